This design comes from an exercise in tuning for small area on the open sky130 flow, not from production work.
RTL that was checked went through simulation tests only; none was proved equivalent to the original.
Runs are listed by start time; runs that overlapped did not see each other's results, and the first one shown may already differ from the original design.
Some runs may be left out. An edit can pass the tests and still lose a function that they never use.
Only the layout flow was run in run 4; the RTL was not checked for function there.
The flow treats the clock pin as an ideal source, which a real chip does not have.
Power and IR drop assume default switching activity.

## flow/run.sh

```bash
#!/bin/bash
# synth_recipe.tcl (not shown) runs the flow's synth.tcl, then flattens the netlist and writes it again
# the make line also repeats each setting of config.mk as NAME=value (left out here)
make -C /OpenROAD-flow-scripts/flow DESIGN_CONFIG=/design/flow/config.mk WORK_HOME=/design/flow/orfs CLKGATE_MAP_FILE= SYNTH_SCRIPT=/design/flow/synth_recipe.tcl finish
```

## flow/config.mk

```make
export PLATFORM = sky130hd
export DESIGN_NAME = NMRPulseSequencer
export DESIGN_NICKNAME = NMRPulseSequencer
export VERILOG_FILES = /design/flow/design.v
export SDC_FILE = /design/flow/constraint.sdc
export NUM_CORES = 4
export LEC_CHECK = 0
export CAP_MARGIN = 20
export CORE_MARGIN = 2
export CORE_UTILIZATION = 40
export PLACE_DENSITY = 0.6
export SLEW_MARGIN = 20
```

## flow/constraint.sdc

```tcl
create_clock -name core_clock -period 8.0 [get_ports {clk}]
set_input_delay 1.6000 -clock core_clock [delete_from_list [all_inputs] [get_ports {clk}]]
set_output_delay 1.6000 -clock core_clock [all_outputs]
set_load 0.01 [all_outputs]
```

## flow/design.v

```verilog
`timescale 1ns / 1ps
module NMRPulseSequencer #(
    parameter US_DIVIDER = 125
    )(
    input wire clk,
    input wire rst,
    input wire force_on,
    input wire amp_on,
    input wire [31:0] Alen_in, 
    input wire [31:0] Blen_in, 
    input wire [31:0] ABdly_in, 
    input wire [31:0] BBdly_in, 
    input wire [15:0] BBcnt_in,
    input wire [31:0] BlankLen_in,
    output wire     sync_out,
    output wire     pulse_out,
    output wire     blank_out
    );
    reg [$clog2(US_DIVIDER)-1:0] us_counter;
    wire us_zero = ~|us_counter;
    always @(posedge clk)
        if(rst) begin
            us_counter <= US_DIVIDER - 1;
        end else begin
            us_counter <= us_counter - 1;
            if (us_zero)
                us_counter <= US_DIVIDER - 1;
        end
     localparam  STATE_A_START = 0;
     localparam  STATE_AH = 1;
     localparam  STATE_AL = 2;
     localparam  STATE_BH = 3;
     localparam  STATE_BNEXT = 4;
     localparam  STATE_BL = 5;
     localparam  STATE_STOP = 6;
     reg  [4:0]  state;
     reg  [31:0] t;
     reg  [15:0] b_cnt;
     reg  [31:0] bn_start;
     reg  [31:0] bn_stop;
     reg         pulse_reg;
     reg         pulse_reg_prv;
     wire        blank_trigger = ~pulse_reg & pulse_reg_prv;
     reg  [31:0] blank_counter;
     wire        blank_counter_zero = ~|blank_counter;
     always @ (posedge clk)
        if(rst) begin
            state <= STATE_AH;
            t <= 0;
            pulse_reg <= 0;
            pulse_reg_prv <= 0;
            blank_counter <= 0;
            b_cnt <= BBcnt_in - 1;
            bn_start <= ABdly_in;
            bn_stop <= ABdly_in + Blen_in;
        end else begin
            if(us_zero)
            begin
                t <= t + 1;
            end
            case(state)
                STATE_AH: begin  
                        pulse_reg <= 1;
                        if( t == Alen_in )
                            state <= STATE_AL;
                    end
                STATE_AL: begin  
                        pulse_reg <= 0;
                        if( t == bn_start )
                        begin
                            if(|BBcnt_in)
                                state <= STATE_BH;
                            else
                                state <= STATE_STOP;
                        end
                    end
                STATE_BH: begin  
                        pulse_reg <= 1;
                        if( t == bn_stop )
                            state <= STATE_BNEXT;
                    end
                STATE_BNEXT: begin  
                        pulse_reg <= 0;
                        bn_start <= bn_start + BBdly_in;
                        bn_stop <= bn_stop + BBdly_in;
                        b_cnt <= b_cnt - 1;
                        if( |b_cnt)
                            state <= STATE_BL;
                        else
                            state <= STATE_STOP;
                    end
                STATE_BL: begin  
                        pulse_reg <= 0;
                        if( t == bn_start)
                            state <= STATE_BH;
                    end
                STATE_STOP: begin  
                        pulse_reg <= 0;
                        state <= STATE_STOP;
                    end
            endcase
            pulse_reg_prv <= pulse_reg;
            if(blank_trigger)
            begin
                blank_counter <= BlankLen_in;
            end
            if(~blank_counter_zero & us_zero)
                blank_counter <= blank_counter -1;
        end
        assign pulse_out = pulse_reg | force_on;
        assign sync_out = (state==STATE_AH) & pulse_out;
        assign blank_out = (~blank_counter_zero | blank_trigger) | ~amp_on;
endmodule
```

==> results of run 1 <==
-- metrics by stage --
stage                     instances  utilization (%)  hold slack (ns)
after floorplan                1572                -            0.427
after global placement         2123             47.1            0.439
after detailed placement       2123             47.1            0.466
after CTS                      2155             48.7            0.476
after global routing           2156             48.8            0.500
final                          2156             48.8            0.468
-- metal layers --
| metal | track usage [%] | vias up | share of wire (%) |
|---|---|---|---|
| met3 | 3.13 | 44 | 6.5 |
| met1 | 32.5 | 5645 | 47 |
| met5 | 0 | - | 0 |
| met2 | 36.7 | 407 | 45 |
| met4 | 5.83 | 0 | 1.5 |
| li1 | - | 6029 | - |
-- layout by cell type (no fill, tap or decap), types with 7 or more instances in the layout --
master	instances
nand2b_1	20
o21ai_0	100
ha_1	97
dfxtp_1	76
nor2_1	144
inv_1	38
edfxtp_1	80
xor2_1	105
and3_1	18
a21oi_1	117
or3_1	16
nand4_1	34
nand3b_1	7
nor4_1	25
a211oi_1	14
nand3_1	43
clkdlybuf4s50_1	181
nand2_1	125
nor3_1	38
or2_2	9
o21a_1	7
o211ai_1	22
o21bai_1	12
a31oi_1	25
clkbuf_16	17
nor3b_1	7
a221oi_1	7
xnor2_1	120
mux2i_1	24
a21o_1	48
nor2b_1	7
-- worst max-delay path: cells and delay by family --
kind                       cells  cell delay [ns]
adders and majority gates      2             0.67
xor gates and xnor gates       1             0.17
AOI/OAI and AO/OA              7             2.10
and+or+nand+nor                1             0.27
buffers and inverters          1             0.44
-- worst paths after layout --
path | startpoint | depth (start not counted) | slack [ns] | end
setup / recovery | BBdly_in[0] | 12 | 2.91 | bn_start[30]
hold / removal | us_counter[0] | 1 | 0.47 | us_counter[0]
setup reg to reg | bn_start[0] | 11 | 4.05 | bn_start[30]
hold reg to reg | us_counter[0] | 1 | 0.47 | us_counter[0]
-- cell type report --
class / count / area, um^2 / share of cell area (%)
Tap cell: 442 / 553 / 3.47
Multi-Input combinational cell: 1300 / 8870 / 55.7
Clock buffer: 19 / 443 / 2.78
Clock inverter: 13 / 104 / 0.652
Timing Repair Buffer: 187 / 1880 / 11.8
Inverter: 39 / 146 / 0.919
Sequential cell: 156 / 3920 / 24.6
-- report_power, final --
part           total (mW)  switching [mW]  leakage, nW  internal (mW)
logic                1.08           0.581         4.54          0.495
clock network       0.789           0.375        0.278          0.414
registers            1.03          0.0875         1.40          0.944
total                2.90            1.04         6.22           1.85
-- kinds of logic after synthesis --
group	synth area share (%)
flip-flops	29.6
buffers and inverters	3.50
AND/OR/NAND/NOR	20.1
adder cells (fa/ha/maj)	9.61
AO/OA/AOI/OAI	20.0
multiplexers	2.32
XOR/XNOR	14.9
-- cells in the mapped netlist, drive strengths merged (12+ instances only) --
master	count	area, um^2
a211oi	15	118
a21o	48	360
nand2	126	475
ha	97	1210
nand3	43	215
nand2b	20	125
o211ai	22	165
inv	39	146
dfxtp	76	1520
or3	17	111
o21ai	108	544
nand4	34	213
xnor2	120	1050
nor3	39	206
xor2	105	920
a31oi	25	156
buf	26	125
edfxtp	80	2400
a21oi	117	586
and3	18	113
nor4	27	199
mux2i	24	240
clkbuf	51	193
o21bai	12	90.1
nor2	145	552
==> metrics.cfg, run 1 <==
[status]
status = complete, no violations

[setup_path]
worstPathArrival_ns = 5.26
end_kind = register
worstSetupPathType = in -> reg
crit_path_max_fanout = 3
worstPathRequired_ns = 8.17
critPathMaxStageDelay_ns = 0.49
worst_setup_path_start_kind = primary input
worstPathCellList = clkdlybuf4s50_1 -> ha_1 -> fa_1 -> a211oi_1 -> o211ai_1 -> and3_1 -> a2111oi_2 -> o21ai_1 -> a221o_1 -> a311oi_1 -> xor2_1 -> o21ai_1
cp_slowest_cell = a2111oi_2
path_common_cell = o21ai_1

[sta]
worst_pin_slew_ns = 0.934
hold_viol = 0
setup_slack_ns = 2.91
fmax_ghz = 0.196
rsz0062_at_grt = no
fin_worst_skew_ns = 0.0117
finalSetupViolCount = 0
maxSlewViolCount = 0
max_slew_margin_pct = 37.7
tns_ns = 0
period_minus_slack_ns = 5.09
finalCritPeriodShare_pct = 63.7

[logic_synthesis]
ys.flop_type = edfxtp_1
synth_edf_count = 80
netlist_area_um2 = 13300
post_synth_inst_count = 1572
syn-num-nets = 1852
ys_seq_area_share_pct = 29.6
ys_types = 83
synthArstFlopShare_pct = 0
yosysWarnings = 1
syn_avg_cell_area_um2 = 8.43
ys_seq_elements = 156

[cts]
cts-resized-gates = 0
cts.clk_slew.worst_paths_ns = 0.07
cts_buffers = 17
htreeDepth = 4
clock-sinks = 156
post_cts_buffers = 0
hold_buffers = 0
clockBufferDepth = 2
cts_tree = done
root_buffer = clkbuf_16
clk_latency_ns = 0.44

[final_layout]
num-nets-final = 1981
fin_area_um2 = 15900
antennaDiodeCount = 0
area_growth_pct = 20.2
fillCellCount = 3152
layout-drive-gt1-share_pct = 4.49

[floorplan]
start_util_pct = 40.6
chipHeight_um = 186
rows = 66
core_um2 = 32600
dieArea_um2 = 34600
ios = 183
die_w_um = 186

[run]
cap_violations = 0

[global_routing]
antenna_found_initial = 0
grt_pass1_vias = 11540
overflow = 0
grtUsageTotal_pct = 23.0
grt_max_degree = 86
grt_pass1_wl_um = 61400

[routing]
dr.pass1.iters = 7
first_iter_violations = 995
drc_errors = 0
detail_route.wl_per_cell_um = 18.5
ant_nets = 0
vias = 12125
via_per_inst = 5.62
totalWireLength_um = 39900

[power_and_ir_drop]
total_power_mw = 2.90
p_leak_nw = 6.22
vdd_drop_max_mv = 0.131
powerDensity_nw_per_um2 = 182

[placement]
placed_area_um2 = 15300
finalWeightedCongestion = 0.904
pre_cts_ws_ns = 2.51
port-buffer-count = 182
place_hpwl_um = 31400

[min_path]
hold_class = reg -> reg

==> run 2: changes to the inputs <==
==> flow/design.v (replaced) <==
`timescale 1ns / 1ps
module NMRPulseSequencer #(
    parameter US_DIVIDER = 125
    )(
    input wire clk,
    input wire rst,
    input wire force_on,
    input wire amp_on,
    input wire [31:0] Alen_in,
    input wire [31:0] Blen_in,
    input wire [31:0] ABdly_in,
    input wire [31:0] BBdly_in,
    input wire [15:0] BBcnt_in,
    input wire [31:0] BlankLen_in,
    output wire     sync_out,
    output wire     pulse_out,
    output wire     blank_out
    );
    reg [$clog2(US_DIVIDER)-1:0] us_counter;
    wire us_zero = ~|us_counter;
    always @(posedge clk)
        if (rst | us_zero)
            us_counter <= US_DIVIDER - 1;
        else
            us_counter <= us_counter - 1;
    localparam STATE_AH    = 3'd0;
    localparam STATE_AL    = 3'd1;
    localparam STATE_BH    = 3'd2;
    localparam STATE_BL    = 3'd3;
    localparam STATE_BNEXT = 3'd4;
    localparam STATE_STOP  = 3'd5;
    reg  [2:0]  state;
    reg  [31:0] p;
    reg  [15:0] b_cnt;
    reg         pulse_reg;
    reg         pulse_reg_prv;
    reg         blank_act;
    reg  [31:0] blank_q;
    reg  [31:0] cmp;
    always @* begin
        case (state[1:0])
            2'd0: cmp = Alen_in;
            2'd1: cmp = ABdly_in;
            2'd2: cmp = Blen_in;
            default: cmp = BBdly_in;
        endcase
    end
    wire hit = (p == cmp);
    wire blank_trigger = ~pulse_reg & pulse_reg_prv;
    wire blank_nz = blank_act & (blank_q != BlankLen_in);
    wire blank_dec = blank_nz & us_zero;
    always @(posedge clk)
        if (rst) begin
            state <= STATE_AH;
            p <= 0;
            pulse_reg <= 0;
            pulse_reg_prv <= 0;
            blank_act <= 0;
            b_cnt <= 16'd1;
        end else begin
            if (~state[2] & state[0] & hit)
                p <= {31'd0, us_zero};
            else if (us_zero)
                p <= p + 1;
            pulse_reg <= 0;
            case (state)
                STATE_AH: begin
                        pulse_reg <= 1;
                        if (hit)
                            state <= STATE_AL;
                    end
                STATE_AL: begin
                        if (hit)
                            state <= (|BBcnt_in) ? STATE_BH : STATE_STOP;
                    end
                STATE_BH: begin
                        pulse_reg <= 1;
                        if (hit)
                            state <= STATE_BNEXT;
                    end
                STATE_BNEXT: begin
                        b_cnt <= b_cnt + 1;
                        state <= (b_cnt == BBcnt_in) ? STATE_STOP : STATE_BL;
                    end
                STATE_BL: begin
                        if (hit)
                            state <= STATE_BH;
                    end
                default: state <= STATE_STOP;
            endcase
            pulse_reg_prv <= pulse_reg;
            if (blank_dec)
                blank_q <= blank_q + 1;
            else if (blank_trigger) begin
                blank_q <= 0;
                blank_act <= 1;
            end
        end
    assign pulse_out = pulse_reg | force_on;
    assign sync_out = (state == STATE_AH) & pulse_out;
    assign blank_out = (blank_nz | blank_trigger) | ~amp_on;
endmodule
==> run 2 against run 1 <==
  * Still clean on timing, DRC and antenna
  * Fmax down 0.74%
  * Area after synthesis decreased by 55%
  * Critical path depth shrank 5
  * Register-to-register slack improved by 0.47 ns
  * Combinational power fell by 86%
  * Clock power is 49% lower
  * Core utilization rose by 7.7 points
  * Global-route usage down 2.9 points
  * Worst hold slack worse by 0.019 ns
  * Clock skew down 0.0018 ns
  * Final cell count decreased by 55%
  * Non-clock buffer count unchanged
==> metrics.cfg, run 2 <==
[setup_path]
worstPathCellList = clkdlybuf4s50_1 -> xor2_1 -> nor4_1 -> nand4_1 -> o21ai_1 -> nand3_1 -> clkdlybuf4s50_1  ; was clkdlybuf4s50_1 -> ha_1 -> fa_1 -> a211oi_1 -> o211ai_1 -> and3_1 -> a2111oi_2 -> o21ai_1 -> a221o_1 -> a311oi_1 -> xor2_1 -> o21ai_1
worst_setup_path_start_kind = primary input  ; unchanged
end_kind = primary output  ; was register
worstPathArrival_ns = 3.53  ; was 5.26 ns
cp_slowest_cell = clkdlybuf4s50_1  ; was a2111oi_2
critPathBufInv = 2  ; was 1
critPathMaxStageDelay_ns = 0.48  ; was 0.49 ns
path_common_cell = clkdlybuf4s50_1  ; was o21ai_1
worstSetupPathType = in -> out  ; was in -> reg
worstPathRequired_ns = 6.40  ; was 8.17 ns
path_delay_family = buffers and inverters  ; was compound AO/OA/AOI/OAI gates
crit_path_max_fanout = 2  ; was 3

[power_and_ir_drop]
swShare_pct = 21.9  ; was 36.0%
switchingPower_mw = 0.229  ; was 1.04 mW
p_comb_share_pct = 14.3  ; was 37.1%
total_power_mw = 1.05  ; was 2.90 mW
vdd_drop_max_mv = 0.109  ; was 0.131 mV
p_clk_share_pct = 38.1  ; was 27.2%
powerDensity_nw_per_um2 = 127  ; was 182 nW/um^2
p_int_mw = 0.818  ; was 1.85 mW
p_leak_nw = 2.73  ; was 6.22 nW
seqPwrFrac_pct = 47.6  ; was 35.6%

[placement]
port-buffer-count = 182  ; unchanged
finalWeightedCongestion = 0.847  ; was 0.904
pre_cts_ws_ns = 2.82  ; was 2.51 ns
placed_area_um2 = 7970  ; was 15300 um^2
placedCellCount = 962  ; was 2123
place_hpwl_um = 12500  ; was 31400 um

[status]
status = complete, no violations  ; unchanged

[floorplan]
core_um2 = 14600  ; was 32600 um^2
dieArea_um2 = 16000  ; was 34600 um^2
start_util_pct = 41.1  ; was 40.6%
die_w_um = 126  ; was 186 um
rows = 44  ; was 66
ios = 183  ; unchanged
chipHeight_um = 126  ; was 186 um

[cts]
post_cts_buffers = 0  ; unchanged
hold_buffers = 0  ; unchanged
htreeDepth = 3  ; was 4
clockBufferDepth = 2  ; unchanged
cts_buffers = 9  ; was 17
clk_latency_ns = 0.35  ; was 0.44 ns
cts.clk_slew.worst_paths_ns = 0.06  ; was 0.07 ns
cts-resized-gates = 0  ; unchanged
cts_tree = done  ; unchanged
root_buffer = clkbuf_16  ; unchanged
clock-sinks = 93  ; was 156

[final_layout]
fin_area_um2 = 8240  ; was 15900 um^2
finish.utilization_pct = 56.5  ; was 48.8%
largestRegisters = blank_q (32), p (32), b_cnt (16)
area_growth_pct = 37.4  ; was 20.2%
instances_no_fill = 978  ; was 2156
final_cell_mix = clkdlybuf4s50_1, nor2_1, xor2_1  ; was clkdlybuf4s50_1, nor2_1, nand2_1
layout_commonest_cell = clkdlybuf4s50_1  ; unchanged
num-nets-final = 974  ; was 1981
antennaDiodeCount = 0  ; unchanged
fillCellCount = 1294  ; was 3152
layout-drive-gt1-share_pct = 7.30  ; was 4.49%

[logic_synthesis]
netlist_area_um2 = 6000  ; was 13300 um^2
ys.flop_type = dfxtp_1  ; was edfxtp_1
ys_types = 43  ; was 83
post_synth_inst_count = 615  ; was 1572
syn-num-nets = 800  ; was 1852
ys_seq_area_share_pct = 36.4  ; was 29.6%
ys_seq_elements = 93  ; was 156
yosysTopAreaCell = dfxtp_1  ; was edfxtp_1
yosysWarnings = 1  ; unchanged
synth.top_cell.area_share_pct = 20.4  ; was 18.1%
synth_edf_count = 32  ; was 80
yosys-top-cells-area = dfxtp_1, edfxtp_1, xor2_1  ; was edfxtp_1, dfxtp_1, ha_1
synthArstFlopShare_pct = 0  ; unchanged
synthTopCellsByCount = nor2_1, xor2_1, xnor2_1, dfxtp_1, nand2_1  ; was nor2_1, nand2_1, xnor2_1, a21oi_1, xor2_1
yosys.cell_count.top_type = nor2_1  ; unchanged
syn_avg_cell_area_um2 = 9.75  ; was 8.43 um^2

[routing]
totalWireLength_um = 15800  ; was 39900 um
dr.pass1.iters = 6  ; was 7
vias = 5054  ; was 12125
drc_errors = 0  ; unchanged
ant_nets = 0  ; unchanged
via_per_inst = 5.17  ; was 5.62
first_iter_violations = 307  ; was 995
detail_route.wl_per_cell_um = 16.1  ; was 18.5 um

[global_routing]
antenna_found_initial = 0  ; unchanged
grt_pass1_vias = 5072  ; was 11540
grtUsageTotal_pct = 20.0  ; was 23.0%
grt_max_degree = 39  ; was 86
overflow = 0  ; unchanged
grt_pass1_wl_um = 25500  ; was 61400 um

[sta]
fmax_ghz = 0.195  ; was 0.196 GHz
fin_worst_skew_ns = 0.00992  ; was 0.0117 ns
period_minus_slack_ns = 5.13  ; was 5.09 ns
fin_hold_ws_ns = 0.450  ; was 0.468 ns
maxSlewViolCount = 0  ; unchanged
setup_slack_ns = 2.87  ; was 2.91 ns
hold_viol = 0  ; unchanged
rsz0062_at_grt = no  ; unchanged
finalSetupViolCount = 0  ; unchanged
finalCritPeriodShare_pct = 64.2  ; was 63.7%
worst_pin_slew_ns = 0.945  ; was 0.934 ns
tns_ns = 0  ; unchanged
max_slew_margin_pct = 36.4  ; was 37.7%

[run]
cap_violations = 0  ; unchanged

[min_path]
hold_class = reg -> reg  ; unchanged

==> run 2: cell count changes after synthesis, moves of 37 or more <==
cell,before,now
a21oi_1,117,8
o21ai_0,101,3
ha_1,97,5
nand2_1,125,34
xnor2_1,120,70
edfxtp_1,80,32
a21o_1,48,1
nor2_1,144,98
clkbuf_1,50,13
==> run 2: path summary, 6_finish.rpt <==
kind / from / to / slack, ns / cells after the start
worst max register to register: us_counter[0] / blank_q[30] / 4.52 / 8
worst max-delay path: BlankLen_in[29] / blank_out / 2.87 / 7
worst min-delay path: us_counter[0] / us_counter[0] / 0.45 / 1
worst min register to register: us_counter[0] / us_counter[0] / 0.45 / 1
==> run 2: cell type report <==
| type | instances | area (um^2) | share of cell area, % |
|---|---|---|---|
| repair buffers | 187 | 1860 | 22.6 |
| well taps | 184 | 230 | 2.79 |
| multi-input cells | 484 | 3650 | 44.3 |
| clock buffers | 12 | 246 | 2.99 |
| clock inverters | 4 | 22.5 | 0.273 |
| flip-flops and latches | 93 | 2180 | 26.5 |
| inverters | 14 | 52.6 | 0.637 |
==> run 2: cells by family (layout without fill, tap and decap cells) <==
group / count (synthesis) / count (layout) / share of synthesized area, %
buffers and inverters: 38 / 217 / 2.88
adders and majority gates: 5 / 5 / 1.04
and+or+nand+nor: 269 / 269 / 22.5
muxes: 33 / 33 / 12.2
DFF: 93 / 93 / 36.4
AOI/OAI and AO/OA: 20 / 20 / 2.11
xor gates and xnor gates: 157 / 157 / 22.9
==> run 2: power by group through the flow <==
stage	Sequential, mW	Combinational, mW	Clock, mW
5_1_grt	0.499	0.161	0.428
6_report	0.499	0.150	0.399
3_3_place_gp	0.509	0.149	0
3_5_place_dp	0.509	0.151	0
4_1_cts	0.499	0.152	0.409
2_1_floorplan	0.507	0.0492	0
==> run 2: layer usage <==
layer | vias to the layer above | wire length (um) | global-route usage [%]
met5 | - | 0 | 0
li1 | 2523 | - | -
met1 | 2383 | 7240 | 27.8
met4 | 0 | 234 | 5.49
met2 | 131 | 7360 | 31.4
met3 | 17 | 932 | 4.81
==> run 2: worst register-to-register path, stage by stage, from the launching register on <==
cell	delay, ns
dfxtp_1	0.32
inv_1	0.08
ha_1	0.14
or3b_2	0.49
nor2_1	0.63
nand2b_1	0.56
buf_4	0.38
a21oi_2	0.13
buf_4	0.38
==> run 3: changes to the inputs <==
--- a/flow/design.v
+++ b/flow/design.v
@@ -56,12 +56,13 @@
             pulse_reg <= 0;
             pulse_reg_prv <= 0;
             blank_act <= 0;
+            blank_q <= 0;
             b_cnt <= 16'd1;
         end else begin
             if (~state[2] & state[0] & hit)
                 p <= {31'd0, us_zero};
-            else if (us_zero)
-                p <= p + 1;
+            else
+                p <= p + us_zero;
             pulse_reg <= 0;
             case (state)
                 STATE_AH: begin
@@ -79,7 +80,6 @@
                             state <= STATE_BNEXT;
                     end
                 STATE_BNEXT: begin
-                        b_cnt <= b_cnt + 1;
                         state <= (b_cnt == BBcnt_in) ? STATE_STOP : STATE_BL;
                     end
                 STATE_BL: begin
@@ -88,13 +88,13 @@
                     end
                 default: state <= STATE_STOP;
             endcase
+            b_cnt <= b_cnt + (state == STATE_BNEXT);
             pulse_reg_prv <= pulse_reg;
-            if (blank_dec)
-                blank_q <= blank_q + 1;
-            else if (blank_trigger) begin
+            if (blank_trigger & ~blank_dec) begin
                 blank_q <= 0;
                 blank_act <= 1;
-            end
+            end else
+                blank_q <= blank_q + blank_dec;
         end
     assign pulse_out = pulse_reg | force_on;
     assign sync_out = (state == STATE_AH) & pulse_out;
==> flow/flow/run.sh (new file) <==
#!/bin/bash
# Layout flow: the standard ORFS flow (standard.sh) with
#  - the standard synthesis, but an area-oriented ABC script (flow/synth.tcl)
#  - minimum-size buffers on the ports (every port still gets one)
#  - small clock-tree buffers
# ORFS writes each step's full log under orfs/logs/; make's output goes to standard.log.
set -euo pipefail
W=$(pwd)
export MY_ABC_SCRIPT=$W/flow/area.abc
bash standard.sh \
  SYNTH_SCRIPT=$W/flow/synth.tcl \
  "BUFFER_PORTS_ARGS=-buffer_cell sky130_fd_sc_hd__buf_1" \
  finish > $W/standard.log 2>&1
==> flow/flow/area.abc (new file) <==
&get -n
&st
&dch -f
&nf -p -a -R 1000
&put
topo
==> flow/flow/synth.tcl (new file) <==
# The standard synthesis (synth_recipe.tcl), with only the ABC script that
# maps the combinational logic replaced by an area-oriented one (flow/area.abc).
# Registers are mapped by dfflibmap before ABC runs, so they are unchanged.
proc synth {args} { yosys synth -nofsm -noshare {*}$args }
proc abc {args} {
  set i [lsearch -exact $args -script]
  if {$i >= 0} { lset args [expr {$i+1}] $::env(MY_ABC_SCRIPT) }
  yosys abc {*}$args
}
source $::env(SCRIPTS_DIR)/synth.tcl
# left out here: clear keep_hierarchy, flatten, clean up, hide names made inside functions, write 1_2_yosys.v
==> flow/standard.sh (new file) <==
#!/bin/bash
# synth_recipe.tcl (not shown) runs the flow's synth.tcl, then flattens the netlist and writes it again
# the make line also repeats each setting of config.mk as NAME=value (left out here)
make -C /OpenROAD-flow-scripts/flow DESIGN_CONFIG=/design/flow/config.mk WORK_HOME=/design/flow/orfs CLKGATE_MAP_FILE= SYNTH_SCRIPT=/design/flow/synth_recipe.tcl "${@:-finish}"
--- a/flow/config.mk
+++ b/flow/config.mk
@@ -8,5 +8,6 @@
 export CAP_MARGIN = 20
 export CORE_MARGIN = 2
 export CORE_UTILIZATION = 40
+export CTS_BUF_LIST = sky130_fd_sc_hd__clkbuf_8
 export PLACE_DENSITY = 0.6
 export SLEW_MARGIN = 20
removed: flow/run.sh
==> run 3 against run 2 <==
  * Wire length is 5.4% lower
  * Highest routed layer unchanged
  * Register-to-register slack lost 0.57 ns
  * Critical path type unchanged
  * Via count increased by 7.1%
  * Clock power down 24%
  * Largest cell class unchanged
  * Critical endpoint unchanged
  * Still clean on timing, DRC and antenna
==> metrics.cfg, run 3 <==
[final_layout]
num-nets-final = 1038  ; was 974
layout.area.seq_um2 = 1860  ; was 2180 um^2
final_cell_mix = buf_1, nand2_1, nor2_1  ; was clkdlybuf4s50_1, nor2_1, xor2_1
largestRegisters = blank_q (32), p (32), b_cnt (16)  ; unchanged
fin_area_um2 = 6510  ; was 8240 um^2
finish.utilization_pct = 49.5  ; was 56.5%
layout-drive-gt1-share_pct = 2.92  ; was 7.30%
fillCellCount = 1349  ; was 1294
area_growth_pct = 21.8  ; was 37.4%
instances_no_fill = 1031  ; was 978
layout_commonest_cell = buf_1  ; was clkdlybuf4s50_1
antennaDiodeCount = 0  ; unchanged
multiInputGateArea_um2 = 3480  ; was 3650 um^2

[routing]
ant_nets = 0  ; unchanged
drc_errors = 0  ; unchanged
first_iter_violations = 445  ; was 307
detail_route.wl_per_cell_um = 14.5  ; was 16.1 um
via_per_inst = 5.25  ; was 5.17
dr.pass1.iters = 9  ; was 6
totalWireLength_um = 14900  ; was 15800 um
vias = 5415  ; was 5054

[global_routing]
grt_pass1_vias = 5138  ; was 5072
overflow = 0  ; unchanged
antenna_found_initial = 0  ; unchanged
grt_max_degree = 33  ; was 39
grt_pass1_wl_um = 24100  ; was 25500 um
grtUsageTotal_pct = 20.8  ; was 20.0%

[placement]
finalWeightedCongestion = 0.881  ; was 0.847
place_hpwl_um = 11700  ; was 12500 um
placed_area_um2 = 6320  ; was 7970 um^2
pre_cts_ws_ns = 3.20  ; was 2.82 ns
placedCellCount = 1015  ; was 962
port-buffer-count = 182  ; unchanged

[logic_synthesis]
syn_avg_cell_area_um2 = 8.22  ; was 9.75 um^2
yosys-top-cells-area = dfxtp_1, xnor2_1, xor2_1  ; was dfxtp_1, edfxtp_1, xor2_1
ys_seq_elements = 93  ; unchanged
yosys.cell_count.top_type = nand2_1  ; was nor2_1
yosysWarnings = 1  ; unchanged
yosysTopAreaCell = dfxtp_1  ; unchanged
netlist_area_um2 = 5350  ; was 6000 um^2
post_synth_inst_count = 650  ; was 615
synthArstFlopShare_pct = 0  ; unchanged
synth_edf_count = 0  ; was 32
ys.flop_type = dfxtp_1  ; unchanged
synthTopCellsByCount = nand2_1, nor2_1, dfxtp_1, xnor2_1, xor2_1  ; was nor2_1, xor2_1, xnor2_1, dfxtp_1, nand2_1
synth.top_cell.area_share_pct = 34.8  ; was 20.4%
ys_seq_area_share_pct = 34.8  ; was 36.4%
syn-num-nets = 838  ; was 800
ys_types = 33  ; was 43

[sta]
fmax_ghz = 0.213  ; was 0.195 GHz
finalSetupViolCount = 0  ; unchanged
worst_pin_slew_ns = 0.667  ; was 0.945 ns
tns_ns = 0  ; unchanged
maxSlewViolCount = 0  ; unchanged
period_minus_slack_ns = 4.69  ; was 5.13 ns
rsz0062_at_grt = no  ; unchanged
fin_worst_skew_ns = 0.0135  ; was 0.00992 ns
hold_viol = 0  ; unchanged
setup_slack_ns = 3.31  ; was 2.87 ns
max_slew_margin_pct = 55.5  ; was 36.4%
finalCritPeriodShare_pct = 58.6  ; was 64.2%

[power_and_ir_drop]
p_leak_nw = 2.27  ; was 2.73 nW
powerDensity_nw_per_um2 = 132  ; was 127 nW/um^2
vdd_drop_max_mv = 0.0882  ; was 0.109 mV

[cts]
post_cts_buffers = 0  ; unchanged
htreeDepth = 3  ; unchanged
cts-resized-gates = 0  ; unchanged
hold_buffers = 0  ; unchanged
cts.clk_slew.worst_paths_ns = 0.09  ; was 0.06 ns
clk_latency_ns = 0.37  ; was 0.35 ns
clock-sinks = 93  ; unchanged
clockBufferDepth = 2  ; unchanged
cts_buffers = 9  ; unchanged
cts_tree = done  ; unchanged
root_buffer = clkbuf_8  ; was clkbuf_16

[run]
cap_violations = 0  ; unchanged

[min_path]
holdPathEnd = blank_act  ; was us_counter[0]
hold_class = reg -> reg  ; unchanged
worstHoldStart = blank_act  ; was us_counter[0]
hold_depth = 2  ; was 1

[setup_path]
worstPathArrival_ns = 3.09  ; was 3.53 ns
reg2reg_depth = 17  ; was 8
r2r_end = p[30]  ; was blank_q[30]
crit_path_max_fanout = 2  ; unchanged
worstSetupPathType = in -> out  ; unchanged
rrSetupSlack_ns = 3.95  ; was 4.52 ns
worstPathRequired_ns = 6.40  ; about the same
end_kind = primary output  ; unchanged
worstReg2RegStart = us_counter[2]  ; was us_counter[0]
worst_setup_path_start_kind = primary input  ; unchanged

[floorplan]
die_w_um = 120  ; was 126 um
core_um2 = 13100  ; was 14600 um^2
chipHeight_um = 120  ; was 126 um
dieArea_um2 = 14300  ; was 16000 um^2
ios = 183  ; unchanged
start_util_pct = 40.7  ; was 41.1%
rows = 42  ; was 44

[status]
status = complete, no violations  ; unchanged

-- run 3: how the worst max path moves through the flow --
stage / start / end / cells after the start
finish: BlankLen_in[21] / blank_out / 7
global route: BlankLen_in[21] / blank_out / 7
CTS: BlankLen_in[21] / blank_out / 7
detailed placement: BlankLen_in[21] / blank_q[31] / 15
global placement: BlankLen_in[21] / blank_q[30] / 17
floorplan: BlankLen_in[14] / blank_q[31] / 14
-- run 3: metrics by stage --
step,hold slack (ns),total power [mW]
after global routing,0.491,0.896
after floorplan,0.411,0.518
after detailed placement,0.451,0.569
after global placement,0.451,0.566
after CTS,0.466,0.868
final,0.467,0.861
-- run 3: cells by family after synthesis --
kind of cell	count (synthesis)	synth area share, %
flops	93	34.8
compound gates	48	7.77
xor+xnor	150	24.6
simple gates	344	30.2
buf+inv	5	0.351
mux	2	0.375
fa+ha+maj	8	1.87
-- run 3: worst max-delay path, stage by stage --
cell     delay (ns)
buf_1          0.08
xor2_1         0.14
nor4_1         0.48
nand4_1        0.17
o21ai_0        0.33
nand3_1        0.13
buf_1          0.14
-- run 3: final cells by class --
| type | instances | share of cell area (%) |
|---|---|---|
| sequential | 93 | 28.6 |
| multi-input combinational | 552 | 53.4 |
| clock buffer | 12 | 2.54 |
| inverter | 5 | 0.288 |
| tap | 176 | 3.38 |
| clock inverter | 4 | 0.365 |
| timing repair buffer | 189 | 11.4 |
-- run 3: power by group --
group	internal [mW]	leakage, nW	switching, mW	total, mW
Sequential	0.466	0.751	0.00296	0.469
Combinational	0.0427	1.41	0.0461	0.0888
Clock	0.137	0.101	0.166	0.304
-- run 3: per-layer routing --
layer | global-route usage [%] | wire [um] | vias to the layer above
met5 | 0 | 0 | -
met4 | 4.19 | 130 | 0
met3 | 4.28 | 938 | 10
met2 | 34.8 | 6870 | 184
met1 | 27.8 | 6980 | 2512
li1 | - | - | 2709
==> run 4: changes to the inputs <==
--- a/flow/design.v
+++ b/flow/design.v
@@ -16,13 +16,13 @@
     output wire     pulse_out,
     output wire     blank_out
     );
-    reg [$clog2(US_DIVIDER)-1:0] us_counter;
-    wire us_zero = ~|us_counter;
+    reg  [6:0] us_lfsr;
+    wire us_zero = (us_lfsr == 7'b1010000);
     always @(posedge clk)
         if (rst | us_zero)
-            us_counter <= US_DIVIDER - 1;
+            us_lfsr <= 7'd0;
         else
-            us_counter <= us_counter - 1;
+            us_lfsr <= {us_lfsr[5:0], ~(us_lfsr[6] ^ us_lfsr[5])};
     localparam STATE_AH    = 3'd0;
     localparam STATE_AL    = 3'd1;
     localparam STATE_BH    = 3'd2;
@@ -34,7 +34,6 @@
     reg  [15:0] b_cnt;
     reg         pulse_reg;
     reg         pulse_reg_prv;
-    reg         blank_act;
     reg  [31:0] blank_q;
     reg  [31:0] cmp;
     always @* begin
@@ -47,7 +46,7 @@
     end
     wire hit = (p == cmp);
     wire blank_trigger = ~pulse_reg & pulse_reg_prv;
-    wire blank_nz = blank_act & (blank_q != BlankLen_in);
+    wire blank_nz = |blank_q;
     wire blank_dec = blank_nz & us_zero;
     always @(posedge clk)
         if (rst) begin
@@ -55,9 +54,8 @@
             p <= 0;
             pulse_reg <= 0;
             pulse_reg_prv <= 0;
-            blank_act <= 0;
             blank_q <= 0;
-            b_cnt <= 16'd1;
+            b_cnt <= BBcnt_in;
         end else begin
             if (~state[2] & state[0] & hit)
                 p <= {31'd0, us_zero};
@@ -80,7 +78,7 @@
                             state <= STATE_BNEXT;
                     end
                 STATE_BNEXT: begin
-                        state <= (b_cnt == BBcnt_in) ? STATE_STOP : STATE_BL;
+                        state <= (b_cnt == 16'd1) ? STATE_STOP : STATE_BL;
                     end
                 STATE_BL: begin
                         if (hit)
@@ -88,13 +86,12 @@
                     end
                 default: state <= STATE_STOP;
             endcase
-            b_cnt <= b_cnt + (state == STATE_BNEXT);
+            b_cnt <= b_cnt - (state == STATE_BNEXT);
             pulse_reg_prv <= pulse_reg;
-            if (blank_trigger & ~blank_dec) begin
-                blank_q <= 0;
-                blank_act <= 1;
-            end else
-                blank_q <= blank_q + blank_dec;
+            if (blank_trigger & ~blank_dec)
+                blank_q <= BlankLen_in;
+            else
+                blank_q <= blank_q - blank_dec;
         end
     assign pulse_out = pulse_reg | force_on;
     assign sync_out = (state == STATE_AH) & pulse_out;
==> flow/flow/run.sh (replaced) <==
#!/bin/bash
# Layout flow: the standard ORFS flow (standard.sh) with
#  - the standard synthesis, but an area-oriented ABC script (flow/synth.tcl,
#    flow/area.abc) for the combinational logic; registers are unchanged
#  - minimum-size buffers on the ports (every port still gets one)
#  - small clock-tree buffers and no dummy clock loads
# ORFS writes each step's full log under orfs/logs/; make's output goes to standard.log.
set -euo pipefail
W=$(pwd)
export MY_ABC_SCRIPT=$W/flow/area.abc
bash standard.sh \
  SYNTH_SCRIPT=$W/flow/synth.tcl \
  "BUFFER_PORTS_ARGS=-buffer_cell sky130_fd_sc_hd__buf_1" \
  "CTS_ARGS=-sink_clustering_enable -repair_clock_nets -dont_use_dummy_load -buf_list sky130_fd_sc_hd__clkbuf_8" \
  finish > $W/standard.log 2>&1
==> flow/flow/area.abc (replaced) <==
&get -n
&st
&deepsyn -T 60
&dch -f
&nf -p -a -R 1000
&put
topo
==> run 4 against run 3 <==
  * Critical path depth grew 3
  * Clock power decreased by 18%
  * Design area is 10% lower
  * Combinational power grew 18%
  * Critical path type is now reg -> out
  * Still clean
  * Core utilization shrank 0.22 points
  * Highest routed layer unchanged
  * Count of clock-buffer cells in the layout is 3 lower
  * Via count decreased by 5.0%
  * Sequential power up 3%
  * Synthesized cell count is 10% lower
  * Power is 2.7% lower
==> metrics.cfg, run 4 <==
[cts]
clk_latency_ns = 0.37  ; about the same
hold_buffers = 0  ; unchanged
root_buffer = clkbuf_8  ; unchanged
cts-resized-gates = 0  ; unchanged
clock-sinks = 92  ; was 93
htreeDepth = 3  ; unchanged
post_cts_buffers = 0  ; unchanged
cts_tree = done  ; unchanged
cts_buffers = 9  ; unchanged
cts.clk_slew.worst_paths_ns = 0.09  ; about the same
clockBufferDepth = 2  ; unchanged

[floorplan]
start_util_pct = 40.5  ; was 40.7%
die_w_um = 114  ; was 120 um
ios = 183  ; unchanged
dieArea_um2 = 12900  ; was 14300 um^2
core_um2 = 11900  ; was 13100 um^2
rows = 40  ; was 42
chipHeight_um = 114  ; was 120 um

[sta]
finalCritPeriodShare_pct = 59.6  ; was 58.6%
worst_pin_slew_ns = 1.01  ; was 0.667 ns
fmax_ghz = 0.210  ; was 0.213 GHz
max_slew_margin_pct = 32.6  ; was 55.5%
fin_worst_skew_ns = 0.0151  ; was 0.0135 ns
hold_viol = 0  ; unchanged
tns_ns = 0  ; unchanged
fin_hold_ws_ns = 0.457  ; was 0.467 ns
maxSlewViolCount = 0  ; unchanged
rsz0062_at_grt = no  ; unchanged
period_minus_slack_ns = 4.77  ; was 4.69 ns
finalSetupViolCount = 0  ; unchanged

[power_and_ir_drop]
powerDensity_nw_per_um2 = 143  ; was 132 nW/um^2
vdd_drop_max_mv = 0.0786  ; was 0.0882 mV
p_leak_nw = 2.14  ; was 2.27 nW

[logic_synthesis]
synthArstFlopShare_pct = 0  ; unchanged
synthTopCellsByCount = dfxtp_1, nand2_1, nor3_1, o21ai_0, a21oi_1  ; was nand2_1, nor2_1, dfxtp_1, xnor2_1, xor2_1
yosys.cell_count.top_type = dfxtp_1  ; was nand2_1
syn_avg_cell_area_um2 = 8.24  ; was 8.22 um^2
syn-num-nets = 770  ; was 838
post_synth_inst_count = 583  ; was 650
yosys-top-cells-area = dfxtp_1, nand2_1, a222oi_1  ; was dfxtp_1, xnor2_1, xor2_1
ys_types = 40  ; was 33
yosysTopAreaCell = dfxtp_1  ; unchanged
ys.flop_type = dfxtp_1  ; unchanged
ys_seq_elements = 92  ; was 93
synth.top_cell.area_share_pct = 38.3  ; was 34.8%
netlist_area_um2 = 4800  ; was 5350 um^2
yosysWarnings = 1  ; unchanged
ys_seq_area_share_pct = 38.3  ; was 34.8%
synth_edf_count = 0  ; unchanged

[placement]
placedCellCount = 918  ; was 1015
finalWeightedCongestion = 0.820  ; was 0.881
place_hpwl_um = 10600  ; was 11700 um
port-buffer-count = 182  ; unchanged

[global_routing]
grt_pass1_wl_um = 22200  ; was 24100 um
antenna_found_initial = 0  ; unchanged
grt_pass1_vias = 4800  ; was 5138
grtUsageTotal_pct = 21.3  ; was 20.8%
grt_max_degree = 42  ; was 33
overflow = 0  ; unchanged

[final_layout]
layout_commonest_cell = buf_1  ; unchanged
largestRegisters = blank_q (32), p (32), b_cnt (16)  ; unchanged
final_cell_mix = buf_1, dfxtp_1, nand2_1  ; was buf_1, nand2_1, nor2_1
layout-drive-gt1-share_pct = 2.44  ; was 2.92%
antennaDiodeCount = 0  ; unchanged
instances_no_fill = 927  ; was 1031
area_growth_pct = 21.8  ; about the same
num-nets-final = 969  ; was 1038

[status]
status = complete, no violations  ; unchanged

[setup_path]
worstSetupPathType = reg -> out  ; was in -> out
worstPathArrival_ns = 3.17  ; was 3.09 ns
end_kind = primary output  ; unchanged
worst_setup_path_start_kind = register  ; was primary input
worstPathRequired_ns = 6.40  ; about the same
crit_path_max_fanout = 5  ; was 2

[min_path]
hold_class = reg -> reg  ; unchanged

[routing]
detail_route.wl_per_cell_um = 15.1  ; was 14.5 um
via_per_inst = 5.55  ; was 5.25
drc_errors = 0  ; unchanged
totalWireLength_um = 14000  ; was 14900 um
dr.pass1.iters = 8  ; was 9
first_iter_violations = 307  ; was 445
vias = 5144  ; was 5415
ant_nets = 0  ; unchanged

[run]
cap_violations = 0  ; unchanged

-- run 4: cell types whose count changed in the layout (fill, tap and decap cells not counted), sizes merged, moves of 29 or more --
cell and change:
xor2 -56, a21oi +32, xnor2 -48, nand4 -29, o21ai +45, nor2 -67
-- run 4: power breakdown --
part           switching [mW]  internal, mW
Sequential             0.0126         0.473
Clock                   0.147         0.101
Combinational          0.0543        0.0502
Total                   0.214         0.624
-- run 4: metal layers --
| metal | vias to the layer above | track usage (%) | wire length [um] |
|---|---|---|---|
| li1 | 2609 | - | - |
| met1 | 2361 | 25.9 | 6400 |
| met2 | 160 | 38.8 | 6670 |
| met3 | 14 | 2.87 | 749 |
| met4 | 0 | 6.50 | 181 |
| met5 | - | 0 | 0 |
-- run 4: logic make-up after synthesis --
group           share of synthesized area, %
buf+inv                                0.547
flops                                   38.3
fa+ha+maj                               1.82
simple gates                            27.2
compound gates                          23.3
xor+xnor                                8.39
mux                                    0.443
-- run 4: worst max-delay path, cell delays in order (launching register included) --
cell and delay, ns:
dfxtp_1 0.32, or2_0 0.28, or4_1 0.49, or4_1 0.44, or3_1 0.35, nor3_1 0.22, nand2_1 0.16, nor2_1 0.14
and3_1 0.20, nand3_1 0.09, buf_1 0.13
-- run 4: cell type report --
class	count	area, um^2
Clock buffer	9	124
Fill cell	1211	6010
Inverter	7	26.3
Multi-Input combinational cell	484	2950
Sequential cell	92	1840
Tap cell	147	184
Timing Repair Buffer	188	728
-- run 4: worst paths after layout --
| path | startpoint | endpoint | slack [ns] | cells past startpoint |
|---|---|---|---|---|
| max | blank_q[12] | blank_out | 3.23 | 10 |
| max reg2reg | us_lfsr[6] | p[31] | 3.64 | 19 |
| min | us_lfsr[1] | us_lfsr[2] | 0.46 | 1 |
| min reg2reg | us_lfsr[1] | us_lfsr[2] | 0.46 | 1 |
-- run 4: metrics by stage --
step | total power, mW | utilization, % | worst slack [ns] | instance area, um^2
3_3_place_gp | 0.598 | 48.3 | 3.40 | 5730
4_1_cts | 0.847 | 49.3 | 3.18 | 5850
6_report | 0.838 | 49.3 | 3.23 | 5850
3_5_place_dp | 0.601 | 48.3 | 3.30 | 5730
5_1_grt | 0.878 | 49.3 | 2.93 | 5850
2_1_floorplan | 0.547 | - | 3.97 | 4800
==> run 5: changes to the inputs <==
--- a/flow/design.v
+++ b/flow/design.v
@@ -16,13 +16,26 @@
     output wire     pulse_out,
     output wire     blank_out
     );
-    reg  [6:0] us_lfsr;
-    wire us_zero = (us_lfsr == 7'b1010000);
-    always @(posedge clk)
-        if (rst | us_zero)
-            us_lfsr <= 7'd0;
-        else
-            us_lfsr <= {us_lfsr[5:0], ~(us_lfsr[6] ^ us_lfsr[5])};
+    wire us_zero;
+    generate
+        if (US_DIVIDER == 125) begin : g_lfsr
+            reg  [6:0] us_lfsr;
+            assign us_zero = (us_lfsr == 7'b1010000);
+            always @(posedge clk)
+                if (rst | us_zero)
+                    us_lfsr <= 7'd0;
+                else
+                    us_lfsr <= {us_lfsr[5:0], ~(us_lfsr[6] ^ us_lfsr[5])};
+        end else begin : g_count
+            reg [$clog2(US_DIVIDER)-1:0] us_counter;
+            assign us_zero = ~|us_counter;
+            always @(posedge clk)
+                if (rst | us_zero)
+                    us_counter <= US_DIVIDER - 1;
+                else
+                    us_counter <= us_counter - 1;
+        end
+    endgenerate
     localparam STATE_AH    = 3'd0;
     localparam STATE_AL    = 3'd1;
     localparam STATE_BH    = 3'd2;
@@ -45,6 +58,8 @@
         endcase
     end
     wire hit = (p == cmp);
+    wire b_start = ~state[2] & state[0] & hit;
+    wire b_zero = ~|b_cnt;
     wire blank_trigger = ~pulse_reg & pulse_reg_prv;
     wire blank_nz = |blank_q;
     wire blank_dec = blank_nz & us_zero;
@@ -57,7 +72,7 @@
             blank_q <= 0;
             b_cnt <= BBcnt_in;
         end else begin
-            if (~state[2] & state[0] & hit)
+            if (b_start)
                 p <= {31'd0, us_zero};
             else
                 p <= p + us_zero;
@@ -70,7 +85,7 @@
                     end
                 STATE_AL: begin
                         if (hit)
-                            state <= (|BBcnt_in) ? STATE_BH : STATE_STOP;
+                            state <= b_zero ? STATE_STOP : STATE_BH;
                     end
                 STATE_BH: begin
                         pulse_reg <= 1;
@@ -78,7 +93,7 @@
                             state <= STATE_BNEXT;
                     end
                 STATE_BNEXT: begin
-                        state <= (b_cnt == 16'd1) ? STATE_STOP : STATE_BL;
+                        state <= b_zero ? STATE_STOP : STATE_BL;
                     end
                 STATE_BL: begin
                         if (hit)
@@ -86,7 +101,7 @@
                     end
                 default: state <= STATE_STOP;
             endcase
-            b_cnt <= b_cnt - (state == STATE_BNEXT);
+            b_cnt <= b_cnt - b_start;
             pulse_reg_prv <= pulse_reg;
             if (blank_trigger & ~blank_dec)
                 blank_q <= BlankLen_in;
==> run 5 against run 4 <==
  * Still clean
  * Synthesized cell count up 0.51%
  * Non-clock buffer count shrank 3
  * Count of clock-buffer cells in the layout unchanged
  * Final cell count fell by 0.43%
  * Power down 1.4%
  * Critical path depth up 9
  * Die area down 0.22%
  * Via count is 1.8% higher
  * Sequential power barely moved
  * Core utilization is 0.96 points higher
  * Global-route usage rose by 1.1 points
  * Combinational power shrank 5%
  * Critical path type is now reg -> reg
  * Largest cell class unchanged
==> metrics.cfg, run 5 <==
[status]
status = complete, no violations  ; unchanged

[sta]
finalCritPeriodShare_pct = 68.2  ; was 59.6%
max_slew_margin_pct = 37.1  ; was 32.6%
fmax_ghz = 0.183  ; was 0.210 GHz
maxSlewViolCount = 0  ; unchanged
finalSetupViolCount = 0  ; unchanged
worst_pin_slew_ns = 0.944  ; was 1.01 ns
rsz0062_at_grt = no  ; unchanged
hold_viol = 0  ; unchanged
fin_worst_skew_ns = 0.0299  ; was 0.0151 ns
period_minus_slack_ns = 5.46  ; was 4.77 ns
tns_ns = 0  ; unchanged

[cts]
htreeDepth = 3  ; unchanged
clock-sinks = 92  ; unchanged
cts.clk_slew.worst_paths_ns = 0.08  ; was 0.09 ns
cts_tree = done  ; unchanged
post_cts_buffers = 0  ; unchanged
clockBufferDepth = 2  ; unchanged
cts-resized-gates = 0  ; unchanged
hold_buffers = 0  ; unchanged
root_buffer = clkbuf_8  ; unchanged
clk_latency_ns = 0.36  ; was 0.37 ns
cts_buffers = 9  ; unchanged

[global_routing]
grt_max_degree = 49  ; was 42
use_met1_pct = 31.6  ; was 25.9%
grtUsageTotal_pct = 22.4  ; was 21.3%
grt_pass1_wl_um = 23600  ; was 22200 um
grt_pass1_vias = 4971  ; was 4800
met3_usage_pct = 4.89  ; was 2.87%
antenna_found_initial = 0  ; unchanged
use_met2_pct = 35.1  ; was 38.8%
grt-busiest-layer = met2  ; unchanged
overflow = 0  ; unchanged

[logic_synthesis]
post_synth_inst_count = 586  ; was 583
netlist_area_um2 = 4790  ; was 4800 um^2
yosysTopAreaCell = dfxtp_1  ; unchanged
synth.top_cell.area_share_pct = 38.4  ; was 38.3%
synthArstFlopShare_pct = 0  ; unchanged
yosys-top-cells-area = dfxtp_1, nand2_1, o21ai_0  ; was dfxtp_1, nand2_1, a222oi_1
yosys.cell_count.top_type = dfxtp_1  ; unchanged
syn-num-nets = 772  ; was 770
ys.flop_type = dfxtp_1  ; unchanged
synth_edf_count = 0  ; unchanged
ys_seq_elements = 92  ; unchanged
ys_seq_area_share_pct = 38.4  ; was 38.3%
yosysWarnings = 1  ; unchanged
syn_avg_cell_area_um2 = 8.18  ; was 8.24 um^2
synthTopCellsByCount = dfxtp_1, nand2_1, nor2_1, o21ai_0, nor3_1  ; was dfxtp_1, nand2_1, nor3_1, o21ai_0, a21oi_1
ys_types = 45  ; was 40

[final_layout]
layout_commonest_cell = buf_1  ; unchanged
layout-drive-gt1-share_pct = 1.92  ; was 2.44%
instances_no_fill = 923  ; was 927
area_growth_pct = 21.3  ; was 21.8%
antennaDiodeCount = 0  ; unchanged
final_cell_mix = buf_1, dfxtp_1, nand2_1  ; unchanged
layout.area.seq_um2 = 1840  ; unchanged
fillCellCount = 1170  ; was 1211
largestRegisters = blank_q (32), p (32), b_cnt (16)  ; unchanged
multiInputGateArea_um2 = 2930  ; was 2950 um^2
num-nets-final = 968  ; was 969

[power_and_ir_drop]
swShare_pct = 24.7  ; was 25.6%
vdd_drop_max_mv = 0.120  ; was 0.0786 mV
switchingPower_mw = 0.205  ; was 0.214 mW
p_comb_share_pct = 12.1  ; was 12.5%
p_leak_nw = 2.09  ; was 2.14 nW
powerDensity_nw_per_um2 = 142  ; was 143 nW/um^2
p_int_mw = 0.622  ; was 0.624 mW
seqPwrFrac_pct = 58.8  ; was 57.9%
p_clk_share_pct = 29.2  ; was 29.6%

[routing]
ant_nets = 0  ; unchanged
vias = 5235  ; was 5144
drc_errors = 0  ; unchanged
dr.pass1.iters = 6  ; was 8
detail_route.wl_per_cell_um = 15.6  ; was 15.1 um
first_iter_violations = 367  ; was 307
totalWireLength_um = 14400  ; was 14000 um
via_per_inst = 5.67  ; was 5.55

[floorplan]
rows = 39  ; was 40
ios = 183  ; unchanged
chipHeight_um = 113  ; was 114 um
core_um2 = 11600  ; was 11900 um^2
dieArea_um2 = 12900  ; about the same
die_w_um = 113  ; was 114 um
start_util_pct = 41.4  ; was 40.5%

[placement]
placedCellCount = 914  ; was 918
place_hpwl_um = 11100  ; was 10600 um
finalWeightedCongestion = 0.908  ; was 0.820
port-buffer-count = 182  ; unchanged

[setup_path]
worstReg2RegStart = state[0]  ; was us_lfsr[6]
worstPathArrival_ns = 5.65  ; was 3.17 ns
worst_setup_path_start_kind = register  ; unchanged
rrSetupSlack_ns = 2.54  ; was 3.64 ns
reg2reg_depth = 19  ; unchanged
end_kind = register  ; was primary output
crit_path_max_fanout = 22  ; was 5
worstPathRequired_ns = 8.19  ; was 6.40 ns
r2r_end = b_cnt[12]  ; was p[31]
worstSetupPathType = reg -> reg  ; was reg -> out

[run]
cap_violations = 0  ; unchanged

[min_path]
worstHoldStart = g_lfsr.us_lfsr[3]  ; was us_lfsr[1]
hold_class = reg -> reg  ; unchanged
holdPathEnd = g_lfsr.us_lfsr[4]  ; was us_lfsr[2]
hold_depth = 1  ; unchanged

-- run 5: cell types whose count changed after synthesis, sizes merged, moves of 4 or more --
| cell | delta |
|---|---|
| a21boi | -13 |
| a221oi | -6 |
| a222oi | -18 |
| and3 | -6 |
| nand2 | -7 |
| nand2b | +4 |
| nand3 | -4 |
| nor2 | +16 |
| nor3 | -6 |
| o221ai | +16 |
| o22a | +16 |
| o22ai | +9 |
| or3 | -4 |
| xnor2 | -5 |
-- run 5: cell families after synthesis --
family	count (synthesis)	synth area share (%)
and+or+nand+nor	267	27.8
AOI/OAI and AO/OA	175	24.4
DFF	92	38.4
xor gates and xnor gates	39	7.13
buffers and inverters	6	0.470
adders and majority gates	6	1.57
muxes	1	0.209
-- run 5: area by class of cell --
type / count / area share [%]
clock buffer: 9 / 2.13
inverter: 6 / 0.387
multi-input combinational: 488 / 50.5
sequential: 92 / 31.7
tap: 143 / 3.08
timing repair buffer: 185 / 12.3
-- run 5: worst max-delay path: stages, from the launching register on --
cell       delay, ns
dfxtp_1         0.54
nand2b_1        0.78
o22a_1          0.26
o221ai_1        0.16
a22oi_1         0.20
o21ai_0         0.10
a21oi_1         0.12
o2111ai_1       0.12
a2111oi_0       0.32
o2111ai_1       0.17
nor4_1          0.68
and2_0          0.32
ha_1            0.26
ha_1            0.20
nand2b_1        0.10
nor3_1          0.19
nand2_1         0.15
nor3_1          0.36
xnor2_1         0.16
o21ai_0         0.09
-- run 5: worst max-delay path by stage --
stage,start,to,slack [ns],depth (start not counted)
floorplan,BBdly_in[30],b_cnt[14],3.21,18
global placement,BBdly_in[30],b_cnt[12],2.57,19
detailed placement,BBdly_in[30],b_cnt[12],2.31,19
CTS,state[0],b_cnt[12],2.62,19
global route,state[0],b_cnt[12],1.95,19
finish,state[0],b_cnt[12],2.54,19
-- run 5: metrics by stage --
stage          hold slack, ns  worst slack [ns]  utilization (%)  instance area, um^2  total power, mW
5_1_grt                 0.475              1.95             50.3                 5820            0.874
3_5_place_dp            0.459              2.31             49.2                 5690            0.596
2_1_floorplan           0.439              3.21                -                 4790            0.542
4_1_cts                 0.477              2.62             50.3                 5810            0.838
6_report                0.473              2.54             50.3                 5820            0.827
3_3_place_gp            0.451              2.57             49.1                 5670            0.593
-- run 5: routing by layer --
layer	up-vias	part of all wire, %
met1	2438	48
met3	7	5.6
met2	162	46
met4	0	0.60
met5	-	0
li1	2628	-
-- run 5: power by group through the flow --
stage / Sequential, mW / Combinational, mW / Clock, mW
after global placement: 0.496 / 0.0970 / 0
after detailed placement: 0.497 / 0.0990 / 0
after global routing: 0.488 / 0.112 / 0.274
final: 0.486 / 0.0997 / 0.241
after CTS: 0.486 / 0.0998 / 0.253
after floorplan: 0.493 / 0.0492 / 0
==> run 6: changes to the inputs <==
==> flow/config.mk (replaced) <==
export PLATFORM = sky130hd
export DESIGN_NAME = NMRPulseSequencer
export DESIGN_NICKNAME = NMRPulseSequencer
export VERILOG_FILES = /design/flow/design.v
export SDC_FILE = /design/flow/constraint.sdc
export NUM_CORES = 4
export LEC_CHECK = 0
export CAP_MARGIN = 0
export CORE_MARGIN = 2
export CORE_UTILIZATION = 40
export PLACE_DENSITY = 0.6
export SLEW_MARGIN = 0
==> run 6 against run 5 <==
  * Die area is the same
  * Global-route usage fell by 0.076 points
  * Combinational power hardly changed
  * Register-to-register slack better by 0.09 ns
  * Design area decreased by 0.30%
  * Core utilization decreased by 0.15 points
  * Non-clock buffer count is 1 lower
  * Via count down 0.82%
  * Largest cell class unchanged
==> metrics.cfg, run 6 <==
[status]
status = complete, no violations  ; unchanged

[routing]
via_per_inst = 5.63  ; was 5.67
drc_errors = 0  ; unchanged
dr.pass1.iters = 5  ; was 6
vias = 5192  ; was 5235
totalWireLength_um = 14300  ; was 14400 um
first_iter_violations = 367  ; unchanged
detail_route.wl_per_cell_um = 15.5  ; was 15.6 um
ant_nets = 0  ; unchanged

[global_routing]
grt_max_degree = 49  ; unchanged
grt_pass1_vias = 4886  ; was 4971
grtUsageTotal_pct = 22.3  ; was 22.4%
antenna_found_initial = 0  ; unchanged
grt_pass1_wl_um = 23300  ; was 23600 um
overflow = 0  ; unchanged

[floorplan]
dieArea_um2 = 12900  ; unchanged
chipHeight_um = 113  ; unchanged
core_um2 = 11600  ; unchanged
start_util_pct = 41.4  ; unchanged
rows = 39  ; unchanged
ios = 183  ; unchanged
die_w_um = 113  ; unchanged

[final_layout]
final_cell_mix = buf_1, dfxtp_1, nand2_1  ; unchanged
num-nets-final = 967  ; was 968
largestRegisters = blank_q (32), p (32), b_cnt (16)  ; unchanged
fillCellCount = 1208  ; was 1170
instances_no_fill = 922  ; was 923
area_growth_pct = 21.0  ; was 21.3%
layout_commonest_cell = buf_1  ; unchanged
antennaDiodeCount = 0  ; unchanged
layout-drive-gt1-share_pct = 1.67  ; was 1.92%

[logic_synthesis]
ys_seq_area_share_pct = 38.4  ; unchanged
yosysWarnings = 1  ; unchanged
ys_seq_elements = 92  ; unchanged
netlist_area_um2 = 4790  ; unchanged
ys.flop_type = dfxtp_1  ; unchanged
syn_avg_cell_area_um2 = 8.18  ; unchanged
yosys.cell_count.top_type = dfxtp_1  ; unchanged
syn-num-nets = 772  ; unchanged
synth_edf_count = 0  ; unchanged
synthArstFlopShare_pct = 0  ; unchanged
post_synth_inst_count = 586  ; unchanged
yosysTopAreaCell = dfxtp_1  ; unchanged
synthTopCellsByCount = dfxtp_1, nand2_1, nor2_1, o21ai_0, nor3_1  ; unchanged
yosys-top-cells-area = dfxtp_1, nand2_1, o21ai_0  ; unchanged
synth.top_cell.area_share_pct = 38.4  ; unchanged
ys_types = 45  ; unchanged

[cts]
clock-sinks = 92  ; unchanged
cts.clk_slew.worst_paths_ns = 0.08  ; about the same
clockBufferDepth = 2  ; unchanged
cts_buffers = 9  ; unchanged
cts_tree = done  ; unchanged
clk_latency_ns = 0.35  ; was 0.36 ns
post_cts_buffers = 0  ; unchanged
htreeDepth = 3  ; unchanged
hold_buffers = 0  ; unchanged
root_buffer = clkbuf_8  ; unchanged
cts-resized-gates = 0  ; unchanged

[sta]
tns_ns = 0  ; unchanged
fin_worst_skew_ns = 0.0184  ; was 0.0299 ns
period_minus_slack_ns = 5.36  ; was 5.46 ns
maxSlewViolCount = 0  ; unchanged
finalSetupViolCount = 0  ; unchanged
worst_pin_slew_ns = 1.22  ; was 0.944 ns
rsz0062_at_grt = no  ; unchanged
fmax_ghz = 0.186  ; was 0.183 GHz
max_slew_margin_pct = 18.4  ; was 37.1%
hold_viol = 0  ; unchanged
finalCritPeriodShare_pct = 67.1  ; was 68.2%

[power_and_ir_drop]
p_int_mw = 0.622  ; about the same
swShare_pct = 24.7  ; about the same
vdd_drop_max_mv = 0.125  ; was 0.120 mV
p_leak_nw = 2.08  ; was 2.09 nW
total_power_mw = 0.826  ; was 0.827 mW
powerDensity_nw_per_um2 = 142  ; about the same
p_clk_share_pct = 29.1  ; was 29.2%
seqPwrFrac_pct = 58.8  ; about the same
switchingPower_mw = 0.204  ; was 0.205 mW
p_comb_share_pct = 12.1  ; about the same

[placement]
placedCellCount = 913  ; was 914
finalWeightedCongestion = 0.908  ; unchanged
place_hpwl_um = 11000  ; was 11100 um
port-buffer-count = 182  ; unchanged

[setup_path]
end_kind = register  ; unchanged
rrSetupSlack_ns = 2.64  ; was 2.54 ns
worstPathCellList = nand2b_1 -> o22a_1 -> o221ai_1 -> a22oi_1 -> o21ai_0 -> a21oi_1 -> o2111ai_1 -> a2111oi_0 -> o2111ai_1 -> nor4_1 -> and2_0 -> ha_1 -> ha_1 -> nand2b_1 -> nor3_1 -> nand2_1 -> nor3_1 -> xnor2_1 -> o21ai_0  ; unchanged
r2r_end = b_cnt[12]  ; unchanged
worstSetupPathType = reg -> reg  ; unchanged
cp_slowest_cell = nand2b_1  ; unchanged
critPathBufInv = 0  ; unchanged
crit_path_max_fanout = 22  ; unchanged
worstPathArrival_ns = 5.57  ; was 5.65 ns
reg2reg_depth = 19  ; unchanged
critPathMaxStageDelay_ns = 0.78  ; about the same
worstPathRequired_ns = 8.20  ; was 8.19 ns
path_delay_family = simple AND/OR/NAND/NOR gates  ; unchanged
worstReg2RegStart = state[0]  ; unchanged
worst_setup_path_start_kind = register  ; unchanged

[min_path]
holdPathEnd = g_lfsr.us_lfsr[1]  ; was g_lfsr.us_lfsr[4]
worstHoldStart = g_lfsr.us_lfsr[0]  ; was g_lfsr.us_lfsr[3]
hold_class = reg -> reg  ; unchanged
hold_depth = 1  ; unchanged

[run]
cap_violations = 0  ; unchanged

==> run 6: cell types whose count changed in the layout (fill, tap and decap cells not counted) <==
cell,previous run,this run
buf_8,1,0
nand2b_2,1,0
nand2b_1,9,10
==> run 6: power by group through the flow <==
stage	sequential, mW	combinational (mW)	clock [mW]
2_1_floorplan	0.493	0.0492	0
3_3_place_gp	0.496	0.0970	0
3_5_place_dp	0.496	0.0992	0
4_1_cts	0.486	0.0999	0.252
5_1_grt	0.488	0.112	0.271
6_report	0.486	0.0995	0.240
==> run 6: cell families after synthesis <==
logic type / share of synthesized area [%]
fa+ha+maj: 1.57
xor+xnor: 7.13
simple gates: 27.8
mux: 0.209
buf+inv: 0.470
compound gates: 24.4
flops: 38.4
==> run 6: layout make-up <==
type / instances / area [um^2] / share of cell area, %
clock buffers: 9 / 124 / 2.14
flip-flops and latches: 92 / 1840 / 31.8
repair buffers: 184 / 699 / 12.1
inverters: 6 / 22.5 / 0.388
multi-input cells: 488 / 2930 / 50.6
well taps: 143 / 179 / 3.09
==> run 6: per-stage QoR <==
stage	hold slack (ns)	utilization [%]	setup slack [ns]	area [um^2]
2_1_floorplan	0.439	-	3.21	4790
5_1_grt	0.480	50.1	1.98	5800
6_report	0.466	50.1	2.64	5800
4_1_cts	0.468	50.1	2.68	5800
3_5_place_dp	0.461	49.1	2.38	5670
3_3_place_gp	0.451	49.1	2.57	5670
==> run 6: routing by layer <==
layer	vias up	track usage (%)	part of all wire (%)
met5	-	0	0
li1	2628	-	-
met2	159	34.4	45
met4	0	5.12	0.81
met3	13	4.73	5.9
met1	2392	32.0	49
==> run 6: worst max path at each step <==
stage	startpoint	to	slack (ns)	depth (start not counted)
after global placement	BBdly_in[30]	b_cnt[12]	2.57	19
final	state[0]	b_cnt[12]	2.64	19
after global routing	state[0]	b_cnt[12]	1.98	19
after floorplan	BBdly_in[30]	b_cnt[14]	3.21	18
after CTS	state[0]	b_cnt[12]	2.68	19
after detailed placement	BBdly_in[30]	b_cnt[12]	2.38	19
==> run 7: changes to the inputs <==
==> flow/config.mk (replaced) <==
export PLATFORM = sky130hd
export DESIGN_NAME = NMRPulseSequencer
export DESIGN_NICKNAME = NMRPulseSequencer
export VERILOG_FILES = /design/flow/design.v
export SDC_FILE = /design/flow/constraint.sdc
export NUM_CORES = 4
export LEC_CHECK = 0
export CAP_MARGIN = 20
export CORE_MARGIN = 2
export CORE_UTILIZATION = 60
export PLACE_DENSITY = 0.75
export SLEW_MARGIN = 20
==> run 7 against run 6 <==
  * Core utilization increased by 24 points
  * Largest power group unchanged
  * Setup slack got worse by 0.19 ns
  * Critical path depth unchanged
  * Fmax shrank 3.4%
  * Combinational power about the same
  * Worst hold slack better by 0.0099 ns
  * Register-to-register slack got worse by 0.17 ns
  * Sequential cell count stayed put
  * Critical endpoint is now b_cnt[14]
  * Design area fell by 0.76%
  * Non-clock buffer count is the same
  * Clock power about the same
==> metrics.cfg, run 7 <==
[status]
status = complete, no violations  ; unchanged

[logic_synthesis]
syn-num-nets = 772  ; unchanged
ys_seq_area_share_pct = 38.4  ; unchanged
post_synth_inst_count = 586  ; unchanged
ys_types = 45  ; unchanged
synth_fa_ha_area_share_pct = 1.57  ; unchanged
yosys.area_share.simple_pct = 27.8  ; unchanged
yosys.cell_count.top_type = dfxtp_1  ; unchanged
netlist_area_um2 = 4790  ; unchanged
ys_seq_elements = 92  ; unchanged
yosys.area_share.xor_xnor_pct = 7.13  ; unchanged
synth_top_family_by_area = simple AND/OR/NAND/NOR gates  ; unchanged
yosys-top-cells-area = dfxtp_1, nand2_1, o21ai_0  ; unchanged
yosysTopAreaCell = dfxtp_1  ; unchanged
syn_avg_cell_area_um2 = 8.18  ; unchanged
synth_edf_count = 0  ; unchanged
synth.top_cell.area_share_pct = 38.4  ; unchanged
synth-compound-area-share_pct = 24.4  ; unchanged
synthArstFlopShare_pct = 0  ; unchanged
yosysWarnings = 1  ; unchanged
synthTopCellsByCount = dfxtp_1, nand2_1, nor2_1, o21ai_0, nor3_1  ; unchanged
synthMuxAreaShare_pct = 0.209  ; unchanged
ys.flop_type = dfxtp_1  ; unchanged

[final_layout]
num-nets-final = 967  ; unchanged
area_growth_pct = 20.0  ; was 21.0%
antennaDiodeCount = 0  ; unchanged
layout_commonest_cell = buf_1  ; unchanged
final_cell_mix = buf_1, dfxtp_1, nand2_1  ; unchanged
layout-drive-gt1-share_pct = 1.80  ; was 1.67%
largestRegisters = blank_q (32), p (32), b_cnt (16)  ; unchanged
finish.utilization_pct = 74.5  ; was 50.1%
instances_no_fill = 881  ; was 922

[global_routing]
grtUsageTotal_pct = 32.3  ; was 22.3%
grt_pass1_vias = 5061  ; was 4886
grt_pass1_wl_um = 22600  ; was 23300 um
overflow = 0  ; unchanged
grt_max_degree = 49  ; unchanged
antenna_found_initial = 0  ; unchanged

[placement]
finalWeightedCongestion = 0.942  ; was 0.908
place_hpwl_um = 10900  ; was 11000 um
placedCellCount = 872  ; was 913
port-buffer-count = 182  ; unchanged

[routing]
drc_errors = 0  ; unchanged
ant_nets = 0  ; unchanged
wl_met1_um = 5880  ; was 6980 um
totalWireLength_um = 14200  ; was 14300 um
detail_route.wl_per_cell_um = 16.1  ; was 15.5 um
first_iter_violations = 372  ; was 367
via_per_inst = 6.14  ; was 5.63
dr.pass1.iters = 6  ; was 5
wl_met2_um = 6770  ; was 6380 um
met3_length_um = 1240  ; was 846 um
highest_layer = met4  ; unchanged
vias = 5408  ; was 5192

[floorplan]
chipHeight_um = 93.4  ; was 113 um
start_util_pct = 62.0  ; was 41.4%
die_w_um = 93.4  ; was 113 um
ios = 183  ; unchanged
rows = 32  ; was 39
dieArea_um2 = 8720  ; was 12900 um^2
core_um2 = 7730  ; was 11600 um^2

[power_and_ir_drop]
p_leak_nw = 2.08  ; about the same
vdd_drop_max_mv = 0.170  ; was 0.125 mV
powerDensity_nw_per_um2 = 144  ; was 142 nW/um^2
total_power_mw = 0.828  ; was 0.826 mW

[cts]
post_cts_buffers = 0  ; unchanged
cts_tree = done  ; unchanged
root_buffer = clkbuf_8  ; unchanged
clockBufferDepth = 2  ; unchanged
cts_buffers = 9  ; unchanged
cts.clk_slew.worst_paths_ns = 0.10  ; was 0.08 ns
cts-resized-gates = 0  ; unchanged
htreeDepth = 3  ; unchanged
clk_latency_ns = 0.36  ; was 0.35 ns
clock-sinks = 92  ; unchanged
hold_buffers = 0  ; unchanged

[setup_path]
end_kind = register  ; unchanged
worstPathRequired_ns = 8.22  ; was 8.20 ns
path_delay_family = compound AO/OA/AOI/OAI gates  ; was simple AND/OR/NAND/NOR gates
reg2reg_depth = 19  ; unchanged
crit_path_max_fanout = 4  ; was 22
critPathBufInv = 1  ; was 0
worstPathArrival_ns = 5.77  ; was 5.57 ns
rrSetupSlack_ns = 2.47  ; was 2.64 ns
critPathMaxStageDelay_ns = 0.63  ; was 0.78 ns
worstSetupPathType = in -> reg  ; was reg -> reg
worstReg2RegStart = state[0]  ; unchanged
cp_num_cells = 19  ; unchanged
worstPathCellList = buf_1 -> o22a_1 -> o221ai_1 -> a22oi_1 -> o21ai_0 -> a21oi_1 -> o2111ai_1 -> a2111oi_0 -> o2111ai_1 -> nor4_1 -> and2_0 -> ha_1 -> ha_1 -> nand2b_1 -> nor3_1 -> nand2_1 -> nor3_1 -> a31o_1 -> o21ai_0  ; was nand2b_1 -> o22a_1 -> o221ai_1 -> a22oi_1 -> o21ai_0 -> a21oi_1 -> o2111ai_1 -> a2111oi_0 -> o2111ai_1 -> nor4_1 -> and2_0 -> ha_1 -> ha_1 -> nand2b_1 -> nor3_1 -> nand2_1 -> nor3_1 -> xnor2_1 -> o21ai_0
worst_setup_path_start_kind = primary input  ; was register
cp-startpoint = Alen_in[30]  ; was state[0]
cp_slowest_cell = nor4_1  ; was nand2b_1
r2r_end = b_cnt[14]  ; was b_cnt[12]

[sta]
rsz0062_at_grt = no  ; unchanged
fin_worst_skew_ns = 0.0257  ; was 0.0184 ns
fmax_ghz = 0.180  ; was 0.186 GHz
hold_viol = 0  ; unchanged
period_minus_slack_ns = 5.55  ; was 5.36 ns
finalSetupViolCount = 0  ; unchanged
finalCritPeriodShare_pct = 69.4  ; was 67.1%
max_slew_margin_pct = 39.6  ; was 18.4%
worst_pin_slew_ns = 0.906  ; was 1.22 ns
tns_ns = 0  ; unchanged
maxSlewViolCount = 0  ; unchanged

[run]
cap_violations = 0  ; unchanged

[min_path]
worstHoldStart = g_lfsr.us_lfsr[6]  ; was g_lfsr.us_lfsr[0]
hold_depth = 2  ; was 1
holdPathEnd = g_lfsr.us_lfsr[0]  ; was g_lfsr.us_lfsr[1]
hold_class = reg -> reg  ; unchanged

run 7: cell types whose count changed in the layout (fill, tap and decap cells not counted):
cell      change
nand2b_1      -1
nor2_4        +1
nand2b_2      +1
nor2_2        -1
run 7: cell type report:
type | count | area (um^2)
inverter | 6 | 22.5
timing repair buffer | 184 | 699
tap | 102 | 128
multi-input combinational | 488 | 2940
sequential | 92 | 1840
clock buffer | 9 | 124
fill | 631 | 1970
run 7: report_power, final:
group	total [mW]	switching (mW)	internal, mW
combinational	0.101	0.0529	0.0482
sequential	0.486	0.0136	0.473
clock	0.240	0.139	0.101
run 7: metrics by stage:
stage | hold slack, ns | instance area [um^2] | worst slack, ns
3_3_place_gp | 0.447 | 5620 | 2.56
3_5_place_dp | 0.457 | 5620 | 2.17
5_1_grt | 0.488 | 5750 | 1.99
2_1_floorplan | 0.439 | 4790 | 3.21
4_1_cts | 0.475 | 5750 | 2.52
6_report | 0.476 | 5750 | 2.45
run 7: worst reg2reg max path: stages, from the launching register on:
cell,delay [ns]
dfxtp_1,0.52
nand2b_1,0.75
o22a_1,0.27
o221ai_1,0.13
a22oi_1,0.20
o21ai_0,0.10
a21oi_1,0.13
o2111ai_1,0.13
a2111oi_0,0.39
o2111ai_1,0.18
nor4_1,0.63
and2_0,0.31
ha_1,0.29
ha_1,0.24
nand2b_1,0.11
nor3_1,0.21
nand2_1,0.15
nor3_1,0.38
a31o_1,0.21
o21ai_0,0.09
run 7: worst max path at each step:
| stage | end |
|---|---|
| finish | b_cnt[14] |
| global route | b_cnt[14] |
| CTS | b_cnt[14] |
| detailed placement | b_cnt[14] |
| global placement | b_cnt[12] |
| floorplan | b_cnt[14] |
run 7: cells by family (layout without fill, tap and decap cells):
family / Yosys count / after routing
AO/OA/AOI/OAI: 175 / 175
XOR/XNOR: 39 / 39
adder cells (fa/ha/maj): 6 / 6
buffers and inverters: 6 / 199
flip-flops: 92 / 92
multiplexers: 1 / 1
AND/OR/NAND/NOR: 267 / 267
run 7: metal layers:
layer	track usage [%]	vias up
met5	0	-
met4	10.0	0
met3	8.54	41
met2	54.8	265
met1	40.1	2481
li1	-	2621
==> run 8: changes to the inputs <==
--- a/flow/flow/run.sh
+++ b/flow/flow/run.sh
@@ -11,5 +11,5 @@
 bash standard.sh \
   SYNTH_SCRIPT=$W/flow/synth.tcl \
   "BUFFER_PORTS_ARGS=-buffer_cell sky130_fd_sc_hd__buf_1" \
-  "CTS_ARGS=-sink_clustering_enable -repair_clock_nets -dont_use_dummy_load -buf_list sky130_fd_sc_hd__clkbuf_8" \
+  "CTS_ARGS=-sink_clustering_enable -repair_clock_nets -dont_use_dummy_load -buf_list {sky130_fd_sc_hd__clkbuf_4 sky130_fd_sc_hd__clkbuf_8 sky130_fd_sc_hd__clkbuf_16}" \
   finish > $W/standard.log 2>&1
--- a/flow/config.mk
+++ b/flow/config.mk
@@ -7,6 +7,7 @@
 export LEC_CHECK = 0
 export CAP_MARGIN = 20
 export CORE_MARGIN = 2
-export CORE_UTILIZATION = 60
-export PLACE_DENSITY = 0.75
+export CORE_UTILIZATION = 40
+export CTS_BUF_LIST = sky130_fd_sc_hd__clkbuf_8
+export PLACE_DENSITY = 0.6
 export SLEW_MARGIN = 20
==> run 8 against run 7 <==
  * Still clean
  * Clock skew is 0.0047 ns lower
  * Worst hold slack got worse by 0.0049 ns
  * Clock power increased by 46%
  * Area after synthesis stayed put
  * First-iteration DRC count decreased by 1.6%
  * Sequential cell count unchanged
  * Register-to-register slack gained 0.12 ns
  * Final cell count rose by 4.8%
  * Core utilization shrank 23 points
  * Sequential power about the same
  * Global-route usage down 9.9 points
  * Fmax is 2.6% higher
  * Critical path type is now reg -> reg
  * Largest cell class unchanged
  * Largest power group unchanged
==> metrics.cfg, run 8 <==
[routing]
first_iter_violations = 366  ; was 372
detail_route.wl_per_cell_um = 15.6  ; was 16.1 um
ant_nets = 0  ; unchanged
wl_met1_um = 6910  ; was 5880 um
met3_length_um = 871  ; was 1240 um
dr.pass1.iters = 5  ; was 6
highest_layer = met4  ; unchanged
wl_met2_um = 6550  ; was 6770 um
via_per_inst = 5.64  ; was 6.14
drc_errors = 0  ; unchanged
totalWireLength_um = 14400  ; was 14200 um
vias = 5202  ; was 5408

[logic_synthesis]
syn_avg_cell_area_um2 = 8.18  ; unchanged
synthTopCellsByCount = dfxtp_1, nand2_1, nor2_1, o21ai_0, nor3_1  ; unchanged
netlist_area_um2 = 4790  ; unchanged
post_synth_inst_count = 586  ; unchanged
ys_seq_area_share_pct = 38.4  ; unchanged
synthArstFlopShare_pct = 0  ; unchanged
yosys.cell_count.top_type = dfxtp_1  ; unchanged
syn-num-nets = 772  ; unchanged
ys.flop_type = dfxtp_1  ; unchanged
yosys-top-cells-area = dfxtp_1, nand2_1, o21ai_0  ; unchanged
ys_seq_elements = 92  ; unchanged
yosysTopAreaCell = dfxtp_1  ; unchanged
synth.top_cell.area_share_pct = 38.4  ; unchanged
synth_edf_count = 0  ; unchanged
yosysWarnings = 1  ; unchanged
ys_types = 45  ; unchanged

[floorplan]
die_w_um = 113  ; was 93.4 um
core_um2 = 11600  ; was 7730 um^2
start_util_pct = 41.4  ; was 62.0%
ios = 183  ; unchanged
rows = 39  ; was 32
dieArea_um2 = 12900  ; was 8720 um^2
chipHeight_um = 113  ; was 93.4 um

[sta]
hold_viol = 0  ; unchanged
fin_worst_skew_ns = 0.0210  ; was 0.0257 ns
setup_slack_ns = 2.59  ; was 2.45 ns
period_minus_slack_ns = 5.41  ; was 5.55 ns
fmax_ghz = 0.185  ; was 0.180 GHz
fin_hold_ws_ns = 0.471  ; was 0.476 ns
max_slew_margin_pct = 36.0  ; was 39.6%
rsz0062_at_grt = no  ; unchanged
maxSlewViolCount = 0  ; unchanged
worst_pin_slew_ns = 0.960  ; was 0.906 ns
tns_ns = 0  ; unchanged
finalCritPeriodShare_pct = 67.6  ; was 69.4%
finalSetupViolCount = 0  ; unchanged

[final_layout]
area_growth_pct = 23.4  ; was 20.0%
num-nets-final = 968  ; was 967
largestRegisters = blank_q (32), p (32), b_cnt (16)  ; unchanged
fillCellCount = 1161  ; was 631
antennaDiodeCount = 0  ; unchanged
fin_area_um2 = 5920  ; was 5750 um^2
layout-drive-gt1-share_pct = 1.92  ; was 1.80%
instances_no_fill = 923  ; was 881
layout_commonest_cell = buf_1  ; unchanged
final_cell_mix = buf_1, dfxtp_1, nand2_1  ; unchanged

[power_and_ir_drop]
p_leak_nw = 2.14  ; was 2.08 nW
vdd_drop_max_mv = 0.142  ; was 0.170 mV
powerDensity_nw_per_um2 = 158  ; was 144 nW/um^2

[cts]
clk_latency_ns = 0.34  ; was 0.36 ns
clock-sinks = 92  ; unchanged
clockBufferDepth = 2  ; unchanged
root_buffer = clkbuf_16  ; was clkbuf_8
post_cts_buffers = 0  ; unchanged
cts_tree = done  ; unchanged
cts_buffers = 9  ; unchanged
cts.clk_slew.worst_paths_ns = 0.06  ; was 0.10 ns
htreeDepth = 3  ; unchanged
cts-resized-gates = 0  ; unchanged
hold_buffers = 0  ; unchanged

[global_routing]
grt_pass1_vias = 4970  ; was 5061
grtUsageTotal_pct = 22.4  ; was 32.3%
overflow = 0  ; unchanged
grt_pass1_wl_um = 23500  ; was 22600 um
antenna_found_initial = 0  ; unchanged
grt_max_degree = 49  ; unchanged

[setup_path]
worst_setup_path_start_kind = register  ; was primary input
worstSetupPathType = reg -> reg  ; was in -> reg
critPathBufInv = 0  ; was 1
worstPathRequired_ns = 8.18  ; was 8.22 ns
end_kind = register  ; unchanged
critPathMaxStageDelay_ns = 0.80  ; was 0.63 ns
rrSetupSlack_ns = 2.59  ; was 2.47 ns
path_delay_family = simple AND/OR/NAND/NOR gates  ; was compound AO/OA/AOI/OAI gates
crit_path_max_fanout = 22  ; was 4
cp_slowest_cell = nand2b_1  ; was nor4_1
worstPathCellList = nand2b_1 -> o22a_1 -> o221ai_1 -> a22oi_1 -> o21ai_0 -> a21oi_1 -> o2111ai_1 -> a2111oi_0 -> o2111ai_1 -> nor4_1 -> and2_0 -> ha_1 -> ha_1 -> nand2b_1 -> nor3_1 -> nand2_1 -> nor3_1 -> xnor2_1 -> o21ai_0  ; was buf_1 -> o22a_1 -> o221ai_1 -> a22oi_1 -> o21ai_0 -> a21oi_1 -> o2111ai_1 -> a2111oi_0 -> o2111ai_1 -> nor4_1 -> and2_0 -> ha_1 -> ha_1 -> nand2b_1 -> nor3_1 -> nand2_1 -> nor3_1 -> a31o_1 -> o21ai_0
worstPathArrival_ns = 5.59  ; was 5.77 ns

[placement]
placedCellCount = 914  ; was 872
place_hpwl_um = 11100  ; was 10900 um
port-buffer-count = 182  ; unchanged
pre_cts_ws_ns = 2.31  ; was 2.17 ns
placed_area_um2 = 5690  ; was 5620 um^2
finalWeightedCongestion = 0.908  ; was 0.942

[status]
status = complete, no violations  ; unchanged

[min_path]
hold_class = reg -> reg  ; unchanged

[run]
cap_violations = 0  ; unchanged

## run 8: cell types whose count changed in the layout (fill, tap and decap cells not counted), sizes merged
cell  previous run  this run
buf            183       184
## run 8: logic make-up after synthesis
group,share of synthesized area (%)
simple gates,27.8
compound gates,24.4
flops,38.4
xor+xnor,7.13
buf+inv,0.470
fa+ha+maj,1.57
mux,0.209
## run 8: final cells by class
type | instances | area (um^2) | share of cell area, %
multi-input cells | 488 | 2930 | 49.6
flip-flops and latches | 92 | 1840 | 31.1
repair buffers | 185 | 714 | 12.1
clock buffers | 9 | 225 | 3.81
well taps | 143 | 179 | 3.02
inverters | 6 | 22.5 | 0.381
## run 8: stage by stage
step	utilization [%]	total power, mW
2_1_floorplan	-	0.542
3_3_place_gp	49.1	0.593
3_5_place_dp	49.2	0.596
4_1_cts	51.1	0.950
5_1_grt	51.2	0.984
6_report	51.2	0.937
## run 8: final timing paths
check	start	endpoint	depth (start not counted)
max	state[0]	b_cnt[12]	19
min	g_lfsr.us_lfsr[0]	g_lfsr.us_lfsr[1]	1
max reg2reg	state[0]	b_cnt[12]	19
min reg2reg	g_lfsr.us_lfsr[0]	g_lfsr.us_lfsr[1]	1
## run 8: where the power goes
part | switching [mW] | internal, mW | total [mW]
Clock | 0.153 | 0.198 | 0.351
Combinational | 0.0513 | 0.0485 | 0.0997
Sequential | 0.0134 | 0.473 | 0.487
## run 8: worst reg2reg max path, delay by kind of cell (launching register included)
family	cells	cell delay [ns]
simple gates	7	2.57
flops	1	0.53
xor+xnor	1	0.16
fa+ha+maj	2	0.46
compound gates	9	1.55
## run 8: metal layers
metal  track usage (%)  up-vias
met3              5.47        6
li1                  -     2628
met5                 0        -
met1              31.3     2412
met4              4.80        0
met2              35.5      156
==> run 9: changes to the inputs <==
==> flow/design.v (replaced) <==
`timescale 1ns / 1ps
module NMRPulseSequencer #(
    parameter US_DIVIDER = 125
    )(
    input wire clk,
    input wire rst,
    input wire force_on,
    input wire amp_on,
    input wire [31:0] Alen_in,
    input wire [31:0] Blen_in,
    input wire [31:0] ABdly_in,
    input wire [31:0] BBdly_in,
    input wire [15:0] BBcnt_in,
    input wire [31:0] BlankLen_in,
    output wire     sync_out,
    output wire     pulse_out,
    output wire     blank_out
    );
    wire us_zero;
    generate
        if (US_DIVIDER == 125) begin : g_lfsr
            reg  [6:0] us_lfsr;
            assign us_zero = (us_lfsr == 7'b1010000);
            always @(posedge clk)
                if (rst | us_zero)
                    us_lfsr <= 7'd0;
                else
                    us_lfsr <= {us_lfsr[5:0], ~(us_lfsr[6] ^ us_lfsr[5])};
        end else begin : g_count
            reg [$clog2(US_DIVIDER)-1:0] us_counter;
            assign us_zero = ~|us_counter;
            always @(posedge clk)
                if (rst | us_zero)
                    us_counter <= US_DIVIDER - 1;
                else
                    us_counter <= us_counter - 1;
        end
    endgenerate
    reg  [1:0]  m;
    reg  [1:0]  s;
    reg  [31:0] p;
    reg  [15:0] b_cnt;
    reg  [31:0] blank_q;
    reg  [31:0] cmp;
    always @* begin
        case (s)
            2'd0: cmp = ABdly_in;
            2'd1: cmp = Blen_in;
            2'd2: cmp = BBdly_in;
            default: cmp = Alen_in;
        endcase
    end
    wire hit = (p == cmp);
    wire pulse_reg = ~m[1] & m[0];
    wire blank_trigger = m[1] & ~m[0];
    wire st_ah = (m == 2'b11) | (pulse_reg & (s == 2'd3));
    wire st_bnext = pulse_reg & (s == 2'd2);
    wire st_high = st_ah | (s == 2'd1);        
    wire b_start = hit & ((s == 2'd0) | ((s == 2'd2) & ~m[0]));
    wire b_zero = ~|b_cnt;
    wire blank_nz = |blank_q;
    wire blank_dec = blank_nz & us_zero;
    reg  [1:0] s_next;
    always @* begin
        if (st_ah)
            s_next = hit ? 2'd0 : 2'd3;
        else if (st_bnext)
            s_next = b_zero ? 2'd3 : 2'd2;
        else case (s)
            2'd0: s_next = hit ? (b_zero ? 2'd3 : 2'd1) : 2'd0;
            2'd1: s_next = hit ? 2'd2 : 2'd1;
            2'd2: s_next = hit ? 2'd1 : 2'd2;
            default: s_next = 2'd3;
        endcase
    end
    always @(posedge clk)
        if (rst) begin
            m <= 2'b11;
            s <= 2'd3;
            p <= 0;
            blank_q <= 0;
            b_cnt <= BBcnt_in;
        end else begin
            if (b_start)
                p <= {31'd0, us_zero};
            else
                p <= p + us_zero;
            m <= {~st_high & pulse_reg, st_high};
            s <= s_next;
            b_cnt <= b_cnt - b_start;
            if (blank_trigger & ~blank_dec)
                blank_q <= BlankLen_in;
            else
                blank_q <= blank_q - blank_dec;
        end
    assign pulse_out = pulse_reg | force_on;
    assign sync_out = st_ah & pulse_out;
    assign blank_out = (blank_nz | blank_trigger) | ~amp_on;
endmodule
--- a/flow/flow/run.sh
+++ b/flow/flow/run.sh
@@ -11,5 +11,5 @@
 bash standard.sh \
   SYNTH_SCRIPT=$W/flow/synth.tcl \
   "BUFFER_PORTS_ARGS=-buffer_cell sky130_fd_sc_hd__buf_1" \
-  "CTS_ARGS=-sink_clustering_enable -repair_clock_nets -dont_use_dummy_load -buf_list {sky130_fd_sc_hd__clkbuf_4 sky130_fd_sc_hd__clkbuf_8 sky130_fd_sc_hd__clkbuf_16}" \
+  "CTS_ARGS=-sink_clustering_enable -repair_clock_nets -dont_use_dummy_load -buf_list sky130_fd_sc_hd__clkbuf_8" \
   finish > $W/standard.log 2>&1
==> flow/config.mk (replaced) <==
export PLATFORM = sky130hd
export DESIGN_NAME = NMRPulseSequencer
export DESIGN_NICKNAME = NMRPulseSequencer
export VERILOG_FILES = /design/flow/design.v
export SDC_FILE = /design/flow/constraint.sdc
export NUM_CORES = 4
export LEC_CHECK = 0
export CAP_MARGIN = 0
export CORE_MARGIN = 2
export CORE_UTILIZATION = 60
export PLACE_DENSITY = 0.75
export SLEW_MARGIN = 0
==> run 9 against run 8 <==
  * Largest power group unchanged
  * Largest cell class unchanged
  * Via count rose by 2.8%
  * First-iteration DRC count rose by 14%
  * Still clean on timing, DRC and antenna
  * Wire length fell by 4.3%
==> metrics.cfg, run 9 <==
[sta]
max_slew_margin_pct = 20.1  ; was 36.0%
period_minus_slack_ns = 5.03  ; was 5.41 ns
rsz0062_at_grt = no  ; unchanged
fmax_ghz = 0.199  ; was 0.185 GHz
hold_viol = 0  ; unchanged
finalCritPeriodShare_pct = 62.9  ; was 67.6%
fin_worst_skew_ns = 0.0238  ; was 0.0210 ns
fin_hold_ws_ns = 0.469  ; was 0.471 ns
worst_pin_slew_ns = 1.20  ; was 0.960 ns
maxSlewViolCount = 0  ; unchanged
tns_ns = 0  ; unchanged
finalSetupViolCount = 0  ; unchanged

[global_routing]
antenna_found_initial = 0  ; unchanged
overflow = 0  ; unchanged
grt_pass1_wl_um = 21700  ; was 23500 um
grt_pass1_vias = 4786  ; was 4970
grt_max_degree = 33  ; was 49
grtUsageTotal_pct = 31.5  ; was 22.4%

[logic_synthesis]
post_synth_inst_count = 593  ; was 586
yosysTopAreaCell = dfxtp_1  ; unchanged
yosys-top-cells-area = dfxtp_1, nand2_1, a21oi_1  ; was dfxtp_1, nand2_1, o21ai_0
synthArstFlopShare_pct = 0  ; unchanged
yosys.area_share.xor_xnor_pct = 5.88  ; was 7.13%
netlist_area_um2 = 4770  ; was 4790 um^2
ys_seq_elements = 91  ; was 92
yosys.area_share.simple_pct = 27.5  ; was 27.8%
synth.top_cell.area_share_pct = 38.2  ; was 38.4%
ys_seq_area_share_pct = 38.2  ; was 38.4%
ys.flop_type = dfxtp_1  ; unchanged
ys_types = 41  ; was 45
yosys.cell_count.top_type = dfxtp_1  ; unchanged
yosysWarnings = 1  ; unchanged
synth_edf_count = 0  ; unchanged
synthMuxAreaShare_pct = 0.446  ; was 0.209%
synthTopCellsByCount = dfxtp_1, nand2_1, a21oi_1, o21ai_0, nor2_1  ; was dfxtp_1, nand2_1, nor2_1, o21ai_0, nor3_1
synth_top_family_by_area = simple AND/OR/NAND/NOR gates  ; unchanged
syn_avg_cell_area_um2 = 8.04  ; was 8.18 um^2
synth_fa_ha_area_share_pct = 1.57  ; about the same
synth-compound-area-share_pct = 25.8  ; was 24.4%
syn-num-nets = 779  ; was 772

[setup_path]
rrSetupSlack_ns = 3.24  ; was 2.59 ns
cp-startpoint = Blen_in[2]  ; was state[0]
worst_setup_path_start_kind = primary input  ; was register
critPathCapture = b_cnt[15]  ; was b_cnt[12]
worstPathRequired_ns = 8.25  ; was 8.18 ns
path_common_cell = nand2b_1
worstReg2RegStart = s[0]  ; was state[0]
worstPathArrival_ns = 5.28  ; was 5.59 ns
end_kind = register  ; unchanged
reg2reg_depth = 18  ; was 19
critPathMaxStageDelay_ns = 0.33  ; was 0.80 ns
cp_slowest_cell = nor4_1  ; was nand2b_1
r2r_end = b_cnt[15]  ; was b_cnt[12]
crit_path_max_fanout = 5  ; was 22
worstPathCellList = buf_1 -> a222oi_1 -> nand2_1 -> xor2_1 -> nor4_1 -> nand4_1 -> nor4_1 -> nand4_1 -> nand2b_1 -> clkinv_1 -> ha_1 -> nand2_1 -> or2_0 -> nand2b_1 -> nand2b_1 -> nor3b_1 -> xor2_1 -> mux2_1  ; was nand2b_1 -> o22a_1 -> o221ai_1 -> a22oi_1 -> o21ai_0 -> a21oi_1 -> o2111ai_1 -> a2111oi_0 -> o2111ai_1 -> nor4_1 -> and2_0 -> ha_1 -> ha_1 -> nand2b_1 -> nor3_1 -> nand2_1 -> nor3_1 -> xnor2_1 -> o21ai_0
worstSetupPathType = in -> reg  ; was reg -> reg

[floorplan]
die_w_um = 93.2  ; was 113 um
core_um2 = 7730  ; was 11600 um^2
rows = 32  ; was 39
start_util_pct = 61.7  ; was 41.4%
chipHeight_um = 93.2  ; was 113 um
ios = 183  ; unchanged
dieArea_um2 = 8680  ; was 12900 um^2

[routing]
dr.pass1.iters = 7  ; was 5
ant_nets = 0  ; unchanged
detail_route.wl_per_cell_um = 15.5  ; was 15.6 um
totalWireLength_um = 13800  ; was 14400 um
first_iter_violations = 416  ; was 366
vias = 5346  ; was 5202
via_per_inst = 6.00  ; was 5.64
drc_errors = 0  ; unchanged

[power_and_ir_drop]
vdd_drop_max_mv = 0.112  ; was 0.142 mV
p_leak_nw = 2.14  ; about the same
powerDensity_nw_per_um2 = 138  ; was 158 nW/um^2
total_power_mw = 0.791  ; was 0.937 mW

[cts]
hold_buffers = 0  ; unchanged
cts_buffers = 9  ; unchanged
clk_latency_ns = 0.36  ; was 0.34 ns
root_buffer = clkbuf_8  ; was clkbuf_16
cts.clk_slew.worst_paths_ns = 0.09  ; was 0.06 ns
cts-resized-gates = 0  ; unchanged
clockBufferDepth = 2  ; unchanged
clock-sinks = 91  ; was 92
htreeDepth = 3  ; unchanged
cts_tree = done  ; unchanged
post_cts_buffers = 0  ; unchanged

[run]
cap_violations = 0  ; unchanged

[final_layout]
largestRegisters = blank_q (32), p (32), b_cnt (16)  ; unchanged
finish.utilization_pct = 74.3  ; was 51.2%
layout_commonest_cell = buf_1  ; unchanged
layout-drive-gt1-share_pct = 1.90  ; was 1.92%
num-nets-final = 977  ; was 968
area_growth_pct = 20.4  ; was 23.4%
final_cell_mix = buf_1, dfxtp_1, nand2_1  ; unchanged
antennaDiodeCount = 0  ; unchanged

[placement]
place_hpwl_um = 10400  ; was 11100 um
port-buffer-count = 182  ; unchanged
finalWeightedCongestion = 0.958  ; was 0.908

[status]
status = complete, no violations  ; unchanged

[min_path]
hold_class = reg -> reg  ; unchanged

==> run 9: changes by cell type in the layout (fill, tap and decap cells not counted), moves of 5 or more <==
cell / change
a21boi_0: +8
a21oi_1: +9
a222oi_1: +6
clkbuf_16: -9
clkbuf_8: +9
nand3_1: +9
o21ai_0: +5
o221ai_1: -7
o22a_1: -9
or4_1: -5
==> run 9: worst min-delay path by stage <==
stage | startpoint | endpoint | depth (start not counted)
after floorplan | g_lfsr.us_lfsr[1] | g_lfsr.us_lfsr[2] | 1
after global placement | g_lfsr.us_lfsr[1] | g_lfsr.us_lfsr[2] | 1
after detailed placement | g_lfsr.us_lfsr[1] | g_lfsr.us_lfsr[2] | 1
after CTS | g_lfsr.us_lfsr[1] | g_lfsr.us_lfsr[2] | 1
after global routing | g_lfsr.us_lfsr[1] | g_lfsr.us_lfsr[2] | 1
final | g_lfsr.us_lfsr[1] | g_lfsr.us_lfsr[2] | 1
==> run 9: cell type report <==
cell class / count / area (um^2)
clock buffer: 9 / 124
tap: 102 / 128
inverter: 8 / 30.0
timing repair buffer: 187 / 721
fill: 650 / 1980
multi-input combinational: 494 / 2920
sequential: 91 / 1820
==> run 9: report_power, final <==
group	internal, mW	switching [mW]	leakage (nW)	total, mW
Sequential	0.462	0.00727	0.740	0.469
Clock	0.101	0.141	0.0647	0.242
Combinational	0.0394	0.0410	1.34	0.0804
==> run 9: metal layers <==
layer / routed length, um / up-vias / track usage [%]
li1: - / 2648 / -
met1: 5550 / 2447 / 39.1
met2: 6680 / 233 / 54.6
met3: 1330 / 18 / 6.29
met4: 223 / 0 / 10.8
met5: 0 / - / 0
==> run 9: worst max-delay path: cells and delay by family <==
family	cells	cell delay (ns)
multiplexers	1	0.29
adder cells (fa/ha/maj)	1	0.17
AND/OR/NAND/NOR	11	2.50
AO/OA/AOI/OAI	1	0.30
buffers and inverters	2	0.15
XOR/XNOR	2	0.26
==> run 9: cells by family (layout without fill, tap and decap cells) <==
kind of cell | after synthesis | in the layout
fa+ha+maj | 6 | 6
simple gates | 265 | 265
xor+xnor | 32 | 32
mux | 2 | 2
flops | 91 | 91
buf+inv | 8 | 204
compound gates | 189 | 189
==> run 9: metrics by stage <==
step	instance area, um^2	cells	setup slack [ns]
global route	5740	891	2.67
CTS	5740	891	3.04
detailed placement	5620	882	2.65
global placement	5620	882	2.89
finish	5740	891	2.97
floorplan	4770	593	3.29
==> run 10: changes to the inputs <==
==> flow/flow/area.abc (replaced) <==
&get -n
&st
&deepsyn -T 60 -S 3
&dch -f
&nf -p -a -R 1000
&put
topo
==> run 10 against run 9 <==
  * Still clean on timing, DRC and antenna
  * Critical endpoint is now b_cnt[13]
  * Fmax shrank 2.1%
  * Core utilization grew 0.14 points
  * Largest power group unchanged
  * Final cell count fell by 0.45%
  * Clock power is 2% lower
  * Combinational power grew 36%
  * Sequential share of layout area is 0.10 points higher
  * Setup slack got worse by 0.11 ns
  * Via count is 3.8% lower
  * Wire length down 4.5%
  * Area after synthesis fell by 0.63%
  * Sequential cell count unchanged
  * Design area decreased by 0.33%
==> metrics.cfg, run 10 <==
[cts]
clock-sinks = 91  ; unchanged
cts_tree = done  ; unchanged
clockBufferDepth = 2  ; unchanged
post_cts_buffers = 0  ; unchanged
clk_latency_ns = 0.34  ; was 0.36 ns
hold_buffers = 0  ; unchanged
cts_buffers = 9  ; unchanged
root_buffer = clkbuf_8  ; unchanged
cts.clk_slew.worst_paths_ns = 0.08  ; was 0.09 ns
cts-resized-gates = 0  ; unchanged
htreeDepth = 3  ; unchanged

[sta]
max_slew_margin_pct = 19.5  ; was 20.1%
fin_worst_skew_ns = 0.0206  ; was 0.0238 ns
maxSlewViolCount = 0  ; unchanged
period_minus_slack_ns = 5.14  ; was 5.03 ns
finalCritPeriodShare_pct = 64.3  ; was 62.9%
hold_viol = 0  ; unchanged
worst_pin_slew_ns = 1.21  ; was 1.20 ns
finalSetupViolCount = 0  ; unchanged
fin_hold_ws_ns = 0.461  ; was 0.469 ns
tns_ns = 0  ; unchanged
rsz0062_at_grt = no  ; unchanged
fmax_ghz = 0.194  ; was 0.199 GHz

[logic_synthesis]
ys_types = 39  ; was 41
yosys.cell_count.top_type = dfxtp_1  ; unchanged
synthTopCellsByCount = dfxtp_1, nand2_1, nor2_1, o21ai_0, nor3_1  ; was dfxtp_1, nand2_1, a21oi_1, o21ai_0, nor2_1
synth.top_cell.area_share_pct = 38.4  ; was 38.2%
syn_avg_cell_area_um2 = 8.06  ; was 8.04 um^2
ys_seq_area_share_pct = 38.4  ; was 38.2%
yosysTopAreaCell = dfxtp_1  ; unchanged
netlist_area_um2 = 4740  ; was 4770 um^2
syn-num-nets = 774  ; was 779
synth_edf_count = 0  ; unchanged
ys.flop_type = dfxtp_1  ; unchanged
yosys-top-cells-area = dfxtp_1, xnor2_1, o22ai_1  ; was dfxtp_1, nand2_1, a21oi_1
post_synth_inst_count = 588  ; was 593
ys_seq_elements = 91  ; unchanged
synthArstFlopShare_pct = 0  ; unchanged
yosysWarnings = 1  ; unchanged

[routing]
dr.pass1.iters = 4  ; was 7
ant_nets = 0  ; unchanged
totalWireLength_um = 13200  ; was 13800 um
first_iter_violations = 232  ; was 416
detail_route.wl_per_cell_um = 14.8  ; was 15.5 um
vias = 5141  ; was 5346
via_per_inst = 5.80  ; was 6.00
drc_errors = 0  ; unchanged

[setup_path]
reg2reg_depth = 20  ; was 18
path_common_cell = nand2_1  ; was nand2b_1
worstPathRequired_ns = 8.20  ; was 8.25 ns
worstPathCellList = buf_1 -> o22a_1 -> o221ai_1 -> a221o_1 -> a2111oi_0 -> nand4_1 -> nor4_1 -> nand2_1 -> nor2_1 -> ha_1 -> nand2_1 -> nor2_1 -> nand2_1 -> nor3_1 -> nand2_1 -> nor3_1 -> xnor2_1 -> o21ai_0  ; was buf_1 -> a222oi_1 -> nand2_1 -> xor2_1 -> nor4_1 -> nand4_1 -> nor4_1 -> nand4_1 -> nand2b_1 -> clkinv_1 -> ha_1 -> nand2_1 -> or2_0 -> nand2b_1 -> nand2b_1 -> nor3b_1 -> xor2_1 -> mux2_1
worst_setup_path_start_kind = primary input  ; unchanged
worstSetupPathType = in -> reg  ; unchanged
crit_path_max_fanout = 4  ; was 5
cp_slowest_cell = nor4_1  ; unchanged
end_kind = register  ; unchanged
critPathMaxStageDelay_ns = 0.57  ; was 0.33 ns
worstPathArrival_ns = 5.35  ; was 5.28 ns

[floorplan]
die_w_um = 92.9  ; was 93.2 um
start_util_pct = 61.7  ; about the same
core_um2 = 7690  ; was 7730 um^2
ios = 183  ; unchanged
dieArea_um2 = 8630  ; was 8680 um^2
chipHeight_um = 92.9  ; was 93.2 um
rows = 32  ; unchanged

[placement]
finalWeightedCongestion = 0.967  ; was 0.958
port-buffer-count = 182  ; unchanged
place_hpwl_um = 10100  ; was 10400 um

[min_path]
hold_class = reg -> reg  ; unchanged
hold_depth = 1  ; unchanged

[global_routing]
grt_pass1_vias = 4752  ; was 4786
grt_max_degree = 39  ; was 33
grtUsageTotal_pct = 29.8  ; was 31.5%
antenna_found_initial = 0  ; unchanged
overflow = 0  ; unchanged
grt_pass1_wl_um = 20900  ; was 21700 um

[final_layout]
largestRegisters = blank_q (32), p (32), b_cnt (16)  ; unchanged
finish.utilization_pct = 74.5  ; was 74.3%
antennaDiodeCount = 0  ; unchanged
final_cell_mix = buf_1, dfxtp_1, nand2_1  ; unchanged
layout_commonest_cell = buf_1  ; unchanged
area_growth_pct = 20.8  ; was 20.4%
num-nets-final = 973  ; was 977
layout-drive-gt1-share_pct = 2.17  ; was 1.90%

[power_and_ir_drop]
p_leak_nw = 2.06  ; was 2.14 nW
powerDensity_nw_per_um2 = 145  ; was 138 nW/um^2
vdd_drop_max_mv = 0.0987  ; was 0.112 mV

[status]
status = complete, no violations  ; unchanged

[run]
cap_violations = 0  ; unchanged

[run 10: changes by cell type after synthesis, sizes merged, moves of 6 or more]
cell | before | now
a222oi | 16 | 0
o22ai | 15 | 40
o221ai | 9 | 15
o22a | 7 | 13
nand2 | 73 | 65
nor2 | 47 | 55
a221oi | 7 | 0
nand3 | 12 | 6
xnor2 | 21 | 30
a21boi | 9 | 0
xor2 | 11 | 18
nor4 | 17 | 11
a21oi | 50 | 38
[run 10: kinds of logic (layout without fill, tap and decap cells)]
group / count (synthesis) / after routing / synth area share, %
AO/OA/AOI/OAI: 181 / 181 / 24.2
multiplexers: 1 / 1 / 0.211
buffers and inverters: 8 / 205 / 0.634
adder cells (fa/ha/maj): 6 / 6 / 1.58
XOR/XNOR: 48 / 48 / 8.87
AND/OR/NAND/NOR: 253 / 253 / 26.1
flip-flops: 91 / 91 / 38.4
[run 10: power by group]
| group | switching [mW] | leakage (nW) | internal, mW |
|---|---|---|---|
| clock network | 0.137 | 0.0647 | 0.101 |
| logic | 0.0556 | 1.25 | 0.0537 |
| registers | 0.0152 | 0.743 | 0.469 |
| total | 0.208 | 2.06 | 0.624 |
[run 10: path summary, 6_finish.rpt]
kind	start	to	slack, ns
max	Alen_in[11]	b_cnt[13]	2.86
min	g_lfsr.us_lfsr[0]	g_lfsr.us_lfsr[1]	0.46
max reg2reg	s[0]	b_cnt[13]	3.14
min reg2reg	g_lfsr.us_lfsr[0]	g_lfsr.us_lfsr[1]	0.46
[run 10: through the flow]
| stage | setup slack (ns) | area, um^2 | std cells | power (mW) |
|---|---|---|---|---|
| after detailed placement | 2.52 | 5600 | 878 | 0.603 |
| after global placement | 2.73 | 5600 | 878 | 0.599 |
| after floorplan | 2.77 | 4740 | 588 | 0.549 |
| final | 2.86 | 5730 | 887 | 0.832 |
| after CTS | 2.87 | 5730 | 887 | 0.835 |
| after global routing | 2.46 | 5730 | 887 | 0.868 |
[run 10: worst max-delay path: cells and delay by family]
kind                       cells  cell delay, ns
and+or+nand+nor               10            2.17
AOI/OAI and AO/OA              5            1.14
adders and majority gates      1            0.21
xor gates and xnor gates       1            0.15
buffers and inverters          1            0.07
[run 10: cell type report]
| type | instances | area, um^2 |
|---|---|---|
| clock buffers | 9 | 124 |
| fillers | 636 | 1960 |
| inverters | 8 | 30.0 |
| multi-input cells | 489 | 2890 |
| flip-flops and latches | 91 | 1820 |
| well taps | 102 | 128 |
| repair buffers | 188 | 728 |
[run 10: layer usage]
metal / share of wire [%] / routed length [um] / GRT usage [%] / vias up
li1: - / - / - / 2606
met1: 43 / 5650 / 36.3 / 2342
met2: 49 / 6490 / 52.8 / 175
met3: 6.1 / 800 / 5.45 / 18
met4: 1.7 / 229 / 10.2 / 0
met5: 0 / 0 / 0 / -
==> run 11: changes to the inputs <==
--- a/flow/config.mk
+++ b/flow/config.mk
@@ -7,6 +7,6 @@
 export LEC_CHECK = 0
 export CAP_MARGIN = 0
 export CORE_MARGIN = 2
-export CORE_UTILIZATION = 60
-export PLACE_DENSITY = 0.75
+export CORE_UTILIZATION = 75
+export PLACE_DENSITY = 0.85
 export SLEW_MARGIN = 0
==> run 11 against run 10 <==
  * The run now fails in global placement (3_3_place_gp)
  * Area after synthesis unchanged
  * Synthesized cell count stayed put
==> metrics.cfg, run 11 <==
[status]
status = aborted with a tool error  ; was complete, no violations
haltStage = global placement (3_3_place_gp)
firstError = [ERROR GPL-0301] Utilization 102.527 % exceeds 100%.

[floorplan]
ios = 183  ; unchanged
start_util_pct = 78.7  ; was 61.7%
rows = 28  ; was 32
chipHeight_um = 83.5  ; was 92.9 um
die_w_um = 83.5  ; was 92.9 um

[logic_synthesis]
ys_seq_area_share_pct = 38.4  ; unchanged
ys.flop_type = dfxtp_1  ; unchanged
netlist_area_um2 = 4740  ; unchanged
ys_types = 39  ; unchanged
synthTopCellsByCount = dfxtp_1, nand2_1, nor2_1, o21ai_0, nor3_1  ; unchanged
post_synth_inst_count = 588  ; unchanged
synth_edf_count = 0  ; unchanged
syn_avg_cell_area_um2 = 8.06  ; unchanged
yosys.cell_count.top_type = dfxtp_1  ; unchanged
ys_seq_elements = 91  ; unchanged
synthArstFlopShare_pct = 0  ; unchanged
synth.top_cell.area_share_pct = 38.4  ; unchanged
yosys-top-cells-area = dfxtp_1, xnor2_1, o22ai_1  ; unchanged
yosysTopAreaCell = dfxtp_1  ; unchanged
syn-num-nets = 774  ; unchanged
yosysWarnings = 1  ; unchanged

[placement]
port-buffer-count = 182  ; unchanged

-- run 11: cell counts after synthesis --
No cell type changed its count.
-- run 11: kinds of logic after synthesis --
group	count (synthesis)	share of synthesized area, %
compound gates	181	24.2
xor+xnor	48	8.87
fa+ha+maj	6	1.58
buf+inv	8	0.634
flops	91	38.4
mux	1	0.211
simple gates	253	26.1
==> run 12: changes to the inputs <==
==> flow/flow/run.sh (replaced) <==
#!/bin/bash
# Layout flow: the standard ORFS flow (standard.sh) with
#  - the standard synthesis, but an area-oriented ABC script (flow/synth.tcl,
#    flow/area.abc) for the combinational logic; registers are unchanged
#  - minimum-size buffers on the ports (every port still gets one)
#  - a clock tree of clkbuf_4 cells, no dummy clock loads, and the
#    buffers that would give a slow clock slew upsized (flow/post_cts.tcl)
# ORFS writes each step's full log under orfs/logs/; make's output goes to standard.log.
set -euo pipefail
W=$(pwd)
export MY_ABC_SCRIPT=$W/flow/area.abc
export MY_CLK_SLEW_PS=100
bash standard.sh \
  SYNTH_SCRIPT=$W/flow/synth.tcl \
  "BUFFER_PORTS_ARGS=-buffer_cell sky130_fd_sc_hd__buf_1" \
  "CTS_ARGS=-sink_clustering_enable -repair_clock_nets -dont_use_dummy_load -buf_list sky130_fd_sc_hd__clkbuf_4" \
  POST_CTS_TCL=$W/flow/post_cts.tcl \
  finish > $W/standard.log 2>&1
==> flow/flow/post_cts.tcl (new file) <==
# Clock-tree sizing after CTS (ORFS POST_CTS_TCL hook). CTS builds the tree
# from clkbuf_4 cells; every clock-tree buffer whose flip-flop clock pins see
# an estimated slew above MY_CLK_SLEW_PS is upsized to clkbuf_8, then the
# placement is legalized again.
set limit_ps $::env(MY_CLK_SLEW_PS)
estimate_parasitics -placement
proc clk_pin_slew_ps {pin} {
  set worst 0
  foreach edge {rise fall} {
    foreach analysis {min max} {
      set s [sta::time_ui_sta [get_property $pin slew_${analysis}_$edge]]
      set worst [expr {max($worst, $s * 1e12)}]
    }
  }
  return $worst
}
set slow {}
foreach pin [all_registers -clock_pins -edge_triggered] {
  set ps [clk_pin_slew_ps $pin]
  if {$ps > $limit_ps} {
    foreach drv [get_pins -of_objects [get_nets -of_objects $pin] -filter "direction == output"] {
      dict set slow [get_full_name [get_cells -of_objects $drv]] 1
    }
  }
}
set n 0
foreach inst [dict keys $slow] {
  if {[get_property [get_cells $inst] ref_name] eq "sky130_fd_sc_hd__clkbuf_4"} {
    replace_cell $inst sky130_fd_sc_hd__clkbuf_8
    puts "post_cts: upsized $inst to clkbuf_8"
    incr n
  }
}
puts "post_cts: upsized $n clock buffers"
if {$n > 0} {
  detailed_placement
  check_placement -verbose
  estimate_parasitics -placement
}
set worst 0
foreach pin [all_registers -clock_pins -edge_triggered] {
  set worst [expr {max($worst, [clk_pin_slew_ps $pin])}]
}
puts "post_cts: worst estimated clock-pin slew $worst ps"
--- a/flow/config.mk
+++ b/flow/config.mk
@@ -7,6 +7,6 @@
 export LEC_CHECK = 0
 export CAP_MARGIN = 0
 export CORE_MARGIN = 2
-export CORE_UTILIZATION = 75
-export PLACE_DENSITY = 0.85
+export CORE_UTILIZATION = 60
+export PLACE_DENSITY = 0.75
 export SLEW_MARGIN = 0
==> run 12 against run 11 <==
  * The run now finishes clean
  * Area after synthesis did not move
  * Synthesized cell count did not move
==> metrics.cfg, run 12 <==
[global_routing]
grt_pass1_vias = 4695
grt_max_degree = 39
antenna_found_initial = 0
overflow = 0
grt_pass1_wl_um = 20800
grtUsageTotal_pct = 29.8

[routing]
vias = 5155
dr.pass1.iters = 5
drc_errors = 0
via_per_inst = 5.81
detail_route.wl_per_cell_um = 14.9
totalWireLength_um = 13200
first_iter_violations = 282
ant_nets = 0

[sta]
max_slew_margin_pct = 18.7
setup_slack_ns = 2.93
hold_viol = 0
period_minus_slack_ns = 5.07
rsz0062_at_grt = no
maxSlewViolCount = 0
fin_worst_skew_ns = 0.0251
finalSetupViolCount = 0
worst_pin_slew_ns = 1.22
tns_ns = 0
finalCritPeriodShare_pct = 63.4
fmax_ghz = 0.197

[cts]
clk_latency_ns = 0.43
cts_tree = done
cts.clk_slew.worst_paths_ns = 0.09
clock-sinks = 91

[setup_path]
critPathMaxStageDelay_ns = 0.58
path_delay_family = simple AND/OR/NAND/NOR gates
path_common_cell = nand2_1
worstPathRequired_ns = 8.28
worstPathArrival_ns = 5.36
cp_slowest_cell = nor4_1
crit_path_max_fanout = 4
worstSetupPathType = in -> reg
worst_setup_path_start_kind = primary input
worstPathCellList = buf_1 -> o22a_1 -> o221ai_1 -> a221o_1 -> a2111oi_0 -> nand4_1 -> nor4_1 -> nand2_1 -> nor2_1 -> ha_1 -> nand2_1 -> nor2_1 -> nand2_1 -> nor3_1 -> nand2_1 -> nor3_1 -> xnor2_1 -> o21ai_0
critPathBufInv = 1
end_kind = register

[logic_synthesis]
syn-num-nets = 774  ; unchanged
yosys.cell_count.top_type = dfxtp_1  ; unchanged
synthArstFlopShare_pct = 0  ; unchanged
ys_seq_area_share_pct = 38.4  ; unchanged
ys_seq_elements = 91  ; unchanged
yosys-top-cells-area = dfxtp_1, xnor2_1, o22ai_1  ; unchanged
synth_edf_count = 0  ; unchanged
netlist_area_um2 = 4740  ; unchanged
synth.top_cell.area_share_pct = 38.4  ; unchanged
yosysTopAreaCell = dfxtp_1  ; unchanged
post_synth_inst_count = 588  ; unchanged
synthTopCellsByCount = dfxtp_1, nand2_1, nor2_1, o21ai_0, nor3_1  ; unchanged
ys.flop_type = dfxtp_1  ; unchanged
yosysWarnings = 1  ; unchanged
ys_types = 39  ; unchanged
syn_avg_cell_area_um2 = 8.06  ; unchanged

[final_layout]
instances_no_fill = 887
area_growth_pct = 20.5
largestRegisters = blank_q (32), p (32), b_cnt (16)
final_cell_mix = buf_1, dfxtp_1, nand2_1
antennaDiodeCount = 0
num-nets-final = 973
layout-drive-gt1-share_pct = 2.17
layout_commonest_cell = buf_1

[placement]
finalWeightedCongestion = 0.967
placedCellCount = 878
port-buffer-count = 182  ; unchanged
pre_cts_ws_ns = 2.52
place_hpwl_um = 10100

[floorplan]
rows = 32  ; was 28
core_um2 = 7690
chipHeight_um = 92.9  ; was 83.5 um
start_util_pct = 61.7  ; was 78.7%
dieArea_um2 = 8630
ios = 183  ; unchanged
die_w_um = 92.9  ; was 83.5 um

[power_and_ir_drop]
vdd_drop_max_mv = 0.0975
p_leak_nw = 2.06
total_power_mw = 0.818
powerDensity_nw_per_um2 = 143

[min_path]
hold_class = reg -> reg

[run]
cap_violations = 0

[status]
status = complete, no violations  ; was aborted with a tool error

run 12: cell counts after synthesis:
No cell type changed its count.
run 12: worst register-to-register path, cell delays in order (launching register included):
cell       delay (ns)
dfxtp_1          0.46
clkinv_1         0.12
nand2_1          0.08
buf_4            0.31
o22a_1           0.23
o221ai_1         0.13
a221o_1          0.39
a2111oi_0        0.38
nand4_1          0.18
nor4_1           0.58
nand2_1          0.23
nor2_1           0.22
ha_1             0.21
nand2_1          0.09
nor2_1           0.20
nand2_1          0.12
nor3_1           0.28
nand2_1          0.12
nor3_1           0.18
xnor2_1          0.15
o21ai_0          0.09
run 12: report_power, final:
part | leakage [nW] | switching (mW) | total [mW] | internal, mW
combinational | 1.25 | 0.0550 | 0.109 | 0.0537
clock | 0.0595 | 0.135 | 0.225 | 0.0892
sequential | 0.743 | 0.0154 | 0.485 | 0.469
total | 2.06 | 0.206 | 0.818 | 0.612
run 12: cell families after synthesis:
| logic type | count (synthesis) | synth area share, % |
|---|---|---|
| xor gates and xnor gates | 48 | 8.87 |
| DFF | 91 | 38.4 |
| buffers and inverters | 8 | 0.634 |
| adders and majority gates | 6 | 1.58 |
| muxes | 1 | 0.211 |
| AOI/OAI and AO/OA | 181 | 24.2 |
| and+or+nand+nor | 253 | 26.1 |
run 12: area by class of cell:
| cell class | instances | area (um^2) |
|---|---|---|
| clock buffer | 9 | 111 |
| fill | 635 | 1970 |
| inverter | 8 | 30.0 |
| multi-input combinational | 489 | 2890 |
| sequential | 91 | 1820 |
| tap | 102 | 128 |
| timing repair buffer | 188 | 728 |
run 12: stage by stage:
step / cell area, um^2 / util [%] / hold slack (ns)
2_1_floorplan: 4740 / - / 0.439
6_report: 5710 / 74.3 / 0.452
3_3_place_gp: 5600 / 72.9 / 0.454
5_1_grt: 5710 / 74.3 / 0.466
3_5_place_dp: 5600 / 72.9 / 0.461
run 12: worst paths after layout:
kind                                         from                end  slack (ns)  depth (start not counted)
worst min register to register  g_lfsr.us_lfsr[2]  g_lfsr.us_lfsr[3]        0.45                          1
worst max-delay path                  Alen_in[11]          b_cnt[13]        2.93                         18
worst min-delay path            g_lfsr.us_lfsr[2]  g_lfsr.us_lfsr[3]        0.45                          1
worst max register to register               s[0]          b_cnt[13]        3.12                         20
run 12: routing by layer:
layer	track usage [%]	up-vias	share of wire, %
met5	0	-	0
met3	5.29	24	6.3
li1	-	2613	-
met4	10.4	0	2.1
met2	52.4	186	49
met1	36.5	2332	43
==> run 13: changes to the inputs <==
--- a/flow/flow/run.sh
+++ b/flow/flow/run.sh
@@ -9,7 +9,7 @@
 set -euo pipefail
 W=$(pwd)
 export MY_ABC_SCRIPT=$W/flow/area.abc
-export MY_CLK_SLEW_PS=100
+export MY_CLK_SLEW_PS=120
 bash standard.sh \
   SYNTH_SCRIPT=$W/flow/synth.tcl \
   "BUFFER_PORTS_ARGS=-buffer_cell sky130_fd_sc_hd__buf_1" \
--- a/flow/flow/post_cts.tcl
+++ b/flow/flow/post_cts.tcl
@@ -15,14 +15,16 @@
   return $worst
 }
 set slow {}
+set drv_worst {}
 foreach pin [all_registers -clock_pins -edge_triggered] {
   set ps [clk_pin_slew_ps $pin]
-  if {$ps > $limit_ps} {
-    foreach drv [get_pins -of_objects [get_nets -of_objects $pin] -filter "direction == output"] {
-      dict set slow [get_full_name [get_cells -of_objects $drv]] 1
-    }
+  foreach drv [get_pins -of_objects [get_nets -of_objects $pin] -filter "direction == output"] {
+    set inst [get_full_name [get_cells -of_objects $drv]]
+    if {![dict exists $drv_worst $inst] || [dict get $drv_worst $inst] < $ps} { dict set drv_worst $inst $ps }
+    if {$ps > $limit_ps} { dict set slow $inst 1 }
   }
 }
+dict for {inst ps} $drv_worst { puts "post_cts: $inst worst clock-pin slew $ps ps" }
 set n 0
 foreach inst [dict keys $slow] {
   if {[get_property [get_cells $inst] ref_name] eq "sky130_fd_sc_hd__clkbuf_4"} {
==> run 13 against run 12 <==
  * Critical endpoint is now b_cnt[10]
  * Highest routed layer unchanged
  * Critical path depth is 1 lower
  * Design area is 0.33% lower
  * Via count is 0.12% higher
  * Synthesized cell count stayed put
  * Still clean on timing, DRC and antenna
  * First-iteration DRC count is 2.8% higher
  * Worst hold slack better by 0.0073 ns
==> metrics.cfg, run 13 <==
[setup_path]
worstPathArrival_ns = 5.37  ; was 5.36 ns
crit_path_max_fanout = 4  ; unchanged
rrSetupSlack_ns = 3.07  ; was 3.12 ns
worstReg2RegStart = s[0]  ; unchanged
cp_num_cells = 17  ; was 18
worstPathCellList = buf_1 -> o22a_1 -> o221ai_1 -> a221o_1 -> a2111oi_0 -> nand4_1 -> nor4_1 -> nand2_1 -> nor2_1 -> ha_1 -> ha_1 -> nand2b_1 -> nor2_1 -> nand2_1 -> or3_1 -> o21ai_0 -> a31oi_1  ; was buf_1 -> o22a_1 -> o221ai_1 -> a221o_1 -> a2111oi_0 -> nand4_1 -> nor4_1 -> nand2_1 -> nor2_1 -> ha_1 -> nand2_1 -> nor2_1 -> nand2_1 -> nor3_1 -> nand2_1 -> nor3_1 -> xnor2_1 -> o21ai_0
path_delay_family = simple AND/OR/NAND/NOR gates  ; unchanged
critPathBufInv = 1  ; unchanged
worstPathRequired_ns = 8.28  ; about the same
worst_setup_path_start_kind = primary input  ; unchanged
end_kind = register  ; unchanged
worstSetupPathType = in -> reg  ; unchanged
critPathMaxStageDelay_ns = 0.59  ; was 0.58 ns
reg2reg_depth = 19  ; was 20
r2r_end = b_cnt[10]  ; was b_cnt[13]
cp_slowest_cell = nor4_1  ; unchanged

[sta]
fin_worst_skew_ns = 0.0437  ; was 0.0251 ns
rsz0062_at_grt = no  ; unchanged
finalCritPeriodShare_pct = 63.6  ; was 63.4%
maxSlewViolCount = 0  ; unchanged
finalSetupViolCount = 0  ; unchanged
hold_viol = 0  ; unchanged
max_slew_margin_pct = 20.1  ; was 18.7%
tns_ns = 0  ; unchanged
worst_pin_slew_ns = 1.20  ; was 1.22 ns
period_minus_slack_ns = 5.09  ; was 5.07 ns
fmax_ghz = 0.196  ; was 0.197 GHz

[run]
cap_violations = 0  ; unchanged

[cts]
clk_latency_ns = 0.44  ; was 0.43 ns
cts.clk_slew.worst_paths_ns = 0.12  ; was 0.09 ns
clock-sinks = 91  ; unchanged
cts_tree = done  ; unchanged

[logic_synthesis]
yosysWarnings = 1  ; unchanged
syn_avg_cell_area_um2 = 8.06  ; unchanged
synth.top_cell.area_share_pct = 38.4  ; unchanged
synthArstFlopShare_pct = 0  ; unchanged
ys_types = 39  ; unchanged
yosys.area_share.xor_xnor_pct = 8.87  ; unchanged
synthTopCellsByCount = dfxtp_1, nand2_1, nor2_1, o21ai_0, nor3_1  ; unchanged
synth_edf_count = 0  ; unchanged
yosys.cell_count.top_type = dfxtp_1  ; unchanged
synth_fa_ha_area_share_pct = 1.58  ; unchanged
yosys-top-cells-area = dfxtp_1, xnor2_1, o22ai_1  ; unchanged
ys_seq_area_share_pct = 38.4  ; unchanged
synthMuxAreaShare_pct = 0.211  ; unchanged
ys_seq_elements = 91  ; unchanged
post_synth_inst_count = 588  ; unchanged
ys.flop_type = dfxtp_1  ; unchanged
synth-compound-area-share_pct = 24.2  ; unchanged
yosysTopAreaCell = dfxtp_1  ; unchanged
synth_top_family_by_area = simple AND/OR/NAND/NOR gates  ; unchanged
yosys.area_share.simple_pct = 26.1  ; unchanged
netlist_area_um2 = 4740  ; unchanged
syn-num-nets = 774  ; unchanged

[floorplan]
rows = 32  ; unchanged
dieArea_um2 = 8630  ; unchanged
ios = 183  ; unchanged
chipHeight_um = 92.9  ; unchanged
start_util_pct = 61.7  ; unchanged
core_um2 = 7690  ; unchanged
die_w_um = 92.9  ; unchanged

[final_layout]
fin_area_um2 = 5690  ; was 5710 um^2
layout_commonest_cell = buf_1  ; unchanged
instances_no_fill = 887  ; unchanged
fillCellCount = 639  ; was 635
final_cell_mix = buf_1, dfxtp_1, nand2_1  ; unchanged
antennaDiodeCount = 0  ; unchanged
layout-drive-gt1-share_pct = 2.17  ; unchanged
num-nets-final = 973  ; unchanged
largestRegisters = blank_q (32), p (32), b_cnt (16)  ; unchanged
area_growth_pct = 20.1  ; was 20.5%

[placement]
port-buffer-count = 182  ; unchanged
placed_area_um2 = 5600  ; unchanged
place_hpwl_um = 10100  ; unchanged
finalWeightedCongestion = 0.967  ; unchanged
placedCellCount = 878  ; unchanged

[power_and_ir_drop]
powerDensity_nw_per_um2 = 141  ; was 143 nW/um^2
vdd_drop_max_mv = 0.0977  ; was 0.0975 mV
total_power_mw = 0.801  ; was 0.818 mW
p_leak_nw = 2.05  ; was 2.06 nW

[min_path]
worstHoldStart = g_lfsr.us_lfsr[0]  ; was g_lfsr.us_lfsr[2]
hold_depth = 1  ; unchanged
holdPathEnd = g_lfsr.us_lfsr[1]  ; was g_lfsr.us_lfsr[3]
hold_class = reg -> reg  ; unchanged

[global_routing]
overflow = 0  ; unchanged
grt_pass1_wl_um = 20700  ; was 20800 um
grt_pass1_vias = 4710  ; was 4695
grtUsageTotal_pct = 29.7  ; was 29.8%
grt_max_degree = 39  ; unchanged
antenna_found_initial = 0  ; unchanged

[routing]
drc_errors = 0  ; unchanged
totalWireLength_um = 13100  ; was 13200 um
via_per_inst = 5.82  ; was 5.81
ant_nets = 0  ; unchanged
first_iter_violations = 290  ; was 282
detail_route.wl_per_cell_um = 14.8  ; was 14.9 um
vias = 5161  ; was 5155
dr.pass1.iters = 5  ; unchanged

[status]
status = complete, no violations  ; unchanged

==> run 13: cell counts after synthesis <==
Identical to the previous run, type by type.
==> run 13: how the worst max path moves through the flow <==
stage                startpoint        end
floorplan           Alen_in[11]      p[10]
global placement    Alen_in[11]  b_cnt[13]
detailed placement  Alen_in[11]  b_cnt[13]
global route        Alen_in[11]  b_cnt[13]
finish              Alen_in[11]  b_cnt[10]
==> run 13: per-stage QoR <==
stage / hold slack [ns] / util (%) / worst slack, ns
6_report: 0.459 / 74.1 / 2.91
5_1_grt: 0.464 / 74.1 / 2.57
3_5_place_dp: 0.461 / 72.9 / 2.52
3_3_place_gp: 0.454 / 72.9 / 2.73
2_1_floorplan: 0.439 / - / 2.77
==> run 13: kinds of logic (layout without fill, tap and decap cells) <==
group,Yosys count,in the layout
AOI/OAI and AO/OA,181,181
adders and majority gates,6,6
DFF,91,91
buffers and inverters,8,205
xor gates and xnor gates,48,48
muxes,1,1
and+or+nand+nor,253,253
==> run 13: worst reg2reg max path: cells and delay by family, from the launching register on <==
kind | cells | cell delay (ns)
compound gates | 6 | 1.43
buf+inv | 2 | 0.43
simple gates | 9 | 2.06
fa+ha+maj | 2 | 0.40
flops | 1 | 0.47
==> run 13: layer usage <==
| layer | GRT usage [%] | vias up | wire length, um |
|---|---|---|---|
| met5 | 0 | - | 0 |
| met4 | 11.6 | 0 | 295 |
| met3 | 4.07 | 25 | 843 |
| met2 | 52.4 | 190 | 6410 |
| met1 | 36.5 | 2336 | 5550 |
| li1 | - | 2610 | - |
==> run 13: report_power, final <==
group / switching (mW) / internal, mW
logic: 0.0550 / 0.0537
registers: 0.0153 / 0.469
clock network: 0.134 / 0.0736
total: 0.204 / 0.597
==> run 13: area by class of cell <==
| class | count | area, um^2 | area share [%] |
|---|---|---|---|
| Sequential cell | 91 | 1820 | 32.0 |
| Multi-Input combinational cell | 489 | 2890 | 50.8 |
| Timing Repair Buffer | 188 | 728 | 12.8 |
| Inverter | 8 | 30.0 | 0.527 |
| Tap cell | 102 | 128 | 2.24 |
| Clock buffer | 9 | 92.6 | 1.63 |
==> run 14: changes to the inputs <==
--- a/flow/design.v
+++ b/flow/design.v
@@ -41,16 +41,8 @@
     reg  [31:0] p;
     reg  [15:0] b_cnt;
     reg  [31:0] blank_q;
-    reg  [31:0] cmp;
-    always @* begin
-        case (s)
-            2'd0: cmp = ABdly_in;
-            2'd1: cmp = Blen_in;
-            2'd2: cmp = BBdly_in;
-            default: cmp = Alen_in;
-        endcase
-    end
-    wire hit = (p == cmp);
+    wire hit;
+    NMRPulseSequencer_cmp u_cmp (.e0(s == 2'd0), .e1(s == 2'd1), .e2(s[1]), .p(p), .t0(ABdly_in), .t1(Blen_in), .t2(BBdly_in), .hit(hit));
     wire pulse_reg = ~m[1] & m[0];
     wire blank_trigger = m[1] & ~m[0];
     wire st_ah = (m == 2'b11) | (pulse_reg & (s == 2'd3));
@@ -63,7 +55,7 @@
     reg  [1:0] s_next;
     always @* begin
         if (st_ah)
-            s_next = hit ? 2'd0 : 2'd3;
+            s_next = blank_nz ? 2'd3 : 2'd0;
         else if (st_bnext)
             s_next = b_zero ? 2'd3 : 2'd2;
         else case (s)
@@ -78,7 +70,7 @@
             m <= 2'b11;
             s <= 2'd3;
             p <= 0;
-            blank_q <= 0;
+            blank_q <= Alen_in;
             b_cnt <= BBcnt_in;
         end else begin
             if (b_start)
@@ -95,5 +87,18 @@
         end
     assign pulse_out = pulse_reg | force_on;
     assign sync_out = st_ah & pulse_out;
-    assign blank_out = (blank_nz | blank_trigger) | ~amp_on;
+    assign blank_out = (blank_nz & ~st_ah) | blank_trigger | ~amp_on;
 endmodule
+module NMRPulseSequencer_cmp (
+    input  wire        e0,
+    input  wire        e1,
+    input  wire        e2,
+    input  wire [31:0] p,
+    input  wire [31:0] t0,
+    input  wire [31:0] t1,
+    input  wire [31:0] t2,
+    output wire        hit
+    );
+    wire [31:0] cmp = ({32{e0}} & t0) | ({32{e1}} & t1) | ({32{e2}} & t2);
+    assign hit = (p == cmp);
+endmodule
==> flow/flow/run.sh (replaced) <==
#!/bin/bash
# Layout flow: the standard ORFS flow (standard.sh) with
#  - the standard synthesis, run per module (SYNTH_HIERARCHICAL=1, then
#    flattened as synth_recipe.tcl does), but with an area-oriented ABC script
#    (flow/synth.tcl, flow/area.abc) for the combinational logic; registers
#    are mapped before ABC and are unchanged.  ABC's deepsyn is randomised:
#    the synthesis is first run with seeds 0..3 and the smallest netlist's
#    seed is used for the layout.
#  - minimum-size buffers on the ports (every port still gets one)
#  - a clock tree of clkbuf_4 cells, no dummy clock loads, and the
#    buffers that would give a slow clock slew upsized (flow/post_cts.tcl)
# ORFS writes each step's full log under orfs/logs/ (seed trials: seedN.log);
# make's output goes to standard.log.
set -euo pipefail
W=$(pwd)
export MY_CLK_SLEW_PS=120
SYN_VARS=(SYNTH_SCRIPT=$W/flow/synth.tcl SYNTH_HIERARCHICAL=1)
best=0; best_area=
for S in 0 1 2 3; do
  sed "s/^&deepsyn .*/\&deepsyn -T 30 -S $S/" flow/area.abc > $W/area_s$S.abc
  ( MY_ABC_SCRIPT=$W/area_s$S.abc make -C $FLOW_HOME DESIGN_CONFIG=$W/config.mk \
      WORK_HOME=$W/seed$S CLKGATE_MAP_FILE= "${SYN_VARS[@]}" synth > $W/seed$S.log 2>&1 || true ) &
done
wait
for S in 0 1 2 3; do
  f=$W/seed$S/reports/$FLOW_PLATFORM/NMRPulseSequencer/base/synth_stat.txt
  [[ -f $f ]] || continue
  a=$(grep "Chip area" $f | tail -1 | awk '{print $NF}')
  echo "seed $S: $a" >> $W/seeds.txt
  if [[ -z $best_area ]] || awk -v a=$a -v b=$best_area 'BEGIN{exit !(a<b)}'; then best=$S; best_area=$a; fi
done
echo "using seed $best" >> $W/seeds.txt
rm -rf $W/seed0 $W/seed1 $W/seed2 $W/seed3
export MY_ABC_SCRIPT=$W/area_s$best.abc
bash standard.sh \
  "${SYN_VARS[@]}" \
  "BUFFER_PORTS_ARGS=-buffer_cell sky130_fd_sc_hd__buf_1" \
  "CTS_ARGS=-sink_clustering_enable -repair_clock_nets -dont_use_dummy_load -buf_list sky130_fd_sc_hd__clkbuf_4" \
  POST_CTS_TCL=$W/flow/post_cts.tcl \
  finish > $W/standard.log 2>&1
==> flow/flow/area.abc (replaced) <==
&get -n
&st
&deepsyn -T 30
&dch -f
&nf -p -a -R 1000
&put
topo
==> run 14 against run 13 <==
  * Fmax decreased by 6.9%
  * Synthesized cell count decreased by 10%
  * First-iteration DRC count shrank 3.4%
  * Via count down 5.9%
  * Clock skew shrank 0.011 ns
  * Critical endpoint is now blank_out
  * Largest cell class unchanged
  * Largest power group unchanged
==> metrics.cfg, run 14 <==
[status]
status = complete, no violations  ; unchanged

[power_and_ir_drop]
vdd_drop_max_mv = 0.117  ; was 0.0977 mV
powerDensity_nw_per_um2 = 147  ; was 141 nW/um^2
switchingPower_mw = 0.208  ; was 0.204 mW
p_clk_share_pct = 25.9  ; about the same
p_leak_nw = 1.96  ; was 2.05 nW
p_int_mw = 0.606  ; was 0.597 mW
swShare_pct = 25.6  ; was 25.5%
seqPwrFrac_pct = 61.1  ; was 60.5%
total_power_mw = 0.814  ; was 0.801 mW
p_comb_share_pct = 13.0  ; was 13.6%

[logic_synthesis]
netlist_area_um2 = 4590  ; was 4740 um^2
ys_seq_area_share_pct = 39.7  ; was 38.4%
post_synth_inst_count = 529  ; was 588
synthArstFlopShare_pct = 0  ; unchanged
yosys-top-cells-area = dfxtp_1, xnor2_1, a222oi_1  ; was dfxtp_1, xnor2_1, o22ai_1
yosysTopAreaCell = dfxtp_1  ; unchanged
synthTopCellsByCount = dfxtp_1, xnor2_1, a21oi_1, nand2_1, nor3_1  ; was dfxtp_1, nand2_1, nor2_1, o21ai_0, nor3_1
ys.flop_type = dfxtp_1  ; unchanged
ys_seq_elements = 91  ; unchanged
syn-num-nets = 716  ; was 774
synth.top_cell.area_share_pct = 39.7  ; was 38.4%
yosysWarnings = 7  ; was 1
syn_avg_cell_area_um2 = 8.69  ; was 8.06 um^2
ys_types = 35  ; was 39
synth_edf_count = 0  ; unchanged
yosys.cell_count.top_type = dfxtp_1  ; unchanged

[setup_path]
worstSetupPathType = reg -> out  ; was in -> reg
worstPathRequired_ns = 6.40  ; was 8.28 ns
end_kind = primary output  ; was register
rrSetupSlack_ns = 2.85  ; was 3.07 ns
worstPathArrival_ns = 3.87  ; was 5.37 ns
crit_path_max_fanout = 4  ; unchanged
worst_setup_path_start_kind = register  ; was primary input

[sta]
max_slew_margin_pct = 23.5  ; was 20.1%
hold_viol = 0  ; unchanged
fin_worst_skew_ns = 0.0325  ; was 0.0437 ns
finalCritPeriodShare_pct = 68.4  ; was 63.6%
fin_hold_ws_ns = 0.461  ; was 0.459 ns
rsz0062_at_grt = no  ; unchanged
worst_pin_slew_ns = 1.15  ; was 1.20 ns
finalSetupViolCount = 0  ; unchanged
fmax_ghz = 0.183  ; was 0.196 GHz
period_minus_slack_ns = 5.47  ; was 5.09 ns
maxSlewViolCount = 0  ; unchanged
tns_ns = 0  ; unchanged
setup_slack_ns = 2.53  ; was 2.91 ns

[final_layout]
area_growth_pct = 20.3  ; was 20.1%
antennaDiodeCount = 0  ; unchanged
num-nets-final = 913  ; was 973
layout-drive-gt1-share_pct = 2.07  ; was 2.17%
finish.utilization_pct = 75.4  ; was 74.1%
final_cell_mix = buf_1, dfxtp_1, xnor2_1  ; was buf_1, dfxtp_1, nand2_1
layout.area.seq_um2 = 1820  ; unchanged
multiInputGateArea_um2 = 2740  ; was 2890 um^2
fillCellCount = 597  ; was 639
layout_commonest_cell = buf_1  ; unchanged
largestRegisters = blank_q (32), p (32), b_cnt (16)  ; unchanged

[global_routing]
antenna_found_initial = 0  ; unchanged
grt_pass1_wl_um = 19700  ; was 20700 um
grtUsageTotal_pct = 28.8  ; was 29.7%
grt_pass1_vias = 4508  ; was 4710
grt_max_degree = 49  ; was 39
overflow = 0  ; unchanged

[run]
cap_violations = 0  ; unchanged

[placement]
place_hpwl_um = 9320  ; was 10100 um
port-buffer-count = 182  ; unchanged
pre_cts_ws_ns = 3.01  ; was 2.52 ns
finalWeightedCongestion = 0.821  ; was 0.967

[routing]
drc_errors = 0  ; unchanged
ant_nets = 0  ; unchanged
totalWireLength_um = 12100  ; was 13100 um
detail_route.wl_per_cell_um = 14.8  ; about the same
dr.pass1.iters = 6  ; was 5
first_iter_violations = 280  ; was 290
vias = 4859  ; was 5161
via_per_inst = 5.90  ; was 5.82

[cts]
cts.clk_slew.worst_paths_ns = 0.11  ; was 0.12 ns
cts_tree = done  ; unchanged
clk_latency_ns = 0.44  ; about the same
clock-sinks = 91  ; unchanged

[floorplan]
ios = 183  ; unchanged
die_w_um = 91.5  ; was 92.9 um
rows = 31  ; was 32
start_util_pct = 62.7  ; was 61.7%
core_um2 = 7330  ; was 7690 um^2
dieArea_um2 = 8370  ; was 8630 um^2
chipHeight_um = 91.5  ; was 92.9 um

[min_path]
hold_class = reg -> reg  ; unchanged

==> run 14: changes by cell type after synthesis, moves of 15 or more <==
cell | previous run | this run
o21ai_0 | 46 | 28
nand2_1 | 65 | 42
nor2_1 | 55 | 30
o221ai_1 | 15 | 0
o22ai_1 | 40 | 22
a222oi_1 | 0 | 32
xnor2_1 | 30 | 52
==> run 14: worst max-delay path, cell delays in order (launching register included) <==
cell,delay (ns)
dfxtp_1,0.35
or3_1,0.40
or4_1,0.45
nor3_1,0.27
nor3b_1,0.39
nand3b_1,0.18
nor3_1,0.36
nor3b_1,0.41
nand2_1,0.18
o21ai_0,0.25
nand2_1,0.08
buf_1,0.13
==> run 14: cell families after synthesis <==
family | synth area share, %
AOI/OAI and AO/OA | 22.7
xor gates and xnor gates | 12.4
adders and majority gates | 1.91
buffers and inverters | 0.735
DFF | 39.7
muxes | 0.490
and+or+nand+nor | 22.1
==> run 14: layer usage <==
layer	track usage, %	wire [um]	vias to the layer above
met2	49.7	5870	194
met3	4.56	879	25
met4	14.3	331	0
met1	34.6	5060	2203
met5	0	0	-
li1	-	-	2437
==> run 14: final timing paths <==
| check | start | end | cells past startpoint |
|---|---|---|---|
| max reg2reg | s[1] | b_cnt[12] | 18 |
| min reg2reg | g_lfsr.us_lfsr[0] | g_lfsr.us_lfsr[1] | 1 |
| min | g_lfsr.us_lfsr[0] | g_lfsr.us_lfsr[1] | 1 |
| max | blank_q[10] | blank_out | 11 |
==> run 14: cell type report <==
cell class                      instances  area share, %
Inverter                                9          0.611
Timing Repair Buffer                  186           12.9
Sequential cell                        91           33.0
Multi-Input combinational cell        429           49.6
Tap cell                               99           2.24
Clock buffer                            9           1.67
==> run 14: power by group through the flow <==
stage / registers (mW) / logic [mW] / clock network [mW]
6_report: 0.498 / 0.106 / 0.211
3_5_place_dp: 0.508 / 0.106 / 0
3_3_place_gp: 0.506 / 0.102 / 0
2_1_floorplan: 0.503 / 0.0565 / 0
5_1_grt: 0.501 / 0.119 / 0.231
==> run 14: metrics by stage <==
step	cells	cell area, um^2
floorplan	529	4590
global placement	814	5440
detailed placement	814	5440
global route	823	5530
finish	823	5530
==> run 14: modules after synthesis (local to each module, per instance) <==
| module | cells | copies in the design | flops+latches |
|---|---|---|---|
| NMRPulseSequencer | 454 | 1 | 91 |
| NMRPulseSequencer_cmp | 75 | 1 | 0 |

==> what the ideal ports hide <==
The results above use ideal ports. As a check the final layouts listed here were re-extracted and re-timed, cells and wires unchanged. Step 1, drivers: a clkbuf_16 drives clk and a buf_2 each remaining input, both assumed. Step 2 also shifts input and output timing later by t, the mid clock arrival at the registers, as if the neighbouring blocks saw the same clock. Slacks: ideal / step 1 / step 2; pairs: ideal / step 1.
| run | t, ns | setup slack, ns | worst setup path after step 2 | latest minus earliest clock arrival (ns) | cell pins on the clock port's net |
|---|---|---|---|---|---|
| run 1 | 0.486 | 2.905 / 2.929 / 2.443 | input to register | 0.014 / 0.014 | 1 |
| run 2 | 0.393 | 2.867 / 2.841 / 2.841 | input to output | 0.010 / 0.010 | 1 |
| run 3 | 0.400 | 3.313 / 3.294 / 3.157 | input to register | 0.014 / 0.013 | 1 |
| run 4 | 0.386 | 3.229 / 3.199 / 3.299 | input to register | 0.026 / 0.026 | 1 |
| run 5 | 0.372 | 2.542 / 2.542 / 2.262 | input to register | 0.029 / 0.030 | 1 |
| run 6 | 0.380 | 2.635 / 2.636 / 2.327 | input to register | 0.019 / 0.019 | 1 |
| run 7 | 0.381 | 2.449 / 2.459 / 2.078 | input to register | 0.026 / 0.026 | 1 |
| run 8 | 0.364 | 2.590 / 2.591 / 2.299 | input to register | 0.021 / 0.021 | 1 |
| run 9 | 0.379 | 2.967 / 2.980 / 2.601 | input to register | 0.027 / 0.026 | 1 |
| run 10 | 0.365 | 2.857 / 2.862 / 2.496 | input to register | 0.021 / 0.021 | 1 |
| run 12 | 0.451 | 2.930 / 2.933 / 2.483 | input to register | 0.025 / 0.025 | 1 |
| run 13 | 0.447 | 2.908 / 2.910 / 2.464 | input to register | 0.044 / 0.043 | 1 |
| run 14 | 0.458 | 2.531 / 2.501 / 2.852 | register to register | 0.033 / 0.033 | 1 |
After both steps setup and hold are still met in every run listed. For run 1, which loses most, drivers alone change the setup slack by +0.024 ns; drivers and shift together by -0.462 ns.
